What follows belongs to an exercise in optimizing a design on an open flow for small area and a short achievable clock period; a production flow would make more cautious choices.
The RTL was checked by simulation tests, not by an equivalence proof against the original design.
The runs stand in the order in which they began. Some may have run side by side, so a run need not build on the results above it, and the first need not be the original design.
Some runs may be left out. An edit can pass the tests and still lose a function that they never use.

`design/flow/config.mk`:
```
export PLATFORM = sky130hd
export DESIGN_NAME = mul64
export DESIGN_NICKNAME = mul64
export VERILOG_FILES = /design/flow/design.v
export SDC_FILE = /design/flow/constraint.sdc
export NUM_CORES = 8
export LEC_CHECK = 0
export CAP_MARGIN = 40
export CORE_MARGIN = 2
export CORE_UTILIZATION = 40
export SLEW_MARGIN = 40
```
`design/flow/constraint.sdc`:
```
create_clock -name core_clock -period 52.0 [get_ports {clk}]
set_input_delay 10.4000 -clock core_clock [delete_from_list [all_inputs] [get_ports {clk}]]
set_output_delay 10.4000 -clock core_clock [all_outputs]
set_load 0.01 [all_outputs]
```
`design/flow/design.v`:
```
`timescale 1ns / 1ps
module fa(
input a,b,c,
output s,cout
);
wire w1,w2,w3;
xor(s,a,b,c);
and(w1,a,b);
xor(w2,a,b);
and(w3,w2,c);
or(cout,w3,w1);
endmodule
module fabit4(a,b,cin,sum,cout);
input[3:0] a,b;
input cin;
output [3:0] sum;
output cout;
wire p0,p1,p2,p3,g0,g1,g2,g3,c1,c2,c3,c4;
assign p0=(a[0]^b[0]),
p1=(a[1]^b[1]),
p2=(a[2]^b[2]),
p3=(a[3]^b[3]);
assign g0=(a[0]&b[0]),
g1=(a[1]&b[1]),
g2=(a[2]&b[2]),
g3=(a[3]&b[3]);
assign c0=cin,
c1=g0|(p0&cin),
c2=g1|(p1&g0)|(p1&p0&cin),
c3=g2|(p2&g1)|(p2&p1&g0)|(p2&p1&p0&cin),
c4=g3|(p3&g2)|(p3&p2&g1)|(p3&p2&p1&g0)|(p3&p2&p1&p0&cin);
assign sum[0]=p0^c0,
sum[1]=p1^c1,
sum[2]=p2^c2,
sum[3]=p3^c3;
assign cout=c4;
endmodule
module bit4(
input [3:0] inp1,
input [3:0] inp2,
output [7:0] outp
);
wire w1,w2,w3,w4,w5,w6,w7,w8,w9,w10,w11,w12,w13,w14,w15;
wire d1,d2,d3,d4,d5,d6,d7,d8,d9,d10,d11,d12,d13,d14,d15,d16,d17,d18;
and a1(outp[0],inp1[0],inp2[0]);
and a2(w15,inp1[1],inp2[0]);
and(w14,inp1[2],inp2[0]);
and(w13,inp1[3],inp2[0]);
and(w12,inp1[0],inp2[1]);
and(w11,inp1[1],inp2[1]);
and(w10,inp1[2],inp2[1]);
and(w9,inp1[3],inp2[1]);
and(w8,inp1[0],inp2[2]);
and(w7,inp1[1],inp2[2]);
and(w6,inp1[2],inp2[2]);
and(w5,inp1[3],inp2[2]);
and(w4,inp1[0],inp2[3]);
and(w3,inp1[1],inp2[3]);
and(w2,inp1[2],inp2[3]);
and(w1,inp1[3],inp2[3]);
fa fa1(w15,w12,0,outp[1],d1);
fa fa2(w14,w11,d1,d2,d3);
fa fa3(d2,w8,0,outp[2],d4);
fa fa4(d3,d4,0,d5,d6);
fa fa5(d5,w13,w10,d7,d8);
fa fa6(d7,w7,w4,outp[3],d9);
fa fa7(d6,d8,d9,d10,d11);
fa fa8(w9,w6,w3,d12,d13);
fa fa9(d10,d12,0,outp[4],d15);
fa fa10(d15,d13,d11,d16,d17);
fa fa11(d16,w5,w2,outp[5],d18);
fa fa12(d17,d18,w1,outp[6],outp[7]);
endmodule
module fabit8(
input [7:0] inp1,
input [7:0] inp2,
input cin,
output [7:0] outp,
output cout
);
wire w1;
fabit4 fa1(inp1[3:0],inp2[3:0],cin,outp[3:0],w1);
fabit4 fa2(inp1[7:4],inp2[7:4],w1,outp[7:4],cout);
endmodule
module fabit16(
input [15:0] inp1,
input [15:0] inp2,
input cin,
output [15:0] outp,
output cout
);
wire w1;
fabit8 fa1(inp1[7:0],inp2[7:0],cin,outp[7:0],w1);
fabit8 fa2(inp1[15:8],inp2[15:8],w1,outp[15:8],cout);
endmodule
module fabit32(a,b,cin,sum,cout);
input[31:0] a,b;
input cin;
output [31:0] sum;
output cout;
wire p[31:0];
wire g[31:0];
wire c[32:0];
assign p[0]=(a[0]^b[0]),
p[1]=(a[1]^b[1]),
p[2]=(a[2]^b[2]),
p[3]=(a[3]^b[3]),
p[4]=(a[4]^b[4]),
p[5]=(a[5]^b[5]),
p[6]=(a[6]^b[6]),
p[7]=(a[7]^b[7]),
p[8]=(a[8]^b[8]),
p[9]=(a[9]^b[9]),
p[10]=(a[10]^b[10]),
p[11]=(a[11]^b[11]),
p[12]=(a[12]^b[12]),
p[13]=(a[13]^b[13]),
p[14]=(a[14]^b[14]),
p[15]=(a[15]^b[15]),
p[16]=(a[16]^b[16]),
p[17]=(a[17]^b[17]),
p[18]=(a[18]^b[18]),
p[19]=(a[19]^b[19]),
p[20]=(a[20]^b[20]),
p[21]=(a[21]^b[21]),
p[22]=(a[22]^b[22]),
p[23]=(a[23]^b[23]),
p[24]=(a[24]^b[24]),
p[25]=(a[25]^b[25]),
p[26]=(a[26]^b[26]),
p[27]=(a[27]^b[27]),
p[28]=(a[28]^b[28]),
p[29]=(a[29]^b[29]),
p[30]=(a[30]^b[30]),
p[31]=(a[31]^b[31]);
assign g[0]=(a[0]&b[0]),
g[1]=(a[1]&b[1]),
g[2]=(a[2]&b[2]),
g[3]=(a[3]&b[3]),
g[4]=(a[4]&b[4]),
g[5]=(a[5]&b[5]),
g[6]=(a[6]&b[6]),
g[7]=(a[7]&b[7]),
g[8]=(a[8]&b[8]),
g[9]=(a[9]&b[9]),
g[10]=(a[10]&b[10]),
g[11]=(a[11]&b[11]),
g[12]=(a[12]&b[12]),
g[13]=(a[13]&b[13]),
g[14]=(a[14]&b[14]),
g[15]=(a[15]&b[15]),
g[16]=(a[16]&b[16]),
g[17]=(a[17]&b[17]),
g[18]=(a[18]&b[18]),
g[19]=(a[19]&b[19]),
g[20]=(a[20]&b[20]),
g[21]=(a[21]&b[21]),
g[22]=(a[22]&b[22]),
g[23]=(a[23]&b[23]),
g[24]=(a[24]&b[24]),
g[25]=(a[25]&b[25]),
g[26]=(a[26]&b[26]),
g[27]=(a[27]&b[27]),
g[28]=(a[28]&b[28]),
g[29]=(a[29]&b[29]),
g[30]=(a[30]&b[30]),
g[31]=(a[31]&b[31]);
assign c[0]=cin,
c[1]=(g[0]|(p[0]&c[0])),
c[2]=(g[1]|(p[1]&(g[0]|(p[0]&c[0])))),
c[3]=(g[2]|(p[2]&(g[1]|(p[1]&(g[0]|(p[0]&c[0])))))),
c[4]=(g[3]|(p[3]&(g[2]|(p[2]&(g[1]|(p[1]&(g[0]|(p[0]&c[0])))))))),
c[5]=(g[4]|(p[4]&(g[3]|(p[3]&(g[2]|(p[2]&(g[1]|(p[1]&(g[0]|(p[0]&c[0])))))))))),
c[6]=(g[5]|(p[5]&(g[4]|(p[4]&(g[3]|(p[3]&(g[2]|(p[2]&(g[1]|(p[1]&(g[0]|(p[0]&c[0])))))))))))),
c[7]=(g[6]|(p[6]&(g[5]|(p[5]&(g[4]|(p[4]&(g[3]|(p[3]&(g[2]|(p[2]&(g[1]|(p[1]&(g[0]|(p[0]&c[0])))))))))))))),
c[8]=(g[7]|(p[7]&(g[6]|(p[6]&(g[5]|(p[5]&(g[4]|(p[4]&(g[3]|(p[3]&(g[2]|(p[2]&(g[1]|(p[1]&(g[0]|(p[0]&c[0])))))))))))))))),
c[9]=(g[8]|(p[8]&(g[7]|(p[7]&(g[6]|(p[6]&(g[5]|(p[5]&(g[4]|(p[4]&(g[3]|(p[3]&(g[2]|(p[2]&(g[1]|(p[1]&(g[0]|(p[0]&c[0])))))))))))))))))),
c[10]=(g[9]|(p[9]&(g[8]|(p[8]&(g[7]|(p[7]&(g[6]|(p[6]&(g[5]|(p[5]&(g[4]|(p[4]&(g[3]|(p[3]&(g[2]|(p[2]&(g[1]|(p[1]&(g[0]|(p[0]&c[0])))))))))))))))))))),
c[11]=(g[10]|(p[10]&(g[9]|(p[9]&(g[8]|(p[8]&(g[7]|(p[7]&(g[6]|(p[6]&(g[5]|(p[5]&(g[4]|(p[4]&(g[3]|(p[3]&(g[2]|(p[2]&(g[1]|(p[1]&(g[0]|(p[0]&c[0])))))))))))))))))))))),
c[12]=(g[11]|(p[11]&(g[10]|(p[10]&(g[9]|(p[9]&(g[8]|(p[8]&(g[7]|(p[7]&(g[6]|(p[6]&(g[5]|(p[5]&(g[4]|(p[4]&(g[3]|(p[3]&(g[2]|(p[2]&(g[1]|(p[1]&(g[0]|(p[0]&c[0])))))))))))))))))))))))),
c[13]=(g[12]|(p[12]&(g[11]|(p[11]&(g[10]|(p[10]&(g[9]|(p[9]&(g[8]|(p[8]&(g[7]|(p[7]&(g[6]|(p[6]&(g[5]|(p[5]&(g[4]|(p[4]&(g[3]|(p[3]&(g[2]|(p[2]&(g[1]|(p[1]&(g[0]|(p[0]&c[0])))))))))))))))))))))))))),
c[14]=(g[13]|(p[13]&(g[12]|(p[12]&(g[11]|(p[11]&(g[10]|(p[10]&(g[9]|(p[9]&(g[8]|(p[8]&(g[7]|(p[7]&(g[6]|(p[6]&(g[5]|(p[5]&(g[4]|(p[4]&(g[3]|(p[3]&(g[2]|(p[2]&(g[1]|(p[1]&(g[0]|(p[0]&c[0])))))))))))))))))))))))))))),
c[15]=(g[14]|(p[14]&(g[13]|(p[13]&(g[12]|(p[12]&(g[11]|(p[11]&(g[10]|(p[10]&(g[9]|(p[9]&(g[8]|(p[8]&(g[7]|(p[7]&(g[6]|(p[6]&(g[5]|(p[5]&(g[4]|(p[4]&(g[3]|(p[3]&(g[2]|(p[2]&(g[1]|(p[1]&(g[0]|(p[0]&c[0])))))))))))))))))))))))))))))),
c[16]=(g[15]|(p[15]&(g[14]|(p[14]&(g[13]|(p[13]&(g[12]|(p[12]&(g[11]|(p[11]&(g[10]|(p[10]&(g[9]|(p[9]&(g[8]|(p[8]&(g[7]|(p[7]&(g[6]|(p[6]&(g[5]|(p[5]&(g[4]|(p[4]&(g[3]|(p[3]&(g[2]|(p[2]&(g[1]|(p[1]&(g[0]|(p[0]&c[0])))))))))))))))))))))))))))))))),
c[17]=(g[16]|(p[16]&(g[15]|(p[15]&(g[14]|(p[14]&(g[13]|(p[13]&(g[12]|(p[12]&(g[11]|(p[11]&(g[10]|(p[10]&(g[9]|(p[9]&(g[8]|(p[8]&(g[7]|(p[7]&(g[6]|(p[6]&(g[5]|(p[5]&(g[4]|(p[4]&(g[3]|(p[3]&(g[2]|(p[2]&(g[1]|(p[1]&(g[0]|(p[0]&c[0])))))))))))))))))))))))))))))))))),
c[18]=(g[17]|(p[17]&(g[16]|(p[16]&(g[15]|(p[15]&(g[14]|(p[14]&(g[13]|(p[13]&(g[12]|(p[12]&(g[11]|(p[11]&(g[10]|(p[10]&(g[9]|(p[9]&(g[8]|(p[8]&(g[7]|(p[7]&(g[6]|(p[6]&(g[5]|(p[5]&(g[4]|(p[4]&(g[3]|(p[3]&(g[2]|(p[2]&(g[1]|(p[1]&(g[0]|(p[0]&c[0])))))))))))))))))))))))))))))))))))),
c[19]=(g[18]|(p[18]&(g[17]|(p[17]&(g[16]|(p[16]&(g[15]|(p[15]&(g[14]|(p[14]&(g[13]|(p[13]&(g[12]|(p[12]&(g[11]|(p[11]&(g[10]|(p[10]&(g[9]|(p[9]&(g[8]|(p[8]&(g[7]|(p[7]&(g[6]|(p[6]&(g[5]|(p[5]&(g[4]|(p[4]&(g[3]|(p[3]&(g[2]|(p[2]&(g[1]|(p[1]&(g[0]|(p[0]&c[0])))))))))))))))))))))))))))))))))))))),
c[20]=(g[19]|(p[19]&(g[18]|(p[18]&(g[17]|(p[17]&(g[16]|(p[16]&(g[15]|(p[15]&(g[14]|(p[14]&(g[13]|(p[13]&(g[12]|(p[12]&(g[11]|(p[11]&(g[10]|(p[10]&(g[9]|(p[9]&(g[8]|(p[8]&(g[7]|(p[7]&(g[6]|(p[6]&(g[5]|(p[5]&(g[4]|(p[4]&(g[3]|(p[3]&(g[2]|(p[2]&(g[1]|(p[1]&(g[0]|(p[0]&c[0])))))))))))))))))))))))))))))))))))))))),
c[21]=(g[20]|(p[20]&(g[19]|(p[19]&(g[18]|(p[18]&(g[17]|(p[17]&(g[16]|(p[16]&(g[15]|(p[15]&(g[14]|(p[14]&(g[13]|(p[13]&(g[12]|(p[12]&(g[11]|(p[11]&(g[10]|(p[10]&(g[9]|(p[9]&(g[8]|(p[8]&(g[7]|(p[7]&(g[6]|(p[6]&(g[5]|(p[5]&(g[4]|(p[4]&(g[3]|(p[3]&(g[2]|(p[2]&(g[1]|(p[1]&(g[0]|(p[0]&c[0])))))))))))))))))))))))))))))))))))))))))),
c[22]=(g[21]|(p[21]&(g[20]|(p[20]&(g[19]|(p[19]&(g[18]|(p[18]&(g[17]|(p[17]&(g[16]|(p[16]&(g[15]|(p[15]&(g[14]|(p[14]&(g[13]|(p[13]&(g[12]|(p[12]&(g[11]|(p[11]&(g[10]|(p[10]&(g[9]|(p[9]&(g[8]|(p[8]&(g[7]|(p[7]&(g[6]|(p[6]&(g[5]|(p[5]&(g[4]|(p[4]&(g[3]|(p[3]&(g[2]|(p[2]&(g[1]|(p[1]&(g[0]|(p[0]&c[0])))))))))))))))))))))))))))))))))))))))))))),
c[23]=(g[22]|(p[22]&(g[21]|(p[21]&(g[20]|(p[20]&(g[19]|(p[19]&(g[18]|(p[18]&(g[17]|(p[17]&(g[16]|(p[16]&(g[15]|(p[15]&(g[14]|(p[14]&(g[13]|(p[13]&(g[12]|(p[12]&(g[11]|(p[11]&(g[10]|(p[10]&(g[9]|(p[9]&(g[8]|(p[8]&(g[7]|(p[7]&(g[6]|(p[6]&(g[5]|(p[5]&(g[4]|(p[4]&(g[3]|(p[3]&(g[2]|(p[2]&(g[1]|(p[1]&(g[0]|(p[0]&c[0])))))))))))))))))))))))))))))))))))))))))))))),
c[24]=(g[23]|(p[23]&(g[22]|(p[22]&(g[21]|(p[21]&(g[20]|(p[20]&(g[19]|(p[19]&(g[18]|(p[18]&(g[17]|(p[17]&(g[16]|(p[16]&(g[15]|(p[15]&(g[14]|(p[14]&(g[13]|(p[13]&(g[12]|(p[12]&(g[11]|(p[11]&(g[10]|(p[10]&(g[9]|(p[9]&(g[8]|(p[8]&(g[7]|(p[7]&(g[6]|(p[6]&(g[5]|(p[5]&(g[4]|(p[4]&(g[3]|(p[3]&(g[2]|(p[2]&(g[1]|(p[1]&(g[0]|(p[0]&c[0])))))))))))))))))))))))))))))))))))))))))))))))),
c[25]=(g[24]|(p[24]&(g[23]|(p[23]&(g[22]|(p[22]&(g[21]|(p[21]&(g[20]|(p[20]&(g[19]|(p[19]&(g[18]|(p[18]&(g[17]|(p[17]&(g[16]|(p[16]&(g[15]|(p[15]&(g[14]|(p[14]&(g[13]|(p[13]&(g[12]|(p[12]&(g[11]|(p[11]&(g[10]|(p[10]&(g[9]|(p[9]&(g[8]|(p[8]&(g[7]|(p[7]&(g[6]|(p[6]&(g[5]|(p[5]&(g[4]|(p[4]&(g[3]|(p[3]&(g[2]|(p[2]&(g[1]|(p[1]&(g[0]|(p[0]&c[0])))))))))))))))))))))))))))))))))))))))))))))))))),
c[26]=(g[25]|(p[25]&(g[24]|(p[24]&(g[23]|(p[23]&(g[22]|(p[22]&(g[21]|(p[21]&(g[20]|(p[20]&(g[19]|(p[19]&(g[18]|(p[18]&(g[17]|(p[17]&(g[16]|(p[16]&(g[15]|(p[15]&(g[14]|(p[14]&(g[13]|(p[13]&(g[12]|(p[12]&(g[11]|(p[11]&(g[10]|(p[10]&(g[9]|(p[9]&(g[8]|(p[8]&(g[7]|(p[7]&(g[6]|(p[6]&(g[5]|(p[5]&(g[4]|(p[4]&(g[3]|(p[3]&(g[2]|(p[2]&(g[1]|(p[1]&(g[0]|(p[0]&c[0])))))))))))))))))))))))))))))))))))))))))))))))))))),
c[27]=(g[26]|(p[26]&(g[25]|(p[25]&(g[24]|(p[24]&(g[23]|(p[23]&(g[22]|(p[22]&(g[21]|(p[21]&(g[20]|(p[20]&(g[19]|(p[19]&(g[18]|(p[18]&(g[17]|(p[17]&(g[16]|(p[16]&(g[15]|(p[15]&(g[14]|(p[14]&(g[13]|(p[13]&(g[12]|(p[12]&(g[11]|(p[11]&(g[10]|(p[10]&(g[9]|(p[9]&(g[8]|(p[8]&(g[7]|(p[7]&(g[6]|(p[6]&(g[5]|(p[5]&(g[4]|(p[4]&(g[3]|(p[3]&(g[2]|(p[2]&(g[1]|(p[1]&(g[0]|(p[0]&c[0])))))))))))))))))))))))))))))))))))))))))))))))))))))),
c[28]=(g[27]|(p[27]&(g[26]|(p[26]&(g[25]|(p[25]&(g[24]|(p[24]&(g[23]|(p[23]&(g[22]|(p[22]&(g[21]|(p[21]&(g[20]|(p[20]&(g[19]|(p[19]&(g[18]|(p[18]&(g[17]|(p[17]&(g[16]|(p[16]&(g[15]|(p[15]&(g[14]|(p[14]&(g[13]|(p[13]&(g[12]|(p[12]&(g[11]|(p[11]&(g[10]|(p[10]&(g[9]|(p[9]&(g[8]|(p[8]&(g[7]|(p[7]&(g[6]|(p[6]&(g[5]|(p[5]&(g[4]|(p[4]&(g[3]|(p[3]&(g[2]|(p[2]&(g[1]|(p[1]&(g[0]|(p[0]&c[0])))))))))))))))))))))))))))))))))))))))))))))))))))))))),
c[29]=(g[28]|(p[28]&(g[27]|(p[27]&(g[26]|(p[26]&(g[25]|(p[25]&(g[24]|(p[24]&(g[23]|(p[23]&(g[22]|(p[22]&(g[21]|(p[21]&(g[20]|(p[20]&(g[19]|(p[19]&(g[18]|(p[18]&(g[17]|(p[17]&(g[16]|(p[16]&(g[15]|(p[15]&(g[14]|(p[14]&(g[13]|(p[13]&(g[12]|(p[12]&(g[11]|(p[11]&(g[10]|(p[10]&(g[9]|(p[9]&(g[8]|(p[8]&(g[7]|(p[7]&(g[6]|(p[6]&(g[5]|(p[5]&(g[4]|(p[4]&(g[3]|(p[3]&(g[2]|(p[2]&(g[1]|(p[1]&(g[0]|(p[0]&c[0])))))))))))))))))))))))))))))))))))))))))))))))))))))))))),
c[30]=(g[29]|(p[29]&(g[28]|(p[28]&(g[27]|(p[27]&(g[26]|(p[26]&(g[25]|(p[25]&(g[24]|(p[24]&(g[23]|(p[23]&(g[22]|(p[22]&(g[21]|(p[21]&(g[20]|(p[20]&(g[19]|(p[19]&(g[18]|(p[18]&(g[17]|(p[17]&(g[16]|(p[16]&(g[15]|(p[15]&(g[14]|(p[14]&(g[13]|(p[13]&(g[12]|(p[12]&(g[11]|(p[11]&(g[10]|(p[10]&(g[9]|(p[9]&(g[8]|(p[8]&(g[7]|(p[7]&(g[6]|(p[6]&(g[5]|(p[5]&(g[4]|(p[4]&(g[3]|(p[3]&(g[2]|(p[2]&(g[1]|(p[1]&(g[0]|(p[0]&c[0])))))))))))))))))))))))))))))))))))))))))))))))))))))))))))),
c[31]=(g[30]|(p[30]&(g[29]|(p[29]&(g[28]|(p[28]&(g[27]|(p[27]&(g[26]|(p[26]&(g[25]|(p[25]&(g[24]|(p[24]&(g[23]|(p[23]&(g[22]|(p[22]&(g[21]|(p[21]&(g[20]|(p[20]&(g[19]|(p[19]&(g[18]|(p[18]&(g[17]|(p[17]&(g[16]|(p[16]&(g[15]|(p[15]&(g[14]|(p[14]&(g[13]|(p[13]&(g[12]|(p[12]&(g[11]|(p[11]&(g[10]|(p[10]&(g[9]|(p[9]&(g[8]|(p[8]&(g[7]|(p[7]&(g[6]|(p[6]&(g[5]|(p[5]&(g[4]|(p[4]&(g[3]|(p[3]&(g[2]|(p[2]&(g[1]|(p[1]&(g[0]|(p[0]&c[0])))))))))))))))))))))))))))))))))))))))))))))))))))))))))))))),
c[32]=(g[31]|(p[31]&(g[30]|(p[30]&(g[29]|(p[29]&(g[28]|(p[28]&(g[27]|(p[27]&(g[26]|(p[26]&(g[25]|(p[25]&(g[24]|(p[24]&(g[23]|(p[23]&(g[22]|(p[22]&(g[21]|(p[21]&(g[20]|(p[20]&(g[19]|(p[19]&(g[18]|(p[18]&(g[17]|(p[17]&(g[16]|(p[16]&(g[15]|(p[15]&(g[14]|(p[14]&(g[13]|(p[13]&(g[12]|(p[12]&(g[11]|(p[11]&(g[10]|(p[10]&(g[9]|(p[9]&(g[8]|(p[8]&(g[7]|(p[7]&(g[6]|(p[6]&(g[5]|(p[5]&(g[4]|(p[4]&(g[3]|(p[3]&(g[2]|(p[2]&(g[1]|(p[1]&(g[0]|(p[0]&c[0]))))))))))))))))))))))))))))))))))))))))))))))))))))))))))))))));
assign cout = c[32];
assign sum[0]=(p[0]^c[0]),
sum[1]=(p[1]^c[1]),
sum[2]=(p[2]^c[2]),
sum[3]=(p[3]^c[3]),
sum[4]=(p[4]^c[4]),
sum[5]=(p[5]^c[5]),
sum[6]=(p[6]^c[6]),
sum[7]=(p[7]^c[7]),
sum[8]=(p[8]^c[8]),
sum[9]=(p[9]^c[9]),
sum[10]=(p[10]^c[10]),
sum[11]=(p[11]^c[11]),
sum[12]=(p[12]^c[12]),
sum[13]=(p[13]^c[13]),
sum[14]=(p[14]^c[14]),
sum[15]=(p[15]^c[15]),
sum[16]=(p[16]^c[16]),
sum[17]=(p[17]^c[17]),
sum[18]=(p[18]^c[18]),
sum[19]=(p[19]^c[19]),
sum[20]=(p[20]^c[20]),
sum[21]=(p[21]^c[21]),
sum[22]=(p[22]^c[22]),
sum[23]=(p[23]^c[23]),
sum[24]=(p[24]^c[24]),
sum[25]=(p[25]^c[25]),
sum[26]=(p[26]^c[26]),
sum[27]=(p[27]^c[27]),
sum[28]=(p[28]^c[28]),
sum[29]=(p[29]^c[29]),
sum[30]=(p[30]^c[30]),
sum[31]=(p[31]^c[31]);
endmodule
module fabit64(
input [63:0] inp1,
input [63:0] inp2,
input cin,
output [63:0] outp,
output cout
);
wire w1;
fabit32 fa1(inp1[31:0],inp2[31:0],cin,outp[31:0],w1);
fabit32 fa2(inp1[63:32],inp2[63:32],w1,outp[63:32],cout);
endmodule
module fabit128(
input [127:0] inp1,
input [127:0] inp2,
input cin,
output [127:0] outp,
output cout
);
wire w1;
fabit64 fa1(inp1[63:0],inp2[63:0],cin,outp[63:0],w1);
fabit64 fa2(inp1[127:64],inp2[127:64],w1,outp[127:64],cout);
endmodule
module bit8(
input [7:0] inp1,
input [7:0] inp2,
output [15:0] outp
);
wire [7:0] w1;
wire [7:0] w2;
wire [7:0] w3;
wire [7:0] w4;
wire [7:0] w5;
wire [7:0] w6;
wire [7:0] w7;
wire w8,w9,w10,w11,w12;
bit4 mul1(inp1[3:0],inp2[3:0],w1);
bit4 mul2(inp1[3:0],inp2[7:4],w2);
bit4 mul3(inp1[7:4],inp2[3:0],w3);
bit4 mul4(inp1[7:4],inp2[7:4],w4);
assign outp[3:0] = w1[3:0];
fabit8 fa1(w3[7:0],w2[7:0],0,w5[7:0],w8);
fabit8 fa2(w5[7:0],{w4[3:0],w1[7:4]},0,outp[11:4],w9);
fa fa3(w8,w9,0,w10,w11);
wire [3:0] w13 = {2'b0,w11,w10};
fabit4 fa4(w4[7:4],w13,0,outp[15:12],w12);
endmodule
module bit16(
input [15:0] inp1,
input [15:0] inp2,
output [31:0] outp
);
wire [15:0] w1;
wire [15:0] w2;
wire [15:0] w3;
wire [15:0] w4;
wire [15:0] w5;
wire [15:0] w6;
wire [15:0] w7;
wire w8,w9,w10,w11,w12;
bit8 mul1(inp1[7:0],inp2[7:0],w1);
bit8 mul2(inp1[7:0],inp2[15:8],w2);
bit8 mul3(inp1[15:8],inp2[7:0],w3);
bit8 mul4(inp1[15:8],inp2[15:8],w4);
assign outp[7:0] = w1[7:0];
fabit16 fa1(w3[15:0],w2[15:0],0,w5[15:0],w8);
fabit16 fa2(w5[15:0],{w4[7:0],w1[15:8]},0,outp[23:8],w9);
fa fa3(w8,w9,0,w10,w11);
wire [7:0] w13 = {6'b0,w11,w10};
fabit16 fa4(w4[15:8],w13,0,outp[31:24],w12);
endmodule
module bit32(
input [31:0] inp1,
input [31:0] inp2,
output [63:0] outp
);
wire [31:0] w1;
wire [31:0] w2;
wire [31:0] w3;
wire [31:0] w4;
wire [31:0] w5;
wire [31:0] w6;
wire [31:0] w7;
wire w8,w9,w10,w11,w12;
bit16 mul1(inp1[15:0],inp2[15:0],w1);
bit16 mul2(inp1[15:0],inp2[31:16],w2);
bit16 mul3(inp1[31:16],inp2[15:0],w3);
bit16 mul4(inp1[31:16],inp2[31:16],w4);
assign outp[15:0] = w1[15:0];
fabit32 fa1(w3[31:0],w2[31:0],0,w5[31:0],w8);
fabit32 fa2(w5[31:0],{w4[15:0],w1[31:16]},0,outp[47:16],w9);
fa fa3(w8,w9,0,w10,w11);
wire [15:0] w13 = {14'b0,w11,w10};
fabit32 fa4(w4[31:16],w13,0,outp[63:48],w12);
endmodule
module bit64(
input [63:0] inp1,
input [63:0] inp2,
output [127:0] outp
);
wire [63:0] w1;
wire [63:0] w2;
wire [63:0] w3;
wire [63:0] w4;
wire [63:0] w5;
wire [63:0] w6;
wire [63:0] w7;
wire w8,w9,w10,w11,w12;
bit32 mul1(inp1[31:0],inp2[31:0],w1);
bit32 mul2(inp1[31:0],inp2[63:32],w2);
bit32 mul3(inp1[63:32],inp2[31:0],w3);
bit32 mul4(inp1[63:32],inp2[63:32],w4);
assign outp[31:0] = w1[31:0];
fabit64 fa1(w3[63:0],w2[63:0],0,w5[63:0],w8);
fabit64 fa2(w5[63:0],{w4[31:0],w1[63:32]},0,outp[95:32],w9);
fa fa3(w8,w9,0,w10,w11);
wire [31:0] w13 = {30'b0,w11,w10};
fabit64 fa4(w4[63:32],w13,0,outp[127:96],w12);
endmodule
module bit128(
input [127:0] inp1,
input [127:0] inp2,
output [255:0] outp
);
wire [127:0] w1;
wire [127:0] w2;
wire [127:0] w3;
wire [127:0] w4;
wire [127:0] w5;
wire [127:0] w6;
wire [127:0] w7;
wire w8,w9,w10,w11,w12;
bit64 mul1(inp1[63:0],inp2[63:0],w1);
bit64 mul2(inp1[63:0],inp2[127:64],w2);
bit64 mul3(inp1[127:64],inp2[63:0],w3);
bit64 mul4(inp1[127:64],inp2[127:64],w4);
assign outp[63:0] = w1[63:0];
fabit128 fa1(w3[127:0],w2[127:0],0,w5[127:0],w8);
fabit128 fa2(w5[127:0],{w4[63:0],w1[127:64]},0,outp[191:64],w9);
fa fa3(w8,w9,0,w10,w11);
wire [63:0] w13 = {62'b0,w11,w10};
fabit128 fa4(w4[127:64],w13,0,outp[255:192],w12);
endmodule
module mul64(clk, a, b, p);
input clk;
input [63:0] a;
input [63:0] b;
output reg [127:0] p;
reg [63:0] a_q;
reg [63:0] b_q;
wire [127:0] prod;
bit64 u_mul(.inp1(a_q), .inp2(b_q), .outp(prod));
always @(posedge clk) begin
    a_q <= a;
    b_q <= b;
    p <= prod;
end
endmodule
```
`design/flow/run.sh`:
```
#!/bin/bash
# synth_recipe.tcl (not shown) runs the flow's synth.tcl, then flattens the netlist and writes it again
# the make line also repeats each setting of config.mk as NAME=value (left out here)
make -C /OpenROAD-flow-scripts/flow DESIGN_CONFIG=/design/flow/config.mk WORK_HOME=/design/flow/orfs CLKGATE_MAP_FILE= SYNTH_SCRIPT=/design/flow/synth_recipe.tcl finish
```
==> impl_results.md, run 1 <==
- Most used cell, CP: sky130_fd_sc_hd__fa_1
- Buffers added on ports: 256
- Area share of the largest cell type after synthesis: 0.357
- R2r setup slk: 3.97 ns
- Pin count of the biggest net entering global routing: between 60 and 70
- Signed area change from the synthesized netlist to the final layout: 6.11%
- Net total in the final layout: 23900
- Number of routed nets with antenna violations: 0
- First-pass GRT wire length: 748 mm
- Setup TNS: 0 ns
- Violation count after the first detailed-routing iteration: 6215
- Vias in the first global route: 124000
- Setup repair after global routing missed its margin: false
- Critical path start-end classification: reg -> reg
- Slowest stage cell on the critical path: sky130_fd_sc_hd__buf_4
- Number of buffers inserted during clock tree synthesis: 46
- Final clock period utilization by the worst path: 0.924
- Share of synthesized flip-flops with an asynchronous set or reset: 0
- Cell count after placement: 23300
- Worst hold endpoint: p[1]$_DFF_P_
- Area of the multi-input gates: roughly 140000 um^2
- Number of failing hold endpoints at the final stage: 0
- Hold Buf Count CTS: 0
- Cell variety after synth: 74
- H-tree depth: 2
- Worst slew slack as a fraction of its limit: 0.393
- Initial core utilization: 0.402
- Max stage delay on crit path: 0.65 ns
- Flip-flop and latch area: 5320 um^2
- Die span in x: between 600 and 700 um
- DR vias/cell: 5.07
- Critical Path Source: b_q[1]$_DFF_P_
- Worst hold path depth: 2
- Ratio of cells with drive above 1 in the final layout: 0.0300
- Clock tree from TritonCTS: done
- Largest cells by area after synthesis: sky130_fd_sc_hd__fa_1, sky130_fd_sc_hd__ha_1, sky130_fd_sc_hd__and2_1, sky130_fd_sc_hd__inv_1, sky130_fd_sc_hd__nand2_1
- Final routed DRC violation total: 0
- Top library cells by usage in the layout, fill and taps aside: sky130_fd_sc_hd__inv_1, sky130_fd_sc_hd__ha_1, sky130_fd_sc_hd__fa_1, sky130_fd_sc_hd__and2_1, sky130_fd_sc_hd__nand2_1
- Type of origin of the critical path: flop
- Nature of the critical path endpoint: flop
- Largest clock skew in the final design: 0.0695 ns
- Clock slew at reported path FFs: about 0.070 ns
- Post-synthesis sequential element count: 256
- Number of pins exceeding their max-slew limit in the final report: 0
- Average instance area after synthesis: about 8.9 um^2
- Cell count after synthesis: 18300
- Worst Setup Slack, final: 3.97 ns
- Top-Level Pins: around 260
- Total routed wirelength: roughly 480 mm
- Number of cell instances on the worst register-to-register path: 155
- Status: complete, no violations
- Maximum clock frequency: 0.0208 GHz
- Transition time at the pin with the least slew margin: 0.904 ns
- Number of buffers between clock root and the deepest sink: 3
- Startpoint of the most critical hold path: a_q[0]$_DFF_P_
- Filler cell count: 40300
- Required time worst endpoint: 52.67 ns
- Synthesis Warnings: 32
- Die height: 641 um
- Crit Reg-Reg Startpoint: b_q[1]$_DFF_P_
- Post-synthesis sequential area ratio: 0.0316
- Total overflow reported by the global router: 0
- Post-CTS setup repair buffer count: 0
- Antenna violations before repair: 61
- Data arrival time of the worst path: 48.70 ns
- Synth Flop Type: sky130_fd_sc_hd__dfxtp_1
- All-layer global routing usage: 0.240
- Largest fanout on the critical path: 55
- Cells resized by post-CTS repair: 0
- Worst-case setup slack after placement: 3.63 ns
- Clock period minus worst slack: 48.03 ns
- Number of endpoints failing setup at the final stage: 0
- 1st-pass router iterations: 6
- Max-capacitance violation count: 0
- Global placer's final weighted congestion: between 0.9 and 1
- Netlist Area Pre-Place: 162000 um^2
- Die area: 411000 um^2
- Library cell occupying the most area in the post-synthesis netlist: sky130_fd_sc_hd__fa_1
- Detail Placement HPWL: between 300 and 400 mm
- Library cell used as clock root buffer: sky130_fd_sc_hd__clkbuf_16
- Source-to-sink clock delay at the later pin of the worst-skew pair: 0.78 ns
- Endpoint of the worst-slack reg-to-reg timing path: p[127]$_DFF_P_
- Clock sinks: 256
- Number of cell rows: 233
- Total via count in the routed design: about 120k
- Hold Crit Class: reg -> reg
- Area of the core region: 403000 um^2
- Most common library cell in the layout ignoring fill and taps: sky130_fd_sc_hd__inv_1
- Post-route insts no fill: ~23000
- Drt wl/cell: 20.6 um
- Number of enable-type register cells in the synthesized netlist: 0
[cell families after synthesis]
family          share of synthesized area
fa+ha+maj                           0.582
flops                              0.0316
buf+inv                             0.104
xor+xnor                           0.0619
mux                               0.00166
simple gates                        0.151
compound gates                     0.0679
[how the worst max path moves through the flow]
| stage | slack (ns) | cells past startpoint | to |
|---|---|---|---|
| floorplan | 6.50 | 157 | p[127]$_DFF_P_ |
| global placement | 3.86 | 155 | p[127]$_DFF_P_ |
| detailed placement | 3.63 | 155 | p[127]$_DFF_P_ |
| CTS | 3.72 | 155 | p[127]$_DFF_P_ |
| global route | 2.35 | 155 | p[127]$_DFF_P_ |
| finish | 3.97 | 155 | p[127]$_DFF_P_ |
[synth_stat cells (8+ instances only)]
cell,count
sky130_fd_sc_hd__a211o_1,9
sky130_fd_sc_hd__a211oi_1,55
sky130_fd_sc_hd__a211oi_2,10
sky130_fd_sc_hd__a21o_1,523
sky130_fd_sc_hd__a21oi_1,532
sky130_fd_sc_hd__a31o_2,12
sky130_fd_sc_hd__a31oi_1,53
sky130_fd_sc_hd__a41o_1,8
sky130_fd_sc_hd__and2_1,2291
sky130_fd_sc_hd__and3_1,21
sky130_fd_sc_hd__clkbuf_1,896
sky130_fd_sc_hd__dfxtp_1,256
sky130_fd_sc_hd__fa_1,2891
sky130_fd_sc_hd__ha_1,2917
sky130_fd_sc_hd__inv_1,3602
sky130_fd_sc_hd__mux2i_1,18
sky130_fd_sc_hd__nand2_1,2070
sky130_fd_sc_hd__nand2b_1,59
sky130_fd_sc_hd__nand3_1,28
sky130_fd_sc_hd__nand4_1,16
sky130_fd_sc_hd__nor2_1,223
sky130_fd_sc_hd__nor2b_1,28
sky130_fd_sc_hd__nor3_1,41
sky130_fd_sc_hd__o211ai_1,10
sky130_fd_sc_hd__o21a_1,23
sky130_fd_sc_hd__o21ai_0,255
sky130_fd_sc_hd__o21ai_1,9
sky130_fd_sc_hd__o21bai_1,125
sky130_fd_sc_hd__o31ai_1,9
sky130_fd_sc_hd__or2_2,20
sky130_fd_sc_hd__xnor2_1,503
sky130_fd_sc_hd__xor2_1,645
[routing by layer]
layer  up-vias  wire length, um  GRT usage
met1     60400           209000      0.317
met4        12            21400     0.0886
met2      2627           228000      0.408
met3       508            24000     0.0231
met5         -               86          0
li1      55100                -          -
[registers in the layout, summed over array words and instances, names as in the netlist]
register	count
b_q	64
p	128
a_q	64
[metrics by stage]
stage,util,instance area [um^2],hold slack (ns)
after floorplan,-,162000,0.783
after global placement,0.423,171000,0.596
after detailed placement,0.423,171000,0.610
after CTS,0.427,172000,0.635
after global routing,0.427,172000,0.674
final,0.427,172000,0.638
[worst max-delay path, delay by kind of cell (launching register included)]
family	cells	cell delay (ns)
flops	1	0.48
simple gates	4	0.55
compound gates	5	0.69
xor+xnor	5	0.76
buf+inv	10	1.22
fa+ha+maj	131	44.22
[cell type report]
type                            count  area share
Sequential cell                   256      0.0309
Multi-Input combinational cell  13500       0.815
Clock inverter                     30     0.00212
Tap cell                         5405      0.0393
Clock buffer                       55     0.00718
Antenna cell                       45    0.000654
Timing Repair Buffer              514      0.0266
Inverter                         3602      0.0785
Power of run 1 is left out: the tool's default activity adds up to more than one toggle a clock period on the data nets, which glitch-free logic cannot reach.
==> run 2: too many edits to list; what changed since run 1 <==
design/flow/design.v: 391 -> 14401 lines; modules unchanged: 1
  fa: edited, 11 -> 4 lines
  ha: new, 4 lines
  bc_pn: new, 4 lines
  bc_np: new, 4 lines
  gc_pn: new, 3 lines
  gc_np: new, 3 lines
  xo2: new, 3 lines
  xn2: new, 3 lines
  iv: new, 3 lines
  bpp: new, 4 lines
  aoi222: new, 3 lines
  aoi22: new, 3 lines
  nd2: new, 3 lines
  oai21: new, 3 lines
  benc: new, 7 lines
  bencn: new, 10 lines
  bit64: edited, 24 -> 14322 lines, shown in part
  removed: fabit4, bit4, fabit8, fabit16, fabit32, fabit64, fabit128, bit8, bit16, bit32, bit128
  code outside the modules changed too, not shown
==> module fa as of run 2 <==
module fa(input a, input b, input c, output s, output co);
  assign s = a ^ b ^ c;
  assign co = (a & b) | (c & (a ^ b));
endmodule
==> module ha as of run 2 <==
module ha(input a, input b, output s, output co);
  assign s = a ^ b;
  assign co = a & b;
endmodule
==> module bc_pn as of run 2 <==
module bc_pn(input gh, input ph, input gl, input pl, output g, output p);
  assign g = ~(gh | (ph & gl));
  assign p = ~(ph & pl);
endmodule
==> module bc_np as of run 2 <==
module bc_np(input gh, input ph, input gl, input pl, output g, output p);
  assign g = ~(gh & (ph | gl));
  assign p = ~(ph | pl);
endmodule
==> module gc_pn as of run 2 <==
module gc_pn(input gh, input ph, input gl, output g);
  assign g = ~(gh | (ph & gl));
endmodule
==> module gc_np as of run 2 <==
module gc_np(input gh, input ph, input gl, output g);
  assign g = ~(gh & (ph | gl));
endmodule
==> module xo2 as of run 2 <==
module xo2(input a, input b, output y);
  assign y = a ^ b;
endmodule
==> module xn2 as of run 2 <==
module xn2(input a, input b, output y);
  assign y = ~(a ^ b);
endmodule
==> module iv as of run 2 <==
module iv(input a, output y);
  assign y = ~a;
endmodule
==> module bpp as of run 2 <==
module bpp(input s1, input s2, input s3, input s4, input neg,
           input x0, input x1, input x2, input x3, output pp);
  assign pp = ((s1 & x0) | (s2 & x1) | (s3 & x3) | (s4 & x2)) ^ neg;
endmodule
==> module aoi222 as of run 2 <==
module aoi222(input a1, input a2, input b1, input b2, input c1, input c2, output y);
  assign y = ~((a1 & a2) | (b1 & b2) | (c1 & c2));
endmodule
==> module aoi22 as of run 2 <==
module aoi22(input a1, input a2, input b1, input b2, output y);
  assign y = ~((a1 & a2) | (b1 & b2));
endmodule
==> module nd2 as of run 2 <==
module nd2(input a, input b, output y);
  assign y = ~(a & b);
endmodule
==> module oai21 as of run 2 <==
module oai21(input a1, input a2, input b1, output y);
  assign y = ~((a1 | a2) & b1);
endmodule
==> module benc as of run 2 <==
module benc(input [3:0] b, output s1, output s2, output s3, output s4, output neg);
  assign s1 = ~(b[3] ^ b[2]) & (b[1] ^ b[0]);
  assign s2 = (~b[3] & ~b[2] & b[1] & b[0]) | (b[3] & b[2] & ~b[1] & ~b[0]) | (~b[3] & b[2] & ~b[1] & ~b[0]) | (b[3] & ~b[2] & b[1] & b[0]);
  assign s3 = (b[3] ^ b[2]) & (b[1] ^ b[0]);
  assign s4 = (~b[3] & b[2] & b[1] & b[0]) | (b[3] & ~b[2] & ~b[1] & ~b[0]);
  assign neg = b[3] & ~(b[2] & b[1] & b[0]);
endmodule
==> module bencn as of run 2 <==
module bencn(input [3:0] b, output s1, output s2, output s3, output s4n, output neg);
  wire x10 = b[1] ^ b[0];
  wire x32 = b[3] ^ b[2];
  wire x21 = b[2] ^ b[1];
  assign s1 = x10 & ~x32;
  assign s3 = x10 & x32;
  assign s2 = x21 & ~x10;
  assign s4n = ~(x32 & ~x21 & ~x10);
  assign neg = b[3] & ~(b[2] & b[1] & b[0]);
endmodule
==> module bit64, changes in run 2, first 70 of 14346 lines <==
@@ -1,24 +1,14322 @@
-module bit64(
-input [63:0] inp1,
-input [63:0] inp2,
-output [127:0] outp
-);
-wire [63:0] w1;
-wire [63:0] w2;
-wire [63:0] w3;
-wire [63:0] w4;
-wire [63:0] w5;
-wire [63:0] w6;
-wire [63:0] w7;
-wire w8,w9,w10,w11,w12;
-bit32 mul1(inp1[31:0],inp2[31:0],w1);
-bit32 mul2(inp1[31:0],inp2[63:32],w2);
-bit32 mul3(inp1[63:32],inp2[31:0],w3);
-bit32 mul4(inp1[63:32],inp2[63:32],w4);
-assign outp[31:0] = w1[31:0];
-fabit64 fa1(w3[63:0],w2[63:0],0,w5[63:0],w8);
-fabit64 fa2(w5[63:0],{w4[31:0],w1[63:32]},0,outp[95:32],w9);
-fa fa3(w8,w9,0,w10,w11);
-wire [31:0] w13 = {30'b0,w11,w10};
-fabit64 fa4(w4[63:32],w13,0,outp[127:96],w12);
+module bit64(inp1, inp2, outp);
+  input [63:0] inp1;
+  input [63:0] inp2;
+  output [127:0] outp;
+  wire [63:0] x = inp1;
+  wire [63:0] y = inp2;
+  wire [127:0] p;
+  assign outp = p;
+  wire n1;
+  wire n2;
+  ha u3(.a(x[1]), .b(x[0]), .s(n1), .co(n2));
+  wire n4;
+  wire n5;
+  ha u6(.a(x[2]), .b(x[1]), .s(n4), .co(n5));
+  wire n7;
+  wire n8;
+  ha u9(.a(x[3]), .b(x[2]), .s(n7), .co(n8));
+  wire n10;
+  wire n11;
+  ha u12(.a(x[4]), .b(x[3]), .s(n10), .co(n11));
+  wire n13;
+  wire n14;
+  ha u15(.a(x[5]), .b(x[4]), .s(n13), .co(n14));
+  wire n16;
+  wire n17;
+  ha u18(.a(x[6]), .b(x[5]), .s(n16), .co(n17));
+  wire n19;
+  wire n20;
+  ha u21(.a(x[7]), .b(x[6]), .s(n19), .co(n20));
+  wire n22;
+  wire n23;
+  ha u24(.a(x[8]), .b(x[7]), .s(n22), .co(n23));
+  wire n25;
+  wire n26;
+  ha u27(.a(x[9]), .b(x[8]), .s(n25), .co(n26));
+  wire n28;
+  wire n29;
+  ha u30(.a(x[10]), .b(x[9]), .s(n28), .co(n29));
+  wire n31;
+  wire n32;
+  ha u33(.a(x[11]), .b(x[10]), .s(n31), .co(n32));
+  wire n34;
+  wire n35;
+  ha u36(.a(x[12]), .b(x[11]), .s(n34), .co(n35));
+  wire n37;
+  wire n38;
removed: design/flow/run.sh
==> design/flow/flow/run.sh (new file) <==
#!/bin/bash
# Layout flow: the standard ORFS flow (standard.sh), with ORFS's own repair
# knobs set: timing repair aims for a setup slack margin, port buffers use a
# plain buffer cell, and gate cloning is off. ORFS writes each tool's log under
# orfs/logs; this script's own output goes to standard.log.
set -uo pipefail
export SETUP_SLACK_MARGIN=40.5
export BUFFER_PORTS_ARGS="-buffer_cell sky130_fd_sc_hd__buf_4"
export SKIP_GATE_CLONING=1
bash standard.sh > standard.log 2>&1
==> design/flow/standard.sh (new file) <==
#!/bin/bash
# synth_recipe.tcl (not shown) runs the flow's synth.tcl, then flattens the netlist and writes it again
# the make line also repeats each setting of config.mk as NAME=value (left out here)
make -C /OpenROAD-flow-scripts/flow DESIGN_CONFIG=/design/flow/config.mk WORK_HOME=/design/flow/orfs CLKGATE_MAP_FILE= SYNTH_SCRIPT=/design/flow/synth_recipe.tcl "${@:-finish}"
--- a/design/flow/config.mk
+++ b/design/flow/config.mk
@@ -7,5 +7,7 @@
 export LEC_CHECK = 0
 export CAP_MARGIN = 40
 export CORE_MARGIN = 2
-export CORE_UTILIZATION = 40
+export CORE_UTILIZATION = 25
+export PLACE_DENSITY = 0.3
 export SLEW_MARGIN = 40
+export SYNTH_HIERARCHICAL = 1
==> run 2 against run 1 <==
Global-route usage rose by 14 points. Fmax rose to 4.1 times the previous value. Routed wire length rose by 27%. Critical endpoint is now p[91]. Clock skew fell by 0.0080 ns. First-iteration DRC count rose to 3.2 times the previous value. Still clean. Clock-buffer cell count rose by 4. Largest cell class unchanged.
==> impl_results.md, run 2 <==
- Global placer's final weighted congestion: 0.957 (was 0.905)
- Top library cells by usage in the layout, fill and taps aside: sky130_fd_sc_hd__o21ai_1, sky130_fd_sc_hd__xor2_1, sky130_fd_sc_hd__a222oi_1, sky130_fd_sc_hd__fa_1, sky130_fd_sc_hd__buf_4 (was sky130_fd_sc_hd__inv_1, sky130_fd_sc_hd__ha_1, sky130_fd_sc_hd__fa_1, sky130_fd_sc_hd__and2_1, sky130_fd_sc_hd__nand2_1)
- Nature of the critical path endpoint: output port (was flop)
- H-tree depth: 2 (unchanged)
- Critical path start-end classification: reg -> out (was reg -> reg)
- Required time worst endpoint: 41.60 ns (was 52.67 ns)
- Number of cell rows: 201 (was 233)
- Register containing the most flip-flops in the final layout: p (unchanged)
- Antenna violations before repair: 43 (was 61)
- Area share of the largest cell type after synthesis: 0.328 (was 0.357)
- Clock tree from TritonCTS: done (unchanged)
- Netlist Area Pre-Place: 75600 um^2 (was 162000 um^2)
- Number of failing hold endpoints at the final stage: 0 (unchanged)
- Drt wl/cell: 51.5 um (was 20.6 um)
- All-layer global routing usage: 0.384 (was 0.240)
- Clock sinks: 256 (unchanged)
- Initial core utilization: 0.252 (was 0.402)
- Net total in the final layout: 9560 (was 23900)
- Status: complete, no violations (unchanged)
- Cell variety after synth: 26 (was 74)
- Die area: 307000 um^2 (was 411000 um^2)
- Buffers and inverters on the worst path: 1 (was 10)
- Total overflow reported by the global router: 0 (unchanged)
- Most repeated cell in the gate-level netlist after synthesis: sky130_fd_sc_hd__o21ai_1 (was sky130_fd_sc_hd__inv_1)
- Clock period minus worst slack: 11.64 ns (was 48.03 ns)
- Buffers added on ports: 256 (unchanged)
- Most common library cell in the layout ignoring fill and taps: sky130_fd_sc_hd__o21ai_1 (was sky130_fd_sc_hd__inv_1)
- Top flop regs: p (128), a_q (64), b_q (64) (unchanged)
- Synth Flop Type: sky130_fd_sc_hd__dfxtp_1 (unchanged)
- Type of origin of the critical path: flop (unchanged)
- Number of buffers inserted during clock tree synthesis: 40 (was 46)
- Final routed DRC violation total: 0 (unchanged)
- Number of buffers between clock root and the deepest sink: 3 (unchanged)
- Clock slew at reported path FFs: 0.07 ns (about the same)
- 1st-pass router iterations: 17 (was 6)
- Synth cell count leaders: sky130_fd_sc_hd__o21ai_1, sky130_fd_sc_hd__xor2_1, sky130_fd_sc_hd__a222oi_1 (was sky130_fd_sc_hd__inv_1, sky130_fd_sc_hd__ha_1, sky130_fd_sc_hd__fa_1)
- Die height: 554 um (was 641 um)
- Post-synthesis sequential element count: 256 (unchanged)
- Vias in the first global route: 85300 (was 124000)
- Worst slew slack as a fraction of its limit: 0.247 (was 0.393)
- Max stage delay on crit path: 0.39 ns (was 0.65 ns)
- Number of pins exceeding their max-slew limit in the final report: 0 (unchanged)
- Die span in x: 554 um (was 641 um)
- Largest fanout on the critical path: 1 (was 55)
- Post-synthesis sequential area ratio: 0.0678 (was 0.0316)
- Synthesis Warnings: 7 (was 32)
- Violation count after the first detailed-routing iteration: 20100 (was 6215)
- Setup repair after global routing missed its margin: true (was false)
- Total routed wirelength: 611 mm (was 482 mm)
- Family with the most delay on the worst path: flip-flops (was adder cells)
- Number of enable-type register cells in the synthesized netlist: 0 (unchanged)
- Share of synthesized flip-flops with an asynchronous set or reset: 0 (unchanged)
- Top-Level Pins: 257 (unchanged)
- Hold Crit Class: reg -> reg (unchanged)
- First-pass GRT wire length: 807 mm (was 748 mm)
- Area of the core region: 300000 um^2 (was 403000 um^2)
- Library cell used as clock root buffer: sky130_fd_sc_hd__clkbuf_16 (unchanged)
- Number of routed nets with antenna violations: 0 (unchanged)
- Final clock period utilization by the worst path: 0.224 (was 0.924)
- Average instance area after synthesis: 10.4 um^2 (was 8.88 um^2)
- DR vias/cell: 7.14 (was 5.07)
- Max-capacitance violation count: 0 (unchanged)
- Signed area change from the synthesized netlist to the final layout: 17.1% (was 6.11%)
- Crit-path cells: buf_6
- Total via count in the routed design: 84700 (was 119000)
- Detail Placement HPWL: 402 mm (was 389 mm)
- Setup TNS: 0 ns (unchanged)
- Max FFs per register: 128 (unchanged)
- Cell count after synthesis: 7252 (was 18300)
- Slowest stage cell on the critical path: sky130_fd_sc_hd__dfxtp_4 (was sky130_fd_sc_hd__buf_4)
- Pin count of the biggest net entering global routing: 67 (was 65)
- Largest cells by area after synthesis: sky130_fd_sc_hd__fa_1, sky130_fd_sc_hd__a222oi_1, sky130_fd_sc_hd__xor2_1, sky130_fd_sc_hd__o21ai_1, sky130_fd_sc_hd__dfxtp_1 (was sky130_fd_sc_hd__fa_1, sky130_fd_sc_hd__ha_1, sky130_fd_sc_hd__and2_1, sky130_fd_sc_hd__inv_1, sky130_fd_sc_hd__nand2_1)
- Ratio of cells with drive above 1 in the final layout: 0.181 (was 0.0300)
- Maximum clock frequency: 0.0859 GHz (was 0.0208 GHz)
- Largest clock skew in the final design: 0.0614 ns (was 0.0695 ns)
- Number of endpoints failing setup at the final stage: 0 (unchanged)
- Transition time at the pin with the least slew margin: 1.13 ns (was 0.904 ns)
- Source-to-sink clock delay at the later pin of the worst-skew pair: 0.73 ns (was 0.78 ns)
- Library cell occupying the most area in the post-synthesis netlist: sky130_fd_sc_hd__fa_1 (unchanged)
- Data arrival time of the worst path: 1.24 ns (was 48.70 ns)
run 2: changes by cell type in the layout (fill, tap and decap cells not counted), moves of 234 or more:
cell,before,now
sky130_fd_sc_hd__a21o_1,523,0
sky130_fd_sc_hd__a21oi_1,532,0
sky130_fd_sc_hd__a222oi_1,0,1344
sky130_fd_sc_hd__and2_1,2291,1
sky130_fd_sc_hd__buf_4,251,530
sky130_fd_sc_hd__clkdlybuf4s50_1,256,0
sky130_fd_sc_hd__fa_1,2891,1239
sky130_fd_sc_hd__ha_1,2917,351
sky130_fd_sc_hd__inv_1,3602,194
sky130_fd_sc_hd__nand2_1,2070,121
sky130_fd_sc_hd__o21ai_0,255,21
sky130_fd_sc_hd__o21ai_1,9,1405
sky130_fd_sc_hd__xnor2_1,500,211
sky130_fd_sc_hd__xor2_1,645,1345
run 2: through the flow:
step | hold slack (ns) | util | setup slack [ns] | std cells | cell area [um^2]
3_5_place_dp | 1.03 | 0.286 | 38.42 | 11700 | 86000
3_3_place_gp | 1.07 | 0.285 | 37.65 | 11700 | 85600
2_1_floorplan | 0.964 | - | 40.51 | 7253 | 75700
6_report | 1.02 | 0.295 | 40.36 | 11900 | 88500
5_1_grt | 1.08 | 0.295 | 40.35 | 11800 | 88500
4_1_cts | 1.04 | 0.294 | 40.32 | 11800 | 88200
run 2: final timing paths:
path	cells past startpoint	end	start	slack [ns]
max	1	p[91]	p[91]$_DFF_P_	40.36
max reg2reg	36	p[59]$_DFF_P_	a_q[12]$_DFF_P_	40.73
min reg2reg	4	p[127]$_DFF_P_	b_q[63]$_DFF_P_	1.02
min	4	p[127]$_DFF_P_	b_q[63]$_DFF_P_	1.02
run 2: cell type report:
class,count,area [um^2]
Sequential cell,256,5380
Timing Repair Buffer,709,6260
Inverter,233,877
Clock inverter,12,223
Clock buffer,59,1200
Multi-Input combinational cell,6600,69600
Fill cell,31700,212000
Tap cell,3958,4950
Antenna cell,31,77.6
run 2: kinds of logic (layout without fill, tap and decap cells):
group                      count (synthesis)  after routing  synth area share
adders and majority gates               1591           1591             0.386
and+or+nand+nor                          260            260            0.0195
buffers and inverters                    397           1013            0.0268
other                                      1             33         0.0000496
xor gates and xnor gates                1619           1619             0.188
AOI/OAI and AO/OA                       3128           3128             0.312
DFF                                      256            256            0.0678
run 2: Yosys stat by module (local to each module, per instance):
module,cells,copies in the design
aoi222,1,1302
bencn,8,21
bit64,736,1
fa,1,1239
gc_np,1,116
gc_pn,1,240
ha,1,289
iv,1,112
mul64,256,1
oai21,1,1302
xn2,1,126
xo2,1,1366
run 2: worst register-to-register path: cells and delay by family, from the launching register on:
kind	cells	cell delay, ns
buf+inv	7	1.66
xor+xnor	3	1.52
flops	1	0.31
fa+ha+maj	9	4.05
compound gates	15	2.90
simple gates	2	0.60
run 2: routing by layer:
metal  share of wire  routed length, um  track usage  vias to the layer above
met3            0.12              71900        0.126                     2301
met4           0.084              51200        0.271                       23
met1            0.37             226000        0.462                    44200
met2            0.43             261000        0.574                     7781
li1                -                  -            -                    30400
met5         0.00066                400      0.00422                        -
run 2: repair_timing:
item                                    4_1_cts  5_1_grt
resized for setup                           256       37
pin swaps                                     4        2
hold buffers                                  0        0
buffers inserted                              7        3
endpoints found under the setup margin      201      169
Power of run 2 is left out for the same reason.
==> run 3: changes to the inputs <==
==> design/flow/flow/run.sh (replaced) <==
#!/bin/bash
# Layout flow: the standard ORFS flow (standard.sh), with ORFS's own repair
# knobs set: timing repair aims for a setup slack margin of 40.5 ns, port buffers
# start as the smallest buffer (timing repair upsizes them where needed), and
# gate cloning is off. ORFS writes each tool's log under orfs/logs; this
# script's own output goes to standard.log.
set -uo pipefail
export SETUP_SLACK_MARGIN=40.5
export BUFFER_PORTS_ARGS="-buffer_cell sky130_fd_sc_hd__buf_1"
export SKIP_GATE_CLONING=1
bash standard.sh > standard.log 2>&1
==> design/flow/config.mk (replaced) <==
export PLATFORM = sky130hd
export DESIGN_NAME = mul64
export DESIGN_NICKNAME = mul64
export VERILOG_FILES = /design/flow/design.v
export SDC_FILE = /design/flow/constraint.sdc
export NUM_CORES = 8
export LEC_CHECK = 0
export CAP_MARGIN = 10
export CORE_MARGIN = 2
export CORE_UTILIZATION = 30
export PLACE_DENSITY = 0.35
export SLEW_MARGIN = 10
export SYNTH_HIERARCHICAL = 1
==> run 3 against run 2 <==
Now fails the layout checks on max-capacitance violations, max-slew violations. Hold slack got worse by 0.041 ns. Clock skew rose by 0.022 ns. Non-clock buffer count rose by 18. First-iteration DRC count rose by 7.2%. Register-to-register slack got worse by 0.10 ns. Critical path type unchanged.
==> impl_results.md, run 3 <==
- Status: complete, but fails checks (was complete, no violations)
- SO Viols: max-capacitance violations, max-slew violations
- Number of buffers between clock root and the deepest sink: 3 (unchanged)
- Netlist Area Pre-Place: 75600 um^2 (unchanged)
- Largest clock skew in the final design: 0.0830 ns (was 0.0614 ns)
- Hold Buf Count CTS: 0 (unchanged)
- Most repeated cell in the gate-level netlist after synthesis: sky130_fd_sc_hd__o21ai_1 (unchanged)
- All-layer global routing usage: 0.434 (was 0.384)
- Number of routed nets with antenna violations: 0 (unchanged)
- Post-layout instance area: 86700 um^2 (was 88500 um^2)
- Number of cell instances on the worst register-to-register path: 33 (was 36)
- Number of pins exceeding their max-slew limit in the final report: 29 (was 0)
- Post-synthesis sequential area ratio: 0.0678 (unchanged)
- Number of endpoints failing setup at the final stage: 0 (unchanged)
- Drt wl/cell: 51.2 um (was 51.5 um)
- Initial core utilization: 0.301 (was 0.252)
- Max stage delay on crit path: 0.39 ns (about the same)
- Number of enable-type register cells in the synthesized netlist: 0 (unchanged)
- Area share of the largest cell type after synthesis: 0.328 (unchanged)
- Largest fanout on the critical path: 1 (unchanged)
- Number of failing hold endpoints at the final stage: 0 (unchanged)
- Clock period minus worst slack: 11.61 ns (was 11.64 ns)
- Net total in the final layout: 9578 (was 9560)
- Critical path start-end classification: reg -> out (unchanged)
- Ratio of cells with drive above 1 in the final layout: 0.159 (was 0.181)
- Total overflow reported by the global router: 0 (unchanged)
- Setup repair after global routing missed its margin: true (unchanged)
- Family with the most delay on the worst path: flip-flops (unchanged)
- Pin count of the biggest net entering global routing: 67 (unchanged)
- H-tree depth: 2 (unchanged)
- Number of cell rows: 184 (was 201)
- Synthesis Warnings: 7 (unchanged)
- Average instance area after synthesis: 10.4 um^2 (unchanged)
- 1st-pass router iterations: 20 (was 17)
- Max FFs per register: 128 (unchanged)
- Antenna violations before repair: 50 (was 43)
- First-pass GRT wire length: 770 mm (was 807 mm)
- Worst slew slack as a fraction of its limit: -0.0358 (was 0.247)
- Die area: 256000 um^2 (was 307000 um^2)
- Buffers and inverters on the worst path: 1 (unchanged)
- Cell count after synthesis: 7252 (unchanged)
- Source-to-sink clock delay at the later pin of the worst-skew pair: 0.73 ns (about the same)
- Library cell used as clock root buffer: sky130_fd_sc_hd__clkbuf_16 (unchanged)
- Clock slew at reported path FFs: 0.05 ns (was 0.07 ns)
- Synth cell count leaders: sky130_fd_sc_hd__o21ai_1, sky130_fd_sc_hd__xor2_1, sky130_fd_sc_hd__a222oi_1 (unchanged)
- Total via count in the routed design: 85300 (was 84700)
- Top-Level Pins: 257 (unchanged)
- Violation count after the first detailed-routing iteration: 21600 (was 20100)
- Area of the core region: 251000 um^2 (was 300000 um^2)
- Slowest stage cell on the critical path: sky130_fd_sc_hd__dfxtp_4 (unchanged)
- Most common library cell in the layout ignoring fill and taps: sky130_fd_sc_hd__o21ai_1 (unchanged)
- Nature of the critical path endpoint: output port (unchanged)
- Area of the multi-input gates: 69500 um^2 (was 69600 um^2)
- Cell variety after synth: 26 (unchanged)
- Max-capacitance violation count: 1 (was 0)
- Number of cells on the critical path: 1 (unchanged)
- Total routed wirelength: 578 mm (was 611 mm)
- Post-route insts no fill: 11300 (was 11900)
- Crit-path cells: buf_6 (unchanged)
- Clock tree from TritonCTS: done (unchanged)
- Register containing the most flip-flops in the final layout: p (unchanged)
- Cell count after placement: 11200 (was 11700)
- Library cell occupying the most area in the post-synthesis netlist: sky130_fd_sc_hd__fa_1 (unchanged)
- Worst hold path depth: 4 (unchanged)
- Share of synthesized flip-flops with an asynchronous set or reset: 0 (unchanged)
- Synth Flop Type: sky130_fd_sc_hd__dfxtp_1 (unchanged)
- Top flop regs: p (128), a_q (64), b_q (64) (unchanged)
- Type of origin of the critical path: flop (unchanged)
- Clock sinks: 256 (unchanged)
- Global placer's final weighted congestion: 0.998 (was 0.957)
- Top library cells by usage in the layout, fill and taps aside: sky130_fd_sc_hd__o21ai_1, sky130_fd_sc_hd__a222oi_1, sky130_fd_sc_hd__xor2_1, sky130_fd_sc_hd__fa_1, sky130_fd_sc_hd__buf_4 (was sky130_fd_sc_hd__o21ai_1, sky130_fd_sc_hd__xor2_1, sky130_fd_sc_hd__a222oi_1, sky130_fd_sc_hd__fa_1, sky130_fd_sc_hd__buf_4)
- Vias in the first global route: 86000 (was 85300)
- Largest cells by area after synthesis: sky130_fd_sc_hd__fa_1, sky130_fd_sc_hd__a222oi_1, sky130_fd_sc_hd__xor2_1, sky130_fd_sc_hd__o21ai_1, sky130_fd_sc_hd__dfxtp_1 (unchanged)
- Detail Placement HPWL: 382 mm (was 402 mm)
- Area of placed instances: 84200 um^2 (was 86000 um^2)
- Data arrival time of the worst path: 1.21 ns (was 1.24 ns)
- Flip-flop and latch area: 5290 um^2 (was 5380 um^2)
- Transition time at the pin with the least slew margin: 1.55 ns (was 1.13 ns)
- Hold Crit Class: reg -> reg (unchanged)
- Final routed DRC violation total: 0 (unchanged)
- Number of buffers inserted during clock tree synthesis: 40 (unchanged)
- DR vias/cell: 7.56 (was 7.14)
- Filler cell count: 25900 (was 31700)
- Maximum clock frequency: 0.0862 GHz (was 0.0859 GHz)
- Die height: 506 um (was 554 um)
- Die span in x: 506 um (was 554 um)
- Post-synthesis sequential element count: 256 (unchanged)
- Setup TNS: 0 ns (unchanged)
- Buffers added on ports: 256 (unchanged)
- Required time worst endpoint: 41.60 ns (about the same)
- Final clock period utilization by the worst path: 0.223 (was 0.224)
- Signed area change from the synthesized netlist to the final layout: 14.6% (was 17.1%)
==> run 3: changes by cell type in the layout (fill, tap and decap cells not counted), moves of 68 or more <==
cell	change
sky130_fd_sc_hd__buf_4	-93
sky130_fd_sc_hd__dfxtp_2	-68
sky130_fd_sc_hd__buf_6	-82
sky130_fd_sc_hd__buf_1	+128
sky130_fd_sc_hd__buf_2	+73
sky130_fd_sc_hd__dfxtp_1	+68
==> run 3: area by class of cell <==
| type | count | area share |
|---|---|---|
| Clock buffer | 53 | 0.0132 |
| Timing Repair Buffer | 727 | 0.0611 |
| Inverter | 233 | 0.0101 |
| Tap cell | 3348 | 0.0483 |
| Multi-Input combinational cell | 6600 | 0.802 |
| Antenna cell | 47 | 0.00136 |
| Clock inverter | 18 | 0.00276 |
| Sequential cell | 256 | 0.0611 |
==> run 3: path summary, 6_finish.rpt <==
check | startpoint | to | slack (ns)
min | a_q[63]$_DFF_P_ | p[127]$_DFF_P_ | 0.98
max reg2reg | a_q[61]$_DFF_P_ | p[127]$_DFF_P_ | 40.63
min reg2reg | a_q[63]$_DFF_P_ | p[127]$_DFF_P_ | 0.98
max | p[88]$_DFF_P_ | p[88] | 40.39
==> run 3: worst reg2reg max path: cells and delay by family (launching register included) <==
family                   cells  cell delay, ns
XOR/XNOR                     2            0.30
AO/OA/AOI/OAI               10            2.15
flip-flops                   1            0.79
buffers and inverters        6            2.22
AND/OR/NAND/NOR              6            1.61
adder cells (fa/ha/maj)      9            4.18
==> run 3: repair_timing <==
item,in CTS,in global routing
buffers inserted,6,4
resized for setup,212,93
pin swaps,6,4
endpoints found under the setup margin,197,173
==> run 3: cells by family (layout without fill, tap and decap cells) <==
kind of cell             Yosys count  in the layout  synth area share
adder cells (fa/ha/maj)         1591           1591             0.386
XOR/XNOR                        1619           1619             0.188
buffers and inverters            397           1031            0.0268
AO/OA/AOI/OAI                   3128           3128             0.312
other                              1             49         0.0000496
flip-flops                       256            256            0.0678
AND/OR/NAND/NOR                  260            260            0.0195
==> run 3: modules after synthesis, one instance, submodules excluded <==
| module | cell area, um^2 | flops+latches | cells | copies in the design |
|---|---|---|---|---|
| bencn | 66.3 | 0 | 8 | 21 |
| xo2 | 8.76 | 0 | 1 | 1366 |
| ha | 12.5 | 0 | 1 | 289 |
| xn2 | 8.76 | 0 | 1 | 126 |
| aoi222 | 10.0 | 0 | 1 | 1302 |
| bit64 | 4930 | 0 | 736 | 1 |
| fa | 20.0 | 0 | 1 | 1239 |
| mul64 | 5120 | 256 | 256 | 1 |
| oai21 | 5.00 | 0 | 1 | 1302 |
| gc_pn | 8.76 | 0 | 1 | 240 |
| gc_np | 5.00 | 0 | 1 | 116 |
| iv | 3.75 | 0 | 1 | 112 |
==> run 3: through the flow <==
step	hold slack (ns)	util	worst slack (ns)
2_1_floorplan	0.964	-	40.51
4_1_cts	0.980	0.343	40.37
3_5_place_dp	0.962	0.335	38.42
3_3_place_gp	0.974	0.335	38.47
6_report	0.979	0.345	40.39
5_1_grt	1.01	0.345	40.39
==> run 3: metal layers <==
metal | GRT usage | vias to the layer above | wire, um
li1 | - | 30500 | -
met5 | 0.00815 | - | 443
met1 | 0.504 | 43300 | 203000
met3 | 0.174 | 2890 | 76600
met2 | 0.627 | 8571 | 238000
met4 | 0.350 | 32 | 59000
Power of run 3 is left out for the same reason.
==> run 4: changes to the inputs <==
==> design/flow/flow/run.sh (replaced) <==
#!/bin/bash
# Layout flow: the standard ORFS flow (standard.sh) with ORFS's own knobs:
# - before floorplanning, flow/downsize.tcl puts every combinational cell at
#   its smallest drive strength (timing repair sizes up what needs it);
# - timing repair aims for a setup slack margin of 40.5 ns;
# - port buffers start as the smallest buffer (repair upsizes them as needed);
# - gate cloning is off.
# ORFS writes each tool's log under orfs/logs; this script's output goes to
# standard.log.
set -uo pipefail
export PRE_FLOORPLAN_TCL="$PWD/flow/downsize.tcl"
export SETUP_SLACK_MARGIN=40.5
export BUFFER_PORTS_ARGS="-buffer_cell sky130_fd_sc_hd__buf_1"
export SKIP_GATE_CLONING=1
bash standard.sh > standard.log 2>&1
==> design/flow/flow/downsize.tcl (new file) <==
# Before floorplanning: put every combinational cell at the smallest drive
# strength of its footprint (same function and pins); timing repair later
# sizes up the cells that need it. Registers keep the cell synthesis gave them.
set db [ord::get_db]
set smallest [dict create]
foreach lib [$db getLibs] {
  foreach m [$lib getMasters] {
    set n [$m getName]
    if {[regexp {^(sky130_fd_sc_hd__[a-z0-9]+)_(\d+)$} $n -> base drv]} {
      set a [expr {[$m getWidth] * [$m getHeight]}]
      if {![dict exists $smallest $base] || $a < [lindex [dict get $smallest $base] 1]} {
        dict set smallest $base [list $m $a]
      }
    }
  }
}
set nswap 0
foreach inst [[ord::get_db_block] getInsts] {
  set m [$inst getMaster]
  set n [$m getName]
  if {![regexp {^(sky130_fd_sc_hd__[a-z0-9]+)_(\d+)$} $n -> base drv]} continue
  if {[string match "sky130_fd_sc_hd__df*" $n] || [string match "*clk*" $n] || [string match "*conb*" $n]} continue
  if {![dict exists $smallest $base]} continue
  set sm [lindex [dict get $smallest $base] 0]
  if {$sm ne $m && [$sm getWidth] < [$m getWidth]} {
    if {[$inst swapMaster $sm]} { incr nswap }
  }
}
puts "downsize: swapped $nswap instances to their smallest size"
==> design/flow/config.mk (replaced) <==
export PLATFORM = sky130hd
export DESIGN_NAME = mul64
export DESIGN_NICKNAME = mul64
export VERILOG_FILES = /design/flow/design.v
export SDC_FILE = /design/flow/constraint.sdc
export NUM_CORES = 8
export LEC_CHECK = 0
export CAP_MARGIN = 40
export CORE_MARGIN = 2
export CORE_UTILIZATION = 30
export PLACE_DENSITY = 0.35
export SLEW_MARGIN = 40
export SYNTH_HIERARCHICAL = 1
==> run 4 against run 3 <==
The run now finishes clean. Die area decreased by 2.0%. Clock skew decreased by 0.051 ns. Final cell count decreased by 1.0%. Fmax increased by 0.13%. Via count increased by 2.7%. Clock-buffer cell count decreased by 6. Register-to-register slack got worse by 0.13 ns. Worst setup slack improved by 0.015 ns. Flip-flop and latch count unchanged. Critical endpoint is now p[93]. Highest routed layer unchanged.
==> impl_results.md, run 4 <==
- Number of endpoints failing setup at the final stage: 0 (unchanged)
- Buffers added on ports: 256 (unchanged)
- Required time worst endpoint: 41.60 ns (about the same)
- Ratio of cells with drive above 1 in the final layout: 0.132 (was 0.159)
- Max-capacitance violation count: 0 (was 1)
- Die span in x: 501 um (was 506 um)
- Endpoint of the worst-slack reg-to-reg timing path: p[91]$_DFF_P_ (was p[127]$_DFF_P_)
- Max FFs per register: 128 (unchanged)
- Transition time at the pin with the least slew margin: 1.06 ns (was 1.55 ns)
- All-layer global routing usage: 0.461 (was 0.434)
- Clock slew at reported path FFs: 0.07 ns (was 0.05 ns)
- Data arrival time of the worst path: 1.19 ns (was 1.21 ns)
- Antenna violations before repair: 58 (was 50)
- Final clock period utilization by the worst path: 0.223 (about the same)
- Family with the most delay on the worst path: flip-flops (unchanged)
- First-pass GRT wire length: 791 mm (was 770 mm)
- R2r setup slk: 40.50 ns (was 40.63 ns)
- Final routed DRC violation total: 0 (unchanged)
- Worst hold endpoint: p[1]$_DFF_P_ (was p[127]$_DFF_P_)
- Clock sinks: 256 (unchanged)
- Number of pins exceeding their max-slew limit in the final report: 0 (was 29)
- Number of routed nets with antenna violations: 0 (unchanged)
- Number of failing hold endpoints at the final stage: 0 (unchanged)
- Worst hold path depth: 4 (unchanged)
- Clock tree from TritonCTS: done (unchanged)
- Total overflow reported by the global router: 0 (unchanged)
- Source-to-sink clock delay at the later pin of the worst-skew pair: 0.70 ns (was 0.73 ns)
- Register containing the most flip-flops in the final layout: p (unchanged)
- Most common library cell in the layout ignoring fill and taps: sky130_fd_sc_hd__o21ai_1 (unchanged)
- Maximum clock frequency: 0.0863 GHz (was 0.0862 GHz)
- Initial core utilization: 0.302 (was 0.301)
- Buffers and inverters on the worst path: 1 (unchanged)
- Synthesis Warnings: 7 (unchanged)
- Global placer's final weighted congestion: 0.998 (about the same)
- Hold Crit Class: reg -> reg (unchanged)
- Largest clock skew in the final design: 0.0324 ns (was 0.0830 ns)
- Pin count of the biggest net entering global routing: 69 (was 67)
- Number of cells on the critical path: 1 (unchanged)
- Total via count in the routed design: 87600 (was 85300)
- Area of the core region: 246000 um^2 (was 251000 um^2)
- Clock period minus worst slack: 11.59 ns (was 11.61 ns)
- Status: complete, no violations (was complete, but fails checks)
- Number of buffers between clock root and the deepest sink: 3 (unchanged)
- Cell count after synthesis: 7252 (unchanged)
- 1st-pass router iterations: 17 (was 20)
- Die height: 501 um (was 506 um)
- Total routed wirelength: 601 mm (was 578 mm)
- Violation count after the first detailed-routing iteration: 22900 (was 21600)
- Nature of the critical path endpoint: output port (unchanged)
- Vias in the first global route: 86000 (about the same)
- Top library cells by usage in the layout, fill and taps aside: sky130_fd_sc_hd__o21ai_1, sky130_fd_sc_hd__a222oi_1, sky130_fd_sc_hd__xor2_1, sky130_fd_sc_hd__fa_1, sky130_fd_sc_hd__buf_4 (unchanged)
- Net total in the final layout: 9573 (was 9578)
- Setup repair after global routing missed its margin: true (unchanged)
- Crit Reg-Reg Startpoint: a_q[30]$_DFF_P_ (was a_q[61]$_DFF_P_)
- Worst slew slack as a fraction of its limit: 0.295 (was -0.0358)
- Die area: 251000 um^2 (was 256000 um^2)
- Detail Placement HPWL: 384 mm (was 382 mm)
- Library cell used as clock root buffer: sky130_fd_sc_hd__clkbuf_16 (unchanged)
- DR vias/cell: 7.85 (was 7.56)
- Post-layout instance area: 86200 um^2 (was 86700 um^2)
- Number of cell rows: 182 (was 184)
- Critical path start-end classification: reg -> out (unchanged)
- Setup TNS: 0 ns (unchanged)
- Number of buffers inserted during clock tree synthesis: 38 (was 40)
- Critical Path Source: p[93]$_DFF_P_ (was p[88]$_DFF_P_)
- Top-Level Pins: 257 (unchanged)
- Hold Buf Count CTS: 0 (unchanged)
- Startpoint of the most critical hold path: b_q[2]$_DFF_P_ (was a_q[63]$_DFF_P_)
- Top flop regs: p (128), a_q (64), b_q (64) (unchanged)
- Largest fanout on the critical path: 1 (unchanged)
- Drt wl/cell: 53.8 um (was 51.2 um)
- Max stage delay on crit path: 0.39 ns (about the same)
- Type of origin of the critical path: flop (unchanged)
- Area of placed instances: 83400 um^2 (was 84200 um^2)
- H-tree depth: 2 (unchanged)
- Crit-path cells: buf_6 (unchanged)
- Slowest stage cell on the critical path: sky130_fd_sc_hd__dfxtp_4 (unchanged)
- Number of cell instances on the worst register-to-register path: 34 (was 33)
## run 4: timing repair
| action | CTS | global route |
|---|---|---|
| setup endpoints to repair | 203 | 170 |
| pin swaps | 3 | 10 |
| gates resized for setup | 245 | 134 |
| setup buffers | 3 | 5 |
## run 4: layout make-up
type                    count  area (um^2)
inverters                 233          886
diodes                     64          160
repair buffers            724         5640
well taps                3220         4030
fillers                 25100       159000
clock buffers              47         1070
multi-input cells        6600        68800
flip-flops and latches    256         5320
clock inverters            23          278
## run 4: metrics by stage
step,worst slack [ns],util,std cells,hold slack [ns]
5_1_grt,40.39,0.350,11100,1.33
6_report,40.41,0.351,11200,1.34
3_3_place_gp,38.00,0.338,11000,1.30
3_5_place_dp,38.06,0.339,11000,1.27
2_1_floorplan,40.61,-,7253,0.941
4_1_cts,40.37,0.348,11100,1.29
## run 4: layer usage
| layer | part of all wire | global-route usage |
|---|---|---|
| met2 | 0.41 | 0.653 |
| met3 | 0.14 | 0.205 |
| met5 | 0.00040 | 0 |
| met1 | 0.35 | 0.544 |
| met4 | 0.097 | 0.350 |
## run 4: worst max path at each step
| stage | endpoint | slack (ns) |
|---|---|---|
| floorplan | p[127]$_DFF_P_ | 40.61 |
| global placement | p[111]$_DFF_P_ | 38.00 |
| detailed placement | p[111]$_DFF_P_ | 38.06 |
| CTS | p[93] | 40.37 |
| global route | p[93] | 40.39 |
| finish | p[93] | 40.41 |
Power of run 4 is left out for the same reason.
--- run 5: outline of the changes from run 4 ---
design/flow/design.v: 14401 -> 14298 lines; modules unchanged: 17
  han: new, 4 lines
  pgn: new, 4 lines
  bencm: new, 10 lines
  nbenc: new, 5 lines
  bit64: edited, 14322 -> 14196 lines, shown in part
==> module han as of run 5 <==
module han(input a, input b, output s, output co);
  assign s = ~(a ^ b);
  assign co = a | b;
endmodule
==> module pgn as of run 5 <==
module pgn(input a, input b, output p, output g);
  assign p = a ^ b;
  assign g = ~(a | b);
endmodule
==> module bencm as of run 5 <==
module bencm(input [3:0] b, output s1, output s2, output s3n, output s4, output neg);
  wire x10 = b[1] ^ b[0];
  wire x32 = b[3] ^ b[2];
  wire x21 = b[2] ^ b[1];
  assign s1 = x10 & ~x32;
  assign s3n = ~(x10 & x32);
  assign s2 = x21 & ~x10;
  assign s4 = x32 & ~x21 & ~x10;
  assign neg = b[3] & ~(b[2] & b[1] & b[0]);
endmodule
==> module nbenc as of run 5 <==
module nbenc(input h, input l, output s1, output s2, output s3);
  assign s1 = l & ~h;
  assign s2 = h & ~l;
  assign s3 = h & l;
endmodule
==> module bit64, changes in run 5, first 55 of 20996 lines <==
@@ -524,13799 +524,13673 @@
   gc_pn u516(.gh(n185), .ph(n184), .gl(n439), .g(n515));
   wire n517 = ~(x[63] & n371);
   wire n518;
-  xo2 u519(.a(n4), .b(n2), .y(n518));
+  iv u519(.a(x[0]), .y(n518));
   wire n520;
-  xn2 u521(.a(n7), .b(n441), .y(n520));
+  iv u521(.a(n1), .y(n520));
   wire n522;
-  xo2 u523(.a(n10), .b(n285), .y(n522));
+  xn2 u523(.a(n4), .b(n2), .y(n522));
   wire n524;
-  xn2 u525(.a(n13), .b(n443), .y(n524));
+  xo2 u525(.a(n7), .b(n441), .y(n524));
   wire n526;
-  xo2 u527(.a(n16), .b(n405), .y(n526));
+  xn2 u527(.a(n10), .b(n285), .y(n526));
   wire n528;
-  xn2 u529(.a(n19), .b(n445), .y(n528));
+  xo2 u529(.a(n13), .b(n443), .y(n528));
   wire n530;
-  xn2 u531(.a(n22), .b(n332), .y(n530));
+  xn2 u531(.a(n16), .b(n405), .y(n530));
   wire n532;
-  xn2 u533(.a(n25), .b(n447), .y(n532));
+  xo2 u533(.a(n19), .b(n445), .y(n532));
   wire n534;
-  xo2 u535(.a(n28), .b(n407), .y(n534));
+  xo2 u535(.a(n22), .b(n332), .y(n534));
   wire n536;
-  xn2 u537(.a(n31), .b(n449), .y(n536));
+  xo2 u537(.a(n25), .b(n447), .y(n536));
   wire n538;
-  xn2 u539(.a(n34), .b(n387), .y(n538));
+  xn2 u539(.a(n28), .b(n407), .y(n538));
   wire n540;
-  xn2 u541(.a(n37), .b(n453), .y(n540));
+  xo2 u541(.a(n31), .b(n449), .y(n540));
   wire n542;
-  xo2 u543(.a(n40), .b(n409), .y(n542));
+  xo2 u543(.a(n34), .b(n387), .y(n542));
   wire n544;
-  xn2 u545(.a(n43), .b(n455), .y(n544));
+  xo2 u545(.a(n37), .b(n453), .y(n544));
   wire n546;
-  xo2 u547(.a(n46), .b(n355), .y(n546));
+  xn2 u547(.a(n40), .b(n409), .y(n546));
   wire n548;
-  xn2 u549(.a(n49), .b(n457), .y(n548));
+  xo2 u549(.a(n43), .b(n455), .y(n548));
   wire n550;
-  xo2 u551(.a(n52), .b(n411), .y(n550));
+  xn2 u551(.a(n46), .b(n355), .y(n550));
   wire n552;
==> run 5 against run 4 <==
Still clean on timing, DRC and antenna. Fmax is 0.51% higher. Flip-flop and latch count did not move. Final cell count shrank 0.45%. Sequential share of layout area about the same. Global-route usage down 3.2 points. Worst setup slack improved by 0.059 ns. Clock skew grew 0.00091 ns. Largest cell class unchanged. Highest routed layer unchanged.
==> impl_results.md, run 5 <==
- Die area: 251000 um^2 (about the same)
- Number of cells on the critical path: 1 (unchanged)
- Number of failing hold endpoints at the final stage: 0 (unchanged)
- Total via count in the routed design: 83600 (was 87600)
- Register containing the most flip-flops in the final layout: p (unchanged)
- Number of endpoints failing setup at the final stage: 0 (unchanged)
- Ratio of cells with drive above 1 in the final layout: 0.122 (was 0.132)
- Setup repair after global routing missed its margin: true (unchanged)
- 1st-pass router iterations: 15 (was 17)
- All-layer global routing usage: 0.430 (was 0.461)
- DR vias/cell: 7.52 (was 7.85)
- Area of placed instances: 83400 um^2 (about the same)
- Number of buffers between clock root and the deepest sink: 3 (unchanged)
- Max FFs per register: 128 (unchanged)
- Antenna violations before repair: 39 (was 58)
- Maximum clock frequency: 0.0867 GHz (was 0.0863 GHz)
- Clock tree from TritonCTS: done (unchanged)
- Buffers and inverters on the worst path: 1 (unchanged)
- Most common library cell in the layout ignoring fill and taps: sky130_fd_sc_hd__o21ai_1 (unchanged)
- Worst hold path depth: 3 (was 4)
- Top flop regs: p (128), a_q (64), b_q (64) (unchanged)
- Max stage delay on crit path: 0.36 ns (was 0.39 ns)
- Detail Placement HPWL: 341 mm (was 384 mm)
- Top library cells by usage in the layout, fill and taps aside: sky130_fd_sc_hd__o21ai_1, sky130_fd_sc_hd__xor2_1, sky130_fd_sc_hd__a222oi_1, sky130_fd_sc_hd__fa_1, sky130_fd_sc_hd__ha_1 (was sky130_fd_sc_hd__o21ai_1, sky130_fd_sc_hd__a222oi_1, sky130_fd_sc_hd__xor2_1, sky130_fd_sc_hd__fa_1, sky130_fd_sc_hd__buf_4)
- Source-to-sink clock delay at the later pin of the worst-skew pair: 0.67 ns (was 0.70 ns)
- Family with the most delay on the worst path: flip-flops (unchanged)
- Total routed wirelength: 560 mm (was 601 mm)
- Pin count of the biggest net entering global routing: 69 (unchanged)
- Max-capacitance violation count: 0 (unchanged)
- Net total in the final layout: 9574 (was 9573)
- Violation count after the first detailed-routing iteration: 20200 (was 22900)
- Cell count after placement: 11000 (about the same)
- Final routed DRC violation total: 0 (unchanged)
- Final clock period utilization by the worst path: 0.222 (was 0.223)
- Synthesis Warnings: 7 (unchanged)
- Largest fanout on the critical path: 1 (unchanged)
- Slowest stage cell on the critical path: sky130_fd_sc_hd__dfxtp_2 (was sky130_fd_sc_hd__dfxtp_4)
- Initial core utilization: 0.302 (about the same)
- Clock period minus worst slack: 11.53 ns (was 11.59 ns)
- Final hold slack: 0.843 ns (was 1.34 ns)
- Setup TNS: 0 ns (unchanged)
- Type of origin of the critical path: flop (unchanged)
- H-tree depth: 2 (unchanged)
- Cell count after synthesis: 7278 (was 7252)
- Worst slew slack as a fraction of its limit: 0.346 (was 0.295)
- Hold Crit Class: reg -> reg (unchanged)
- Top-Level Pins: 257 (unchanged)
- First-pass GRT wire length: 748 mm (was 791 mm)
- Post-route insts no fill: 11100 (was 11200)
- Die span in x: 501 um (about the same)
- Total overflow reported by the global router: 0 (unchanged)
- Number of pins exceeding their max-slew limit in the final report: 0 (unchanged)
- Drt wl/cell: 50.4 um (was 53.8 um)
- Data arrival time of the worst path: 1.13 ns (was 1.19 ns)
- Buffers added on ports: 256 (unchanged)
- Library cell used as clock root buffer: sky130_fd_sc_hd__clkbuf_16 (unchanged)
- Critical path start-end classification: reg -> out (unchanged)
- Post-layout instance area: 86300 um^2 (was 86200 um^2)
- Required time worst endpoint: 41.60 ns (about the same)
- Number of buffers inserted during clock tree synthesis: 36 (was 38)
- Vias in the first global route: 85000 (was 86000)
- Number of cell instances on the worst register-to-register path: 37 (was 34)
- Area of the multi-input gates: 69200 um^2 (was 68800 um^2)
- Area of the core region: 246000 um^2 (about the same)
- Clock sinks: 256 (unchanged)
- Clock slew at reported path FFs: 0.06 ns (was 0.07 ns)
- Startpoint of the most critical hold path: a_q[63]$_DFF_P_ (was b_q[2]$_DFF_P_)
- Critical Path Source: p[94]$_DFF_P_ (was p[93]$_DFF_P_)
- Die height: 501 um (about the same)
- Filler cell count: 25300 (was 25100)
- Crit Reg-Reg Startpoint: a_q[4]$_DFF_P_ (was a_q[30]$_DFF_P_)
- Nature of the critical path endpoint: output port (unchanged)
- Flip-flop and latch area: 5300 um^2 (was 5320 um^2)
- Hold Buf Count CTS: 0 (unchanged)
- Status: complete, no violations (unchanged)
- Crit-path cells: buf_6 (unchanged)
- Global placer's final weighted congestion: 0.957 (was 0.998)
- Number of routed nets with antenna violations: 0 (unchanged)
- Transition time at the pin with the least slew margin: 0.981 ns (was 1.06 ns)
- Number of cell rows: 182 (unchanged)
- Largest clock skew in the final design: 0.0333 ns (was 0.0324 ns)
run 5: worst paths after layout:
check | to | slack, ns
worst min register to register | p[127]$_DFF_P_ | 0.84
worst max register to register | p[79]$_DFF_P_ | 40.53
worst max-delay path | p[94] | 40.47
worst min-delay path | p[127]$_DFF_P_ | 0.84
run 5: area by class of cell:
type	count	share of cell area
Antenna cell	16	0.000464
Clock buffer	47	0.0116
Clock inverter	18	0.00216
Inverter	151	0.00661
Multi-Input combinational cell	6707	0.802
Sequential cell	256	0.0614
Tap cell	3220	0.0467
Timing Repair Buffer	702	0.0692
run 5: timing repair:
action,CTS,global route
gates resized for setup,310,75
hold endpoints to repair,0,0
buffers inserted,14,7
setup endpoints to repair,201,169
pin swaps,1,6
run 5: per-stage QoR:
stage	utilization	setup WS (ns)
global route	0.351	40.44
CTS	0.348	40.41
floorplan	-	40.59
global placement	0.338	37.30
finish	0.351	40.47
detailed placement	0.339	37.49
run 5: per-layer routing:
layer	global-route usage	wire [um]	part of all wire
met5	0.00424	426	0.00076
met4	0.330	51200	0.091
met3	0.146	71600	0.13
met2	0.636	236000	0.42
met1	0.511	201000	0.36
Power of run 5 is left out for the same reason.
==> run 6: changes to the inputs <==
--- a/design/flow/config.mk
+++ b/design/flow/config.mk
@@ -7,7 +7,7 @@
 export LEC_CHECK = 0
 export CAP_MARGIN = 40
 export CORE_MARGIN = 2
-export CORE_UTILIZATION = 30
-export PLACE_DENSITY = 0.35
+export CORE_UTILIZATION = 35
+export PLACE_DENSITY = 0.42
 export SLEW_MARGIN = 40
 export SYNTH_HIERARCHICAL = 1
==> run 6 against run 5 <==
First-iteration DRC count is 9.5% higher. Flip-flop and latch count stayed put. Synthesized cell count stayed put. Core utilization is 5.5 points higher. Non-clock buffer count is 20 lower. Fmax is 0.26% higher. Still clean. Sequential share of layout area is 0.11 points higher.
==> impl_results.md, run 6 <==
- Synthesis Warnings: 7 (unchanged)
- DR vias/cell: 7.94 (was 7.52)
- 1st-pass router iterations: 22 (was 15)
- Type of origin of the critical path: flop (unchanged)
- Final routed DRC violation total: 0 (unchanged)
- Area of the multi-input gates: 69100 um^2 (was 69200 um^2)
- Detail Placement HPWL: 320 mm (was 341 mm)
- Buffers added on ports: 256 (unchanged)
- Die span in x: 464 um (was 501 um)
- Top library cells by usage in the layout, fill and taps aside: sky130_fd_sc_hd__o21ai_1, sky130_fd_sc_hd__xor2_1, sky130_fd_sc_hd__a222oi_1, sky130_fd_sc_hd__fa_1, sky130_fd_sc_hd__ha_1 (unchanged)
- Setup TNS: 0 ns (unchanged)
- Die area: 216000 um^2 (was 251000 um^2)
- Number of endpoints failing setup at the final stage: 0 (unchanged)
- Number of cells on the critical path: 1 (unchanged)
- Max stage delay on crit path: 0.35 ns (was 0.36 ns)
- Nature of the critical path endpoint: output port (unchanged)
- Family with the most delay on the worst path: flip-flops (unchanged)
- Clock slew at reported path FFs: 0.06 ns (about the same)
- Cell count after synthesis: 7278 (unchanged)
- Buffers and inverters on the worst path: 1 (unchanged)
- Final clock period utilization by the worst path: 0.221 (was 0.222)
- Status: complete, no violations (unchanged)
- Max FFs per register: 128 (unchanged)
- Grt met3 use: 0.191 (was 0.146)
- Hold Crit Class: reg -> reg (unchanged)
- Worst slew slack as a fraction of its limit: 0.331 (was 0.346)
- Hold Buf Count CTS: 0 (unchanged)
- Flip-flop and latch area: 5330 um^2 (was 5300 um^2)
- Transition time at the pin with the least slew margin: 1.00 ns (was 0.981 ns)
- Slowest stage cell on the critical path: sky130_fd_sc_hd__dfxtp_4 (was sky130_fd_sc_hd__dfxtp_2)
- Area of the core region: 210000 um^2 (was 246000 um^2)
- Pin count of the biggest net entering global routing: 68 (was 69)
- Number of cell rows: 168 (was 182)
- R2r setup slk: 40.61 ns (was 40.53 ns)
- Clock period minus worst slack: 11.50 ns (was 11.53 ns)
- Filler cell count: 20900 (was 25300)
- Largest fanout on the critical path: 1 (unchanged)
- Antenna violations before repair: 37 (was 39)
- Number of buffers between clock root and the deepest sink: 3 (unchanged)
- Vias in the first global route: 84900 (was 85000)
- Die height: 464 um (was 501 um)
- Clock tree from TritonCTS: done (unchanged)
- Source-to-sink clock delay at the later pin of the worst-skew pair: 0.66 ns (was 0.67 ns)
- Total overflow reported by the global router: 0 (unchanged)
- Ratio of cells with drive above 1 in the final layout: 0.121 (was 0.122)
- Number of buffers inserted during clock tree synthesis: 34 (was 36)
- Worst hold path depth: 3 (unchanged)
- Maximum clock frequency: 0.0869 GHz (was 0.0867 GHz)
- First-pass GRT wire length: 705 mm (was 748 mm)
- Initial core utilization: 0.353 (was 0.302)
- Top-Level Pins: 257 (unchanged)
- Number of cell instances on the worst register-to-register path: 36 (was 37)
- Top flop regs: p (128), a_q (64), b_q (64) (unchanged)
- Crit-path cells: buf_6 (unchanged)
- Number of routed nets with antenna violations: 0 (unchanged)
- Global placer's final weighted congestion: 1.02 (was 0.957)
- GR peak layer: met2 (unchanged)
- Total via count in the routed design: 84900 (was 83600)
- Number of pins exceeding their max-slew limit in the final report: 0 (unchanged)
- All-layer global routing usage: 0.463 (was 0.430)
- Register containing the most flip-flops in the final layout: p (unchanged)
- Library cell used as clock root buffer: sky130_fd_sc_hd__clkbuf_16 (unchanged)
- Clock sinks: 256 (unchanged)
- Largest clock skew in the final design: 0.0370 ns (was 0.0333 ns)
- Required time worst endpoint: 41.60 ns (about the same)
- Number of failing hold endpoints at the final stage: 0 (unchanged)
- Max-capacitance violation count: 0 (unchanged)
- Most common library cell in the layout ignoring fill and taps: sky130_fd_sc_hd__o21ai_1 (unchanged)
- Net total in the final layout: 9552 (was 9574)
- GR Util met1: 0.541 (was 0.511)
- Data arrival time of the worst path: 1.10 ns (was 1.13 ns)
- Critical path start-end classification: reg -> out (unchanged)
- Setup repair after global routing missed its margin: true (unchanged)
- H-tree depth: 2 (unchanged)
- Total routed wirelength: 521 mm (was 560 mm)
- Drt wl/cell: 48.7 um (was 50.4 um)
- Violation count after the first detailed-routing iteration: 22200 (was 20200)
- Met2 global-route usage: 0.665 (was 0.636)
==> run 6: routing by layer <==
| metal | routed length (um) | share of wire |
|---|---|---|
| met3 | 78000 | 0.15 |
| met5 | 224 | 0.00043 |
| met1 | 177000 | 0.34 |
| met2 | 213000 | 0.41 |
| met4 | 52300 | 0.10 |
==> run 6: timing repair <==
item / in CTS / in global routing
pin swaps: 3 / 5
gates resized for setup: 274 / 117
setup buffers: 3 / 8
setup endpoints to repair: 201 / 116
==> run 6: tightest hold or removal path: cells and delay by family (launching register included) <==
| kind | cells | cell delay (ns) |
|---|---|---|
| flip-flops | 1 | 0.43 |
| XOR/XNOR | 2 | 0.20 |
| AND/OR/NAND/NOR | 1 | 0.12 |
==> run 6: final cells by class <==
type / instances / share of cell area
Clock inverter: 11 / 0.00200
Tap cell: 2805 / 0.0412
Multi-Input combinational cell: 6707 / 0.811
Inverter: 151 / 0.00669
Timing Repair Buffer: 682 / 0.0639
Antenna cell: 39 / 0.00114
Clock buffer: 50 / 0.0119
Sequential cell: 256 / 0.0625
==> run 6: through the flow <==
step | hold slack (ns) | cells | area [um^2] | util | worst slack, ns
2_1_floorplan | 0.987 | 7280 | 74200 | - | 40.59
3_3_place_gp | 0.776 | 10600 | 82500 | 0.392 | 37.87
3_5_place_dp | 0.770 | 10600 | 82600 | 0.393 | 38.42
4_1_cts | 0.821 | 10700 | 84600 | 0.402 | 40.45
5_1_grt | 0.838 | 10700 | 85200 | 0.405 | 40.45
6_report | 0.810 | 10700 | 85300 | 0.406 | 40.50
==> run 6: worst paths after layout <==
path | from | to
setup reg to reg | a_q[50]$_DFF_P_ | p[127]$_DFF_P_
hold reg to reg | a_q[63]$_DFF_P_ | p[127]$_DFF_P_
setup / recovery | p[121]$_DFF_P_ | p[121]
hold / removal | a_q[63]$_DFF_P_ | p[127]$_DFF_P_
Power of run 6 is left out for the same reason.

## static timing again, ports no longer ideal
The flow's constraints put no driver on any port. The routed layouts listed below were extracted and timed again, unchanged, in two steps. Step 1: set_driving_cell puts a clkbuf_16 on clk and a buf_2 on each other input, an assumption about the parent block. Step 2 adds t to the input delays and takes it off the output delays; t is the mean of the earliest and latest rising clock arrival at the registers after step 1. Input paths then give back, and output paths get back, about the clock's delay inside the block. a / b / c = ideal ports / drivers / drivers and shift; a / b = the first two.
run | t, ns | setup slack, ns | worst slew at a driven data input, ns
run 1 | 0.865 | 3.971 / 3.971 / 3.971 | 0.22
run 2 | 0.812 | 40.362 / 40.253 / 40.728 | 0.06
run 3 | 0.801 | 40.395 / 40.285 / 40.632 | 0.14
run 4 | 0.790 | 40.410 / 40.301 / 40.500 | 0.12
run 5 | 0.748 | 40.468 / 40.372 / 40.525 | 0.08
run 6 | 0.732 | 40.498 / 40.405 / 40.608 | 0.15
